This is an optimization exercise on Yosys and OpenROAD, whose aim is a short achievable clock period and few clock cycles, not a production implementation. RTL that was checked went through simulation tests only; none was proved equivalent to the original. Runs are listed by start time; runs that overlapped did not see each other's results, and the first one shown may already differ from the original design. The series may have gaps, and a smaller design here may also do less where the tests do not look. The RTL of run 2 was laid out without a check of its function. Power and IR drop assume default switching activity.

File: design.v
`timescale 1ns / 1ps
`default_nettype none
module mips(
    input wire clk,
    input wire reset,
    output wire [31:0] i_addr,
    input wire [31:0] i_data,
    output wire [11:0] d_addr,
    output wire d_we,
    output wire [3:0] d_be,
    output wire [31:0] d_wdata,
    input wire [31:0] d_rdata,
    output wire rf_we,
    output wire [4:0] rf_waddr,
    output wire [31:0] rf_wdata,
    output wire [31:0] rf_wpc
    );
    localparam DIV_BPC = 16;
    localparam DIV_STEPS = 32 / DIV_BPC;
    reg [31:0] pcF;
    reg        vD;
    reg [31:0] irD, pcD;
    reg        vE;
    reg [3:0]  opE;
    reg [31:0] aE, bE, pcE;
    reg        fwdAE, fwdBE;           
    reg        weE, ldE;
    reg [4:0]  waE;
    reg [2:0]  ltE;                    
    reg [1:0]  alE;                    
    reg        multE, divE, sgnE, mthiE, mtloE;
    reg        vM;
    reg        weM, ldM;
    reg [4:0]  waM;
    reg [2:0]  ltM;
    reg [1:0]  alM;
    reg [31:0] resM_alu, rdM, pcM;
    reg        dwe_q;
    reg [11:0] daddr_q;
    reg [3:0]  dbe_q;
    reg [31:0] dwdata_q;
    reg        twe_q;
    reg [4:0]  twa_q;
    reg [31:0] twd_q, tpc_q;
    reg [31:0] HI, LO;
    reg [31:0] rf [1:31];
    reg [31:1] rfv;
    localparam LW = 3'd0, LH = 3'd1, LHU = 3'd2, LB = 3'd3, LBU = 3'd4;
    wire [15:0] halfM = alM[1] ? rdM[31:16] : rdM[15:0];
    wire [7:0]  byteM = alM[0] ? halfM[15:8] : halfM[7:0];
    reg  [31:0] ldvM;
    always @* begin
        case (ltM)
            LH:  ldvM = {{16{halfM[15]}}, halfM};
            LHU: ldvM = {16'h0, halfM};
            LB:  ldvM = {{24{byteM[7]}}, byteM};
            LBU: ldvM = {24'h0, byteM};
            default: ldvM = rdM;
        endcase
    end
    wire [31:0] resM = ldM ? ldvM : resM_alu;
    wire wrM = vM & weM;
    wire [31:0] A = fwdAE ? resM : aE;
    wire [31:0] B = fwdBE ? resM : bE;
    wire [32:0] sub33 = {1'b0, A} - {1'b0, B};
    wire        sltv = (A[31] ^ B[31]) ? A[31] : sub33[32];
    wire        sltuv = sub33[32];
    reg  [31:0] resE;
    always @* begin
        case (opE)
            4'd0:  resE = A + B;
            4'd1:  resE = sub33[31:0];
            4'd2:  resE = A & B;
            4'd3:   resE = A | B;
            4'd4:  resE = A ^ B;
            4'd5:  resE = ~(A | B);
            4'd6:  resE = {31'b0, sltv};
            4'd7: resE = {31'b0, sltuv};
            4'd8:  resE = B << A[4:0];
            4'd9:  resE = B >> A[4:0];
            4'd10:  resE = $signed(B) >>> A[4:0];
            4'd12: resE = HI;
            4'd13: resE = LO;
            default:  resE = B;
        endcase
    end
    wire wrE = vE & weE & ~ldE;        
    wire signed [32:0] mA = {sgnE & A[31], A};
    wire signed [32:0] mB = {sgnE & B[31], B};
    wire signed [65:0] prod = mA * mB;
    reg        dbusy;
    reg [4:0]  dcnt;
    reg [31:0] drem, dquo, ddvs;
    reg        dnegQ, dnegR;
    wire dlast = (dcnt == DIV_STEPS - 1);
    reg [31:0] nrem, nquo;
    reg [32:0] dpart, ddiff;
    integer k;
    always @* begin
        nrem = drem;
        nquo = dquo;
        for (k = 0; k < DIV_BPC; k = k + 1) begin
            dpart = {nrem, nquo[31]};
            ddiff = dpart - {1'b0, ddvs};
            nquo = {nquo[30:0], ~ddiff[32]};
            nrem = ddiff[32] ? dpart[31:0] : ddiff[31:0];
        end
    end
    wire [31:0] dq_fin = dnegQ ? -nquo : nquo;
    wire [31:0] dr_fin = dnegR ? -nrem : nrem;
    wire startDiv = vE & divE;
    wire negA = sgnE & A[31];
    wire negB = sgnE & B[31];
    always @(posedge clk) begin
        if (reset) begin
            dbusy <= 1'b0;
            HI <= 0;
            LO <= 0;
        end
        else begin
            if (startDiv) begin
                dbusy <= 1'b1;
                dcnt <= 0;
                drem <= 0;
                dquo <= negA ? -A : A;
                ddvs <= negB ? -B : B;
                dnegQ <= (negA ^ negB) & (B != 0);
                dnegR <= negA;
            end
            else if (vE & multE) begin
                dbusy <= 1'b0;
            end
            else if (dbusy) begin
                dcnt <= dcnt + 1'b1;
                drem <= nrem;
                dquo <= nquo;
                if (dlast) dbusy <= 1'b0;
            end
            if (vE & multE) begin
                HI <= prod[63:32];
                LO <= prod[31:0];
            end
            else if (vE & mthiE) HI <= A;
            else if (vE & mtloE) LO <= A;
            else if (dbusy & dlast & ~startDiv) begin
                HI <= dr_fin;
                LO <= dq_fin;
            end
        end
    end
    wire [5:0]  op = irD[31:26];
    wire [5:0]  fn = irD[5:0];
    wire [4:0]  rs = irD[25:21];
    wire [4:0]  rt = irD[20:16];
    wire [4:0]  rd = irD[15:11];
    wire [4:0]  sh = irD[10:6];
    wire [15:0] imm = irD[15:0];
    wire [31:0] sext = {{16{imm[15]}}, imm};
    wire rtype = (op == 6'h00);
    wire iSLL  = rtype & (fn == 6'h00);
    wire iSRL  = rtype & (fn == 6'h02);
    wire iSRA  = rtype & (fn == 6'h03);
    wire iSLLV = rtype & (fn == 6'h04);
    wire iSRLV = rtype & (fn == 6'h06);
    wire iSRAV = rtype & (fn == 6'h07);
    wire iJR   = rtype & (fn == 6'h08);
    wire iJALR = rtype & (fn == 6'h09);
    wire iMFHI = rtype & (fn == 6'h10);
    wire iMTHI = rtype & (fn == 6'h11);
    wire iMFLO = rtype & (fn == 6'h12);
    wire iMTLO = rtype & (fn == 6'h13);
    wire iMULT = rtype & (fn == 6'h18);
    wire iMULTU= rtype & (fn == 6'h19);
    wire iDIV  = rtype & (fn == 6'h1a);
    wire iDIVU = rtype & (fn == 6'h1b);
    wire iADD  = rtype & (fn == 6'h20 || fn == 6'h21);
    wire iSUB  = rtype & (fn == 6'h22 || fn == 6'h23);
    wire iAND  = rtype & (fn == 6'h24);
    wire iOR   = rtype & (fn == 6'h25);
    wire iXOR  = rtype & (fn == 6'h26);
    wire iNOR  = rtype & (fn == 6'h27);
    wire iSLT  = rtype & (fn == 6'h2a);
    wire iSLTU = rtype & (fn == 6'h2b);
    wire iREGIMM = (op == 6'h01);
    wire iJ    = (op == 6'h02);
    wire iJAL  = (op == 6'h03);
    wire iBEQ  = (op == 6'h04);
    wire iBNE  = (op == 6'h05);
    wire iBLEZ = (op == 6'h06);
    wire iBGTZ = (op == 6'h07);
    wire iADDI = (op == 6'h08 || op == 6'h09);
    wire iSLTI = (op == 6'h0a);
    wire iSLTIU= (op == 6'h0b);
    wire iANDI = (op == 6'h0c);
    wire iORI  = (op == 6'h0d);
    wire iXORI = (op == 6'h0e);
    wire iLUI  = (op == 6'h0f);
    wire iLB   = (op == 6'h20);
    wire iLH   = (op == 6'h21);
    wire iLW   = (op == 6'h23);
    wire iLBU  = (op == 6'h24);
    wire iLHU  = (op == 6'h25);
    wire iSB   = (op == 6'h28);
    wire iSH   = (op == 6'h29);
    wire iSW   = (op == 6'h2b);
    wire isLoad  = iLB | iLH | iLW | iLBU | iLHU;
    wire isStore = iSB | iSH | iSW;
    wire isBranch = iREGIMM | iBEQ | iBNE | iBLEZ | iBGTZ;
    wire isImmAlu = iADDI | iSLTI | iSLTIU | iANDI | iORI | iXORI | iLUI;
    wire isShImm = iSLL | iSRL | iSRA;
    wire isRAlu = iADD | iSUB | iAND | iOR | iXOR | iNOR | iSLT | iSLTU |
                  iSLLV | iSRLV | iSRAV | isShImm;
    wire isMdu = iMULT | iMULTU | iDIV | iDIVU | iMTHI | iMTLO;
    wire isHiLoRd = iMFHI | iMFLO;
    wire [4:0] wa = (isRAlu | isHiLoRd | iJALR) ? rd :
                    (isImmAlu | isLoad) ? rt :
                    iJAL ? 5'd31 : 5'd0;
    wire we = (wa != 5'd0);
    wire useRs = ~(iLUI | iJ | iJAL | isShImm | isHiLoRd);
    wire useRt = isRAlu | iBEQ | iBNE | isStore | iMULT | iMULTU | iDIV | iDIVU;
    wire needRsD = isBranch | iJR | iJALR | isLoad | isStore;
    wire needRtD = iBEQ | iBNE | isStore;
    wire [31:0] rf_rs = (rfv[rs] ? rf[rs] : 32'h0);
    wire [31:0] rf_rt = (rfv[rt] ? rf[rt] : 32'h0);
    wire eHitRs = vE & weE & (waE == rs);
    wire eHitRt = vE & weE & (waE == rt);
    wire mHitRs = wrM & (waM == rs);
    wire mHitRt = wrM & (waM == rt);
    wire [31:0] rsv = (rs == 5'd0) ? 32'h0 :
                      eHitRs ? resE :
                      mHitRs ? resM : rf_rs;
    wire [31:0] rtv = (rt == 5'd0) ? 32'h0 :
                      eHitRt ? resE :
                      mHitRt ? resM : rf_rt;
    wire ldHitRs = (rs != 5'd0) & eHitRs & ldE;
    wire ldHitRt = (rt != 5'd0) & eHitRt & ldE;
    wire mduPending = startDiv | (dbusy & ~dlast);
    wire stall = vD & ((ldHitRs & useRs & needRsD) |
                       (ldHitRt & useRt & needRtD) |
                       ((isHiLoRd | iMTHI | iMTLO) & mduPending));
    wire rsZero = (rsv == 32'h0);
    wire eq = (rsv == rtv);
    wire taken = iBEQ & eq |
                 iBNE & ~eq |
                 iBLEZ & (rsv[31] | rsZero) |
                 iBGTZ & ~(rsv[31] | rsZero) |
                 iREGIMM & (rt[0] ^ rsv[31]);
    wire [31:0] pcD4 = pcD + 32'd4;
    wire [31:0] npc = ~vD ? pcF + 32'd4 :
                      (isBranch & taken) ? pcD4 + {sext[29:0], 2'b00} :
                      (iJ | iJAL) ? {pcF[31:28], irD[25:0], 2'b00} :
                      (iJR | iJALR) ? rsv :
                      pcF + 32'd4;
    wire [31:0] agu = rsv + sext;
    reg [3:0] opD;
    always @* begin
        opD = 4'd11;
        if (iADD | iADDI) opD = 4'd0;
        else if (iSUB) opD = 4'd1;
        else if (iAND | iANDI) opD = 4'd2;
        else if (iOR | iORI) opD = 4'd3;
        else if (iXOR | iXORI) opD = 4'd4;
        else if (iNOR) opD = 4'd5;
        else if (iSLT | iSLTI) opD = 4'd6;
        else if (iSLTU | iSLTIU) opD = 4'd7;
        else if (iSLL | iSLLV) opD = 4'd8;
        else if (iSRL | iSRLV) opD = 4'd9;
        else if (iSRA | iSRAV) opD = 4'd10;
        else if (iMFHI) opD = 4'd12;
        else if (iMFLO) opD = 4'd13;
    end
    wire [31:0] aD = isShImm ? {27'b0, sh} : rsv;
    wire [31:0] zimm = {16'h0, imm};
    wire [31:0] bD = (iJAL | iJALR) ? pcD + 32'd8 :
                     iLUI ? {imm, 16'h0} :
                     (iANDI | iORI | iXORI) ? zimm :
                     (iADDI | iSLTI | iSLTIU) ? sext :
                     rtv;
    wire bIsReg = ~(iJAL | iJALR | isImmAlu);
    reg [3:0]  beD;
    reg [31:0] wdD;
    always @* begin
        if (iSW) begin
            beD = 4'b1111; wdD = rtv;
        end
        else if (iSH) begin
            beD = agu[1] ? 4'b1100 : 4'b0011; wdD = {2{rtv[15:0]}};
        end
        else begin
            beD = 4'b0001 << agu[1:0]; wdD = {4{rtv[7:0]}};
        end
    end
    wire [2:0] ltD = iLH ? LH : iLHU ? LHU : iLB ? LB : iLBU ? LBU : LW;
    wire go = vD & ~stall;             
    always @(posedge clk) begin
        if (reset) begin
            pcF <= 32'h00003000;
            vD <= 1'b0;
            vE <= 1'b0;
            vM <= 1'b0;
            dwe_q <= 1'b0;
            twe_q <= 1'b0;
            rfv <= 31'b0;
        end
        else begin
            if (~stall) begin
                pcF <= npc;
                irD <= i_data;
                pcD <= pcF;
                vD <= 1'b1;
            end
            vE <= go;
            dwe_q <= go & isStore;
            vM <= vE;
            twe_q <= wrM;
            if (wrM) rfv[waM] <= 1'b1;
        end
    end
    always @(posedge clk) begin
        opE <= opD;
        aE <= aD;
        bE <= bD;
        pcE <= pcD;
        fwdAE <= ldHitRs & ~isShImm;
        fwdBE <= ldHitRt & bIsReg;
        weE <= we & ~isStore & ~isBranch;
        waE <= wa;
        ldE <= isLoad;
        ltE <= ltD;
        alE <= agu[1:0];
        multE <= iMULT | iMULTU;
        divE <= iDIV | iDIVU;
        sgnE <= iMULT | iDIV;
        mthiE <= iMTHI;
        mtloE <= iMTLO;
        daddr_q <= agu[13:2];
        dbe_q <= beD;
        dwdata_q <= wdD;
        weM <= weE;
        ldM <= ldE;
        waM <= waE;
        ltM <= ltE;
        alM <= alE;
        resM_alu <= resE;
        rdM <= d_rdata;
        pcM <= pcE;
        twa_q <= waM;
        twd_q <= resM;
        tpc_q <= pcM;
        if (wrM) rf[waM] <= resM;
    end
    assign i_addr = pcF;
    assign d_addr = daddr_q;
    assign d_we = dwe_q;
    assign d_be = dbe_q;
    assign d_wdata = dwdata_q;
    assign rf_we = twe_q;
    assign rf_waddr = twa_q;
    assign rf_wdata = twd_q;
    assign rf_wpc = tpc_q;
endmodule
File: run.sh
#!/bin/bash
# synth_recipe.tcl (not shown) runs the flow's synth.tcl, then flattens the netlist and writes it again
# the make line also repeats each setting of config.mk as NAME=value (left out here)
make -C /OpenROAD-flow-scripts/flow DESIGN_CONFIG=/design/flow/config.mk WORK_HOME=/design/flow/orfs CLKGATE_MAP_FILE= SYNTH_SCRIPT=/design/flow/synth_recipe.tcl finish
File: config.mk
export PLATFORM = sky130hd
export DESIGN_NAME = mips
export DESIGN_NICKNAME = mips
export VERILOG_FILES = /design/flow/design.v
export SDC_FILE = /design/flow/constraint.sdc
export NUM_CORES = 4
export LEC_CHECK = 0
export CAP_MARGIN = 20
export CORE_MARGIN = 2
export CORE_UTILIZATION = 45
export PLACE_DENSITY = 0.6
export SETUP_SLACK_MARGIN = 5
export SLEW_MARGIN = 20
File: constraint.sdc
create_clock -name core_clock -period 180.0 [get_ports {clk}]
set_input_delay 36.0000 -clock core_clock [delete_from_list [all_inputs] [get_ports {clk}]]
set_output_delay 36.0000 -clock core_clock [all_outputs]
set_load 0.01 [all_outputs]
==> results by group, run 1 <==
Outcome
  • Status: no timing/DRC/antenna violations

Die
  • CORE AREA: 332900 sq um
  • Die span in y: 581.9 um
  • Die footprint: around 340000 sq um
  • # IOs: between 200 and 250
  • Site Rows: ~210
  • Chip Width: 581.9 um
  • Starting Density: roughly 45%

Yosys
  • Seq/Total Area, Yosys: a little under 30%
  • Syn avg cell area: approximately 10 sq um
  • Syn. warnings: 1
  • Synth area leader: edfxtp_1
  • Number of flops mapped to enable cells by yosys: 1159
  • Main synth FF type: edfxtp_1
  • Ys async rst share: 0%
  • Post-Synthesis Cells: 15190
  • Synth cell count leaders: 1693 x nand2_1, 1587 x inv_1, 1446 x nor2_1
  • Syn_nets: 17320
  • Cell variety after synth: 121
  • Post-Syn Area: 150300 sq um
  • Most numerous cell in the Yosys netlist: nand2_1
  • Flops & latches, synth: 1646
  • Synth top area share: between 20 and 25%
  • Largest cells by area after synthesis: edfxtp_1 23%, fa_1 15%, mux4_2 8.9%

Critical path
  • Most frequent CP cell: o21ai_0
  • Critical Path Start Type: flop
  • Slowest stage cell, crit path: edfxtp_1
  • CP Data Required Time: 180680 ps
  • Flop-to-flop setup slack: 92290 ps
  • CP arrival: 88400 ps
  • Critical path capture point type: flop
  • CP Max Fanout: 54
  • Max incr delay on CP: roughly 850 ps
  • Crit Path Category: reg2reg

Clocking
  • Clk sinks: 1646
  • CTS-repair resized insts: 0
  • Clk buf depth: 4
  • CTS Buf Count: 182
  • Root Buffer: clkbuf_16
  • Worst skew pair latency: around 910 ps
  • TritonCTS clock tree: built
  • Htree depth: 4
  • Clock transition at the registers of the reported paths: 60 ps
  • Cts-stage hold buffer count: 0
  • Postcts setup bufs: 0

Routing
  • Initial DRC Count: around 17000
  • Via density: between 6 and 7
  • WL met2: 251300 um
  • Met3 wire length: 89300 um
  • Detailed-routing wirelength on met1: 250000 um
  • Via count: 125500
  • Final wirelength: about 630000 um
  • DR pass1 iterations: 10
  • Top sig layer: met5
  • Wire per inst: approximately 32 um
  • Residual DRC: 0
  • Final antenna-violating net count: 0

STA
  • RSZ-0062 raised after global routing: no
  • Slew HR: 2.081%
  • Max Freq: 0.01140 GHz
  • Setup TNS Final: 0 ps
  • Clock skew: a little under 80 ps
  • Measured slew at the worst slew-check pin: roughly 1500 ps
  • Endpoints failing setup: 0
  • Minimum period implied by the final worst setup slack: between 80000 and 90000 ps
  • Slew Limit Fails: 0
  • Final Cycle Share: 48.73%
  • Endpoints failing hold: 0

GRT
  • Total track usage: 36.55%
  • GRT Residual Overflow: 0
  • First-pass GRT wire length: 884100 um
  • Initial antenna violation count: 78
  • Vias in the first global route: 119900
  • Largest net degree at the start of global routing: 66

Placed design
  • Port Buffers: about 220
  • Routability Congestion: 1.098
  • HPWL after detailed placement: 464100 um

Job
  • Max Cap Viol: 0

Finish
  • Layout cell share with drive strength beyond 1: a little under an eighth
  • Fillers: around 30000
  • Area Growth Syn to Fin: 10.16%
  • Final-stage net count: ~17000

Worst hold path
  • HP Class: reg2reg
==> critical path, delay by kind of cell (launching register included) <==
family          cells  cell delay (ps)
mux                 6             2000
compound gates    278            62190
buf+inv            16             4690
xor+xnor            7             2110
flops               1              850
simple gates       43             9310
fa+ha+maj          18             6150
==> final cells by class <==
class                   instances  area (sq um)  share of cell area (%)
well taps                    4387          5489                   3.316
clock buffers                 232          4913                   2.968
flip-flops and latches       1646         44600                   26.94
diodes                         50         125.1                 0.07558
clock inverters                89         972.2                  0.5873
inverters                    1617          6073                   3.669
multi-input cells           11140         97720                   59.03
repair buffers                679          5652                   3.414
==> cell families (layout without fill, tap and decap cells) <==
logic type | after synthesis | count (layout) | synth area share [%]
other | 0 | 50 | 0
flip-flops | 1646 | 1646 | 29.65
adder cells (fa/ha/maj) | 2060 | 2060 | 22.87
multiplexers | 1075 | 1075 | 12.26
buffers and inverters | 2408 | 2617 | 6.081
AND/OR/NAND/NOR | 4104 | 4104 | 11.67
XOR/XNOR | 675 | 675 | 3.954
AO/OA/AOI/OAI | 3226 | 3226 | 13.51
==> final timing paths <==
path / from / depth (start not counted) / endpoint
max: ddvs[0]$_DFFE_PP_ / 368 / LO[30]$_SDFFE_PP0P_
min: pcM[4]$_DFF_P_ / 0 / tpc_q[4]$_DFF_P_
max reg2reg: ddvs[0]$_DFFE_PP_ / 368 / LO[30]$_SDFFE_PP0P_
min reg2reg: pcM[4]$_DFF_P_ / 0 / tpc_q[4]$_DFF_P_
==> placed cells by master, fill, tap and decap left out, drive strengths merged, types with 195 or more instances in the layout <==
| master | count |
|---|---|
| mux2 | 203 |
| inv | 1609 |
| buf | 463 |
| nand3 | 195 |
| nor2 | 1447 |
| edfxtp | 1159 |
| mux2i | 280 |
| a21oi | 1006 |
| clkdlybuf4s50 | 215 |
| xnor2 | 458 |
| o21ai | 760 |
| xor2 | 217 |
| clkbuf | 233 |
| nand2 | 1698 |
| mux4 | 592 |
| fa | 1145 |
| ha | 915 |
| dfxtp | 487 |
==> routing by layer <==
layer / track usage, % / vias to the layer above
met1: 49.88 / 62400
met4: 18.36 / 41
met3: 13.67 / 1672
met5: 0.5528 / -
li1: - / 53540
met2: 50.43 / 7883
==> registers in the layout (all words and copies together) (netlist names), 12 cells and up, named ones only <==
signal / flops
pcM: 32
pcD: 32
daddr_q: 12
twd_q: 32
HI: 32
bE: 32
drem: 32
pcF: 32
LO: 32
resM_alu: 32
ddvs: 32
tpc_q: 32
rfv: 31
pcE: 32
irD: 32
dquo: 32
aE: 32
rf: 992
rdM: 32
dwdata_q: 32
==> metrics by stage <==
step / worst slack, ps / cells / area [sq um] / util [%] / hold WS [ps]
final: 92290 / 19840 / 165500 / 49.73 / 291.8
after global routing: 83090 / 19800 / 165400 / 49.70 / 286.4
after CTS: 93710 / 19790 / 165300 / 49.66 / 274.0
after detailed placement: 94450 / 19470 / 159400 / 47.89 / 312.1
after global placement: 95670 / 19470 / 159400 / 47.88 / 310.2
after floorplan: 102890 / 15190 / 150300 / - / 309.6
Testbench counts, summed over its fixed seeds: cycles 27,632.
Power of run 1 is not shown: default switching activity piles up to over one toggle a cycle in this logic, so the estimate is an artifact.
==> inputs of run 2 (changes only) <==
--- a/design.v
+++ b/design.v
@@ -81,4 +81,4 @@
             4'd10:  resE = $signed(B) >>> A[4:0];
-            4'd12: resE = HI;
-            4'd13: resE = LO;
+            4'd12: resE = HIv;
+            4'd13: resE = LOv;
             default:  resE = B;
@@ -93,2 +93,3 @@
     reg [31:0] drem, dquo, ddvs;
+    reg [33:0] ddvs3;
     reg        dnegQ, dnegR;
@@ -96,3 +97,4 @@
     reg [31:0] nrem, nquo;
-    reg [32:0] dpart, ddiff;
+    reg [33:0] dpart;
+    reg [34:0] s1, s2, s3;
     integer k;
@@ -101,7 +103,19 @@
         nquo = dquo;
-        for (k = 0; k < DIV_BPC; k = k + 1) begin
-            dpart = {nrem, nquo[31]};
-            ddiff = dpart - {1'b0, ddvs};
-            nquo = {nquo[30:0], ~ddiff[32]};
-            nrem = ddiff[32] ? dpart[31:0] : ddiff[31:0];
+        for (k = 0; k < DIV_BPC / 2; k = k + 1) begin
+            dpart = {nrem, nquo[31:30]};
+            s1 = {1'b0, dpart} - {3'b0, ddvs};
+            s2 = {1'b0, dpart} - {2'b0, ddvs, 1'b0};
+            s3 = {1'b0, dpart} - {1'b0, ddvs3};
+            if (!s3[34]) begin
+                nquo = {nquo[29:0], 2'd3}; nrem = s3[31:0];
+            end
+            else if (!s2[34]) begin
+                nquo = {nquo[29:0], 2'd2}; nrem = s2[31:0];
+            end
+            else if (!s1[34]) begin
+                nquo = {nquo[29:0], 2'd1}; nrem = s1[31:0];
+            end
+            else begin
+                nquo = {nquo[29:0], 2'd0}; nrem = dpart[31:0];
+            end
         end
@@ -113,37 +127,56 @@
     wire negB = sgnE & B[31];
+    wire [31:0] magA = negA ? -A : A;
+    wire [31:0] magB = negB ? -B : B;
     always @(posedge clk) begin
-        if (reset) begin
+        if (reset)
+            dbusy <= 1'b0;
+        else if (startDiv)
+            dbusy <= 1'b1;
+        else if (vE & multE)
             dbusy <= 1'b0;
-            HI <= 0;
-            LO <= 0;
+        else if (dbusy & dlast)
+            dbusy <= 1'b0;
+    end
+    always @(posedge clk) begin
+        if (startDiv) begin
+            dcnt <= 0;
+            drem <= 0;
+            dquo <= magA;
+            ddvs <= magB;
+            ddvs3 <= {2'b0, magB} + {1'b0, magB, 1'b0};
+            dnegQ <= (negA ^ negB) & (B != 0);
+            dnegR <= negA;
+        end
+        else if (dbusy) begin
+            dcnt <= dcnt + 1'b1;
+            drem <= nrem;
+            dquo <= nquo;
+        end
+    end
+    reg hiv, lov;
+    wire [31:0] HIv = hiv ? HI : 32'h0;
+    wire [31:0] LOv = lov ? LO : 32'h0;
+    wire wHIdiv = dbusy & dlast & ~startDiv & ~(vE & multE);
+    wire wHI = vE & (multE | mthiE) | wHIdiv;
+    wire wLO = vE & (multE | mtloE) | wHIdiv;
+    always @(posedge clk) begin
+        if (reset) begin
+            hiv <= 1'b0;
+            lov <= 1'b0;
         end
         else begin
-            if (startDiv) begin
-                dbusy <= 1'b1;
-                dcnt <= 0;
-                drem <= 0;
-                dquo <= negA ? -A : A;
-                ddvs <= negB ? -B : B;
-                dnegQ <= (negA ^ negB) & (B != 0);
-                dnegR <= negA;
-            end
-            else if (vE & multE) begin
-                dbusy <= 1'b0;
-            end
-            else if (dbusy) begin
-                dcnt <= dcnt + 1'b1;
-                drem <= nrem;
-                dquo <= nquo;
-                if (dlast) dbusy <= 1'b0;
-            end
-            if (vE & multE) begin
-                HI <= prod[63:32];
-                LO <= prod[31:0];
-            end
-            else if (vE & mthiE) HI <= A;
-            else if (vE & mtloE) LO <= A;
-            else if (dbusy & dlast & ~startDiv) begin
-                HI <= dr_fin;
-                LO <= dq_fin;
-            end
+            if (wHI) hiv <= 1'b1;
+            if (wLO) lov <= 1'b1;
+        end
+    end
+    always @(posedge clk) begin
+        if (vE & multE) begin
+            HI <= prod[63:32];
+            LO <= prod[31:0];
+        end
+        else if (vE & mthiE) HI <= A;
+        else if (vE & mtloE) LO <= A;
+        else if (wHIdiv) begin
+            HI <= dr_fin;
+            LO <= dq_fin;
         end
@@ -307,4 +340,2 @@
                 pcF <= npc;
-                irD <= i_data;
-                pcD <= pcF;
                 vD <= 1'b1;
@@ -319,2 +350,6 @@
     always @(posedge clk) begin
+        if (~stall) begin
+            irD <= i_data;
+            pcD <= pcF;
+        end
         opE <= opD;
==> flow/run.sh (new file) <==
#!/bin/bash
# Layout flow: the standard ORFS flow (standard.sh: standard synthesis,
# floorplan, placement, CTS, routing, finish) with the same constraint.sdc,
# but with ORFS's timing repair told to aim for a large setup slack margin,
# so that repair keeps sizing and buffering paths far below the 180 ns
# constraint. The make output goes to flow_make.log; each ORFS step writes
# its own log under orfs/logs/.
set -euo pipefail
MARGIN=${MARGIN:-141}
bash standard.sh SETUP_SLACK_MARGIN=$MARGIN finish > flow_make.log 2>&1
==> standard.sh (new file) <==
#!/bin/bash
# synth_recipe.tcl (not shown) runs the flow's synth.tcl, then flattens the netlist and writes it again
# the make line also repeats each setting of config.mk as NAME=value (left out here)
make -C /OpenROAD-flow-scripts/flow DESIGN_CONFIG=/design/flow/config.mk WORK_HOME=/design/flow/orfs CLKGATE_MAP_FILE= SYNTH_SCRIPT=/design/flow/synth_recipe.tcl "${@:-finish}"
removed: run.sh
==> results by group, run 2 <==
Clocking
  • TritonCTS clock tree: built (unchanged)
  • Clock transition at the registers of the reported paths: 60 ps (about the same)
  • Htree depth: 4 (unchanged)
  • Clk sinks: 1681 (was 1646)
  • Clk buf depth: 4 (unchanged)
  • Worst skew pair latency: 970 ps (was 910 ps)
  • Cts-stage hold buffer count: 0 (unchanged)
  • Root Buffer: clkbuf_16 (unchanged)
  • CTS Buf Count: 186 (was 182)

Yosys
  • Seq/Total Area, Yosys: 27.77% (was 29.65%)
  • Syn avg cell area: 9.755 sq um (was 9.890 sq um)
  • Syn. warnings: 1 (unchanged)
  • Flops & latches, synth: 1681 (was 1646)
  • Synth cell count leaders: 1673 x nand2_1, 1542 x inv_1, 1471 x nor2_1 (was 1693 x nand2_1, 1587 x inv_1, 1446 x nor2_1)
  • Number of flops mapped to enable cells by yosys: 1219 (was 1159)
  • Synth area leader: edfxtp_1 (unchanged)
  • Post-Syn Area: 165100 sq um (was 150300 sq um)
  • Post-Synthesis Cells: 16930 (was 15190)
  • Most numerous cell in the Yosys netlist: nand2_1 (unchanged)
  • Largest cells by area after synthesis: edfxtp_1 22%, fa_1 14%, ha_1 9.2% (was edfxtp_1 23%, fa_1 15%, mux4_2 8.9%)
  • Syn_nets: 19360 (was 17320)
  • Cell variety after synth: 113 (was 121)
  • Synth top area share: 22.17% (was 23.16%)
  • Main synth FF type: edfxtp_1 (unchanged)
  • Ys async rst share: 0% (unchanged)

STA
  • Final WS setup: 141810 ps (was 92290 ps)
  • Max Freq: 0.02618 GHz (was 0.01140 GHz)
  • Endpoints failing setup: 0 (unchanged)
  • Final Cycle Share: 21.22% (was 48.73%)
  • Minimum period implied by the final worst setup slack: 38190 ps (was 87710 ps)
  • RSZ-0062 raised after global routing: no (unchanged)
  • Clock skew: 139.4 ps (was 78.18 ps)
  • Endpoints failing hold: 0 (unchanged)
  • Slew HR: 10.03% (was 2.081%)
  • Slew Limit Fails: 0 (unchanged)
  • Measured slew at the worst slew-check pin: 1340 ps (was 1463 ps)
  • Setup TNS Final: 0 ps (unchanged)

Finish
  • Number of flip-flops in the largest register: 992 (unchanged)
  • Commonest non-fill, non-tap cell in the layout: nand2_1 (unchanged)
  • Layout cell share with drive strength beyond 1: 11.41% (was 11.74%)
  • Final-stage net count: 19510 (was 17390)
  • Most flops, register: rf (unchanged)
  • Area Growth Syn to Fin: 10.68% (was 10.16%)
  • Regs by FF count: rf: 992 flops, ddvs3: 34 flops
  • Commonest non-fill, non-tap cells in the layout: 1667 x nand2_1, 1538 x inv_1, 1433 x nor2_1, 1219 x edfxtp_1, 1212 x ha_1 (was 1689 x nand2_1, 1579 x inv_1, 1405 x nor2_1, 1159 x edfxtp_1, 1145 x fa_1)

GRT
  • GRT Residual Overflow: 0 (unchanged)
  • Largest net degree at the start of global routing: 92 (was 66)
  • First-pass GRT wire length: 1020000 um (was 884100 um)
  • Vias in the first global route: 137100 (was 119900)
  • Total track usage: 38.39% (was 36.55%)
  • Initial antenna violation count: 61 (was 78)

Critical path
  • Reg2reg end: LO[20]$_DFFE_PP_ (was LO[30]$_SDFFE_PP0P_)
  • CP cell instances: clkdlybuf4s50_1
  • Slowest stage cell, crit path: clkdlybuf4s50_1 (was edfxtp_1)
  • Crit Path Category: reg2out (was reg2reg)
  • Worst-case reg-to-reg path depth: 165 (was 368)
  • Worst R2R Start: ddvs3[0]$_DFFE_PP_ (was ddvs[0]$_DFFE_PP_)
  • Buf+Inv Stages, Crit Path: 1 (was 16)
  • Critical path capture point type: output port (was flop)
  • CP Max Fanout: 1 (was 54)
  • CP Data Required Time: 144000 ps (was 180680 ps)
  • Critical Path Start Type: flop (unchanged)
  • Max incr delay on CP: 680 ps (was 850 ps)
  • CP arrival: 2190 ps (was 88400 ps)
  • Worst path top cell family by delay: buffers and inverters (was compound AO/OA/AOI/OAI gates)
  • Flop-to-flop setup slack: 142790 ps (was 92290 ps)

Routing
  • Wire per inst: 32.93 um (was 31.72 um)
  • Residual DRC: 0 (unchanged)
  • Via count: 142900 (was 125500)
  • Final antenna-violating net count: 0 (unchanged)
  • Via density: 6.454 (was 6.328)
  • DR pass1 iterations: 7 (was 10)
  • Final wirelength: 728900 um (was 629400 um)
  • Initial DRC Count: 17910 (was 16810)

Worst hold path
  • Hold path depth: 0 (unchanged)
  • HP Class: reg2reg (unchanged)
  • Hold path start: pcE[3]$_DFF_P_ (was pcM[4]$_DFF_P_)
  • Hold path endpoint: pcM[3]$_DFF_P_ (was tpc_q[4]$_DFF_P_)

Placed design
  • Post-Place Worst Slack: 136330 ps (was 94450 ps)
  • Port Buffers: 216 (unchanged)
  • HPWL after detailed placement: 533700 um (was 464100 um)
  • Routability Congestion: 1.066 (was 1.098)

Die
  • Die footprint: 371800 sq um (was 338600 sq um)
  • # IOs: 217 (unchanged)
  • Die span in y: 609.8 um (was 581.9 um)
  • Site Rows: 222 (was 212)
  • CORE AREA: 365500 sq um (was 332900 sq um)
  • Starting Density: 45.17% (was 45.14%)
  • Chip Width: 609.8 um (was 581.9 um)

Job
  • Max Cap Viol: 0 (unchanged)

Outcome
  • Status: no timing/DRC/antenna violations (unchanged)
run 2: worst max path at each step:
stage / start / cells past startpoint / endpoint
after global routing: ddvs3[0]$_DFFE_PP_ / 166 / LO[24]$_DFFE_PP_
after floorplan: reset / 5 / pcF[11]$_SDFFE_PP0N_
final: dwdata_q[19]$_DFF_P_ / 1 / d_wdata[19]
after detailed placement: ddvs3[0]$_DFFE_PP_ / 157 / LO[28]$_DFFE_PP_
after global placement: ddvs[1]$_DFFE_PP_ / 156 / LO[30]$_DFFE_PP_
after CTS: ddvs3[0]$_DFFE_PP_ / 164 / LO[20]$_DFFE_PP_
run 2: through the flow:
step / hold slack (ps) / cells / cell area (sq um) / utilization, %
floorplan: 309.6 / 16930 / 165100 / -
CTS: 281.3 / 22020 / 181800 / 49.72
global placement: 310.7 / 21660 / 175000 / 47.88
detailed placement: 312.1 / 21660 / 175100 / 47.89
global route: 305.3 / 22110 / 182700 / 49.98
finish: 294.4 / 22140 / 182800 / 50.00
run 2: routing by layer:
layer  global-route usage [%]  vias up  part of all wire, %
met5                  0.06457        -                0.029
met4                    28.79       34                  9.0
met3                    9.461     2085                   11
met2                    57.55     8698                   43
met1                    47.94    70970                   37
li1                         -    61080                    -
run 2: cells by family (layout without fill, tap and decap cells):
family                     count (synthesis)  count (layout)  share of synthesized area, %
other                                      0              92                             0
adders and majority gates               2366            2366                         23.17
muxes                                    947             947                         10.35
DFF                                     1681            1681                         27.77
xor gates and xnor gates                 921             921                         4.885
AOI/OAI and AO/OA                       3983            3983                         15.78
buffers and inverters                   2425            2724                         5.559
and+or+nand+nor                         4605            4605                         12.49
run 2: what timing repair did:
| item | 4_1_cts | 5_1_grt |
|---|---|---|
| setup endpoints to repair | 98 | 98 |
| pin swaps | 6 | 24 |
| resized for setup | 77 | 133 |
| buffers inserted | 14 | 22 |
run 2: final cells by class:
type / instances / area [sq um]
Fill cell: 33620 / 182800
Multi-Input combinational cell: 12820 / 111700
Sequential cell: 1681 / 45890
Timing Repair Buffer: 797 / 6638
Tap cell: 4816 / 6026
Inverter: 1585 / 5961
Clock buffer: 243 / 5209
Clock inverter: 99 / 1060
Antenna cell: 92 / 230.2
Power of run 2 is left out for the same reason.
==> inputs of run 3 (changes only) <==
--- a/design.v
+++ b/design.v
@@ -1,2 +1,37 @@
 `timescale 1ns / 1ps
+module DivSteps #(parameter N = 1) (
+    input  [31:0] remIn,
+    input  [31:0] quoIn,
+    input  [31:0] dvs,
+    input  [33:0] dvs3,
+    output reg [31:0] remOut,
+    output reg [31:0] quoOut
+    );
+    reg [33:0] part;
+    reg [34:0] s1, s2, s3;
+    integer k;
+    always @* begin
+        remOut = remIn;
+        quoOut = quoIn;
+        for (k = 0; k < N; k = k + 1) begin
+            part = {remOut, quoOut[31:30]};
+            s1 = {1'b0, part} - {3'b0, dvs};
+            s2 = {1'b0, part} - {2'b0, dvs, 1'b0};
+            s3 = {1'b0, part} - {1'b0, dvs3};
+            if (!s3[34]) begin
+                quoOut = {quoOut[29:0], 2'd3}; remOut = s3[31:0];
+            end
+            else if (!s2[34]) begin
+                quoOut = {quoOut[29:0], 2'd2}; remOut = s2[31:0];
+            end
+            else if (!s1[34]) begin
+                quoOut = {quoOut[29:0], 2'd1}; remOut = s1[31:0];
+            end
+            else begin
+                quoOut = {quoOut[29:0], 2'd0}; remOut = part[31:0];
+            end
+        end
+    end
+endmodule
+`timescale 1ns / 1ps
 `default_nettype none
@@ -17,4 +52,2 @@
     );
-    localparam DIV_BPC = 16;
-    localparam DIV_STEPS = 32 / DIV_BPC;
     reg [31:0] pcF;
@@ -90,4 +123,4 @@
     wire signed [65:0] prod = mA * mB;
-    reg        dbusy;
-    reg [4:0]  dcnt;
+    localparam DIV_D = 4, DIV_E = 6, DIV_C1 = 16 - DIV_D - DIV_E;
+    reg        dbusy, dph;             
     reg [31:0] drem, dquo, ddvs;
@@ -95,62 +128,10 @@
     reg        dnegQ, dnegR;
-    wire dlast = (dcnt == DIV_STEPS - 1);
-    reg [31:0] nrem, nquo;
-    reg [33:0] dpart;
-    reg [34:0] s1, s2, s3;
-    integer k;
-    always @* begin
-        nrem = drem;
-        nquo = dquo;
-        for (k = 0; k < DIV_BPC / 2; k = k + 1) begin
-            dpart = {nrem, nquo[31:30]};
-            s1 = {1'b0, dpart} - {3'b0, ddvs};
-            s2 = {1'b0, dpart} - {2'b0, ddvs, 1'b0};
-            s3 = {1'b0, dpart} - {1'b0, ddvs3};
-            if (!s3[34]) begin
-                nquo = {nquo[29:0], 2'd3}; nrem = s3[31:0];
-            end
-            else if (!s2[34]) begin
-                nquo = {nquo[29:0], 2'd2}; nrem = s2[31:0];
-            end
-            else if (!s1[34]) begin
-                nquo = {nquo[29:0], 2'd1}; nrem = s1[31:0];
-            end
-            else begin
-                nquo = {nquo[29:0], 2'd0}; nrem = dpart[31:0];
-            end
-        end
-    end
-    wire [31:0] dq_fin = dnegQ ? -nquo : nquo;
-    wire [31:0] dr_fin = dnegR ? -nrem : nrem;
-    wire startDiv = vE & divE;
-    wire negA = sgnE & A[31];
-    wire negB = sgnE & B[31];
-    wire [31:0] magA = negA ? -A : A;
-    wire [31:0] magB = negB ? -B : B;
-    always @(posedge clk) begin
-        if (reset)
-            dbusy <= 1'b0;
-        else if (startDiv)
-            dbusy <= 1'b1;
-        else if (vE & multE)
-            dbusy <= 1'b0;
-        else if (dbusy & dlast)
-            dbusy <= 1'b0;
-    end
-    always @(posedge clk) begin
-        if (startDiv) begin
-            dcnt <= 0;
-            drem <= 0;
-            dquo <= magA;
-            ddvs <= magB;
-            ddvs3 <= {2'b0, magB} + {1'b0, magB, 1'b0};
-            dnegQ <= (negA ^ negB) & (B != 0);
-            dnegR <= negA;
-        end
-        else if (dbusy) begin
-            dcnt <= dcnt + 1'b1;
-            drem <= nrem;
-            dquo <= nquo;
-        end
-    end
+    wire [31:0] e_rem, e_quo, c1_rem, c1_quo;
+    DivSteps #(.N(DIV_E)) divSE (.remIn(drem), .quoIn(dquo), .dvs(ddvs), .dvs3(ddvs3),
+                                 .remOut(e_rem), .quoOut(e_quo));
+    DivSteps #(.N(DIV_C1)) divSC (.remIn(drem), .quoIn(dquo), .dvs(ddvs), .dvs3(ddvs3),
+                                  .remOut(c1_rem), .quoOut(c1_quo));
+    wire dlast = dph;
+    wire [31:0] dq_fin = dnegQ ? -c1_quo : c1_quo;
+    wire [31:0] dr_fin = dnegR ? -c1_rem : c1_rem;
     reg hiv, lov;
@@ -158,3 +139,3 @@
     wire [31:0] LOv = lov ? LO : 32'h0;
-    wire wHIdiv = dbusy & dlast & ~startDiv & ~(vE & multE);
+    wire wHIdiv = dbusy & dlast & ~(vE & multE);
     wire wHI = vE & (multE | mthiE) | wHIdiv;
@@ -253,4 +234,4 @@
     wire useRt = isRAlu | iBEQ | iBNE | isStore | iMULT | iMULTU | iDIV | iDIVU;
-    wire needRsD = isBranch | iJR | iJALR | isLoad | isStore;
-    wire needRtD = iBEQ | iBNE | isStore;
+    wire needRsD = isBranch | iJR | iJALR | isLoad | isStore | iDIV | iDIVU;
+    wire needRtD = iBEQ | iBNE | isStore | iDIV | iDIVU;
     wire [31:0] rf_rs = (rfv[rs] ? rf[rs] : 32'h0);
@@ -269,3 +250,3 @@
     wire ldHitRt = (rt != 5'd0) & eHitRt & ldE;
-    wire mduPending = startDiv | (dbusy & ~dlast);
+    wire mduPending = dbusy & ~dlast;
     wire stall = vD & ((ldHitRs & useRs & needRsD) |
@@ -273,2 +254,3 @@
                        ((isHiLoRd | iMTHI | iMTLO) & mduPending));
+    wire go = vD & ~stall;             
     wire rsZero = (rsv == 32'h0);
@@ -286,2 +268,38 @@
                       pcF + 32'd4;
+    wire isDiv = iDIV | iDIVU;
+    wire startDiv = go & isDiv;
+    wire dNegA = iDIV & rsv[31];
+    wire dNegB = iDIV & rtv[31];
+    wire [31:0] dMagA = dNegA ? -rsv : rsv;
+    wire [31:0] dMagB = dNegB ? -rtv : rtv;
+    wire [33:0] dMagB3 = {2'b0, dMagB} + {1'b0, dMagB, 1'b0};
+    wire [31:0] d_rem, d_quo;
+    DivSteps #(.N(DIV_D)) divSD (.remIn(32'h0), .quoIn(dMagA), .dvs(dMagB), .dvs3(dMagB3),
+                                 .remOut(d_rem), .quoOut(d_quo));
+    always @(posedge clk) begin
+        if (reset)
+            dbusy <= 1'b0;
+        else if (startDiv)
+            dbusy <= 1'b1;
+        else if (vE & multE)
+            dbusy <= 1'b0;
+        else if (dbusy & dlast)
+            dbusy <= 1'b0;
+    end
+    always @(posedge clk) begin
+        if (startDiv) begin
+            dph <= 1'b0;
+            drem <= d_rem;
+            dquo <= d_quo;
+            ddvs <= dMagB;
+            ddvs3 <= dMagB3;
+            dnegQ <= (dNegA ^ dNegB) & (rtv != 0);
+            dnegR <= dNegA;
+        end
+        else if (dbusy & ~dph) begin
+            dph <= 1'b1;
+            drem <= e_rem;
+            dquo <= e_quo;
+        end
+    end
     wire [31:0] agu = rsv + sext;
@@ -326,3 +344,2 @@
     wire [2:0] ltD = iLH ? LH : iLHU ? LHU : iLB ? LB : iLBU ? LBU : LW;
-    wire go = vD & ~stall;             
     always @(posedge clk) begin
--- a/flow/run.sh
+++ b/flow/run.sh
@@ -8,3 +8,3 @@
 set -euo pipefail
-MARGIN=${MARGIN:-141}
+MARGIN=${MARGIN:-143}
 bash standard.sh SETUP_SLACK_MARGIN=$MARGIN finish > flow_make.log 2>&1
--- a/config.mk
+++ b/config.mk
@@ -9,4 +9,4 @@
 export CORE_MARGIN = 2
-export CORE_UTILIZATION = 45
-export PLACE_DENSITY = 0.6
+export CORE_UTILIZATION = 35
+export PLACE_DENSITY = 0.5
 export SETUP_SLACK_MARGIN = 5
==> results by group, run 3 <==
Routing
  • Final antenna-violating net count: 0 (unchanged)
  • DR pass1 iterations: 8 (was 7)
  • Initial DRC Count: 18110 (was 17910)
  • Via density: 6.071 (was 6.454)
  • Final wirelength: 835200 um (was 728900 um)
  • Via count: 154900 (was 142900)
  • Wire per inst: 32.73 um (was 32.93 um)
  • Residual DRC: 0 (unchanged)

Yosys
  • Post-Syn Area: 176500 sq um (was 165100 sq um)
  • Synth area leader: edfxtp_1 (unchanged)
  • Post-synthesis xor/xnor area fraction: 5.139% (was 4.885%)
  • Synth Area in Simple Gates: 13.02% (was 12.49%)
  • Syn avg cell area: 9.549 sq um (was 9.755 sq um)
  • Main combinational cell family by area after synthesis: adder cells (unchanged)
  • Synth top area share: 21.29% (was 22.17%)
  • Number of flops mapped to enable cells by yosys: 1251 (was 1219)
  • Synth Area in Compound Gates: 17.36% (was 15.78%)
  • Syn_nets: 21050 (was 19360)
  • Largest cells by area after synthesis: edfxtp_1 21%, fa_1 13%, ha_1 9.5% (was edfxtp_1 22%, fa_1 14%, ha_1 9.2%)
  • Ys async rst share: 0% (unchanged)
  • Post-Synthesis Cells: 18480 (was 16930)
  • Seq/Total Area, Yosys: 26.11% (was 27.77%)
  • Main synth FF type: edfxtp_1 (unchanged)
  • Cell variety after synth: 140 (was 113)
  • Post-Synth Adder-Cell Area: 22.66% (was 23.17%)
  • Syn. warnings: 3 (was 1)
  • Mux contribution to synthesized area: 10.18% (was 10.35%)
  • Flops & latches, synth: 1676 (was 1681)
  • Synth cell count leaders: 1806 x nand2_1, 1602 x inv_1, 1480 x nor2_1 (was 1673 x nand2_1, 1542 x inv_1, 1471 x nor2_1)
  • Most numerous cell in the Yosys netlist: nand2_1 (unchanged)

Critical path
  • Critical path capture point type: output port (unchanged)
  • Slowest stage cell, crit path: dfxtp_4 (was clkdlybuf4s50_1)
  • Worst path top cell family by delay: flip-flops (was buffers and inverters)
  • CP Max Fanout: 2 (was 1)
  • CP arrival: 1410 ps (was 2190 ps)
  • CP Data Required Time: 144000 ps (about the same)
  • Buf+Inv Stages, Crit Path: 1 (unchanged)
  • Crit Path Category: reg2out (unchanged)
  • CP cell instances: buf_6 (was clkdlybuf4s50_1)
  • Critical Path Start Type: flop (unchanged)
  • Max incr delay on CP: 350 ps (was 680 ps)

Power
  • Int Pwr: approximately 0.0014 W
  • Clock share of power: 14.8%
  • P_leak: 77.65 nW
  • P per Cell Area: 13.97 nW/um^2
  • Power Total: 0.002738 W
  • Max VDD drop: 0.07254 mV
  • Sw Ratio: 49.80%
  • Net Sw Power: about 0.0014 W
  • Logic pwr share: 69.0%
  • Sequential Power Share: 16.1%

Die
  • Chip Width: 714.1 um (was 609.8 um)
  • Die footprint: 509900 sq um (was 371800 sq um)
  • Starting Density: 35.18% (was 45.17%)
  • # IOs: 217 (unchanged)
  • Die span in y: 714.1 um (was 609.8 um)
  • Site Rows: 260 (was 222)
  • CORE AREA: 501600 sq um (was 365500 sq um)

Finish
  • Regs by FF count: rf: 992 flops, ddvs3: 33 flops (was rf: 992 flops, ddvs3: 34 flops)
  • Final-stage net count: 21220 (was 19510)
  • Finished Layout Cells: 25510 (was 22140)
  • Most flops, register: rf (unchanged)
  • Final core occ: 39.08% (was 50.00%)
  • Commonest non-fill, non-tap cells in the layout: 1803 x nand2_1, 1595 x inv_1, 1439 x nor2_1, 1342 x ha_1, 1251 x edfxtp_1 (was 1667 x nand2_1, 1538 x inv_1, 1433 x nor2_1, 1219 x edfxtp_1, 1212 x ha_1)
  • Layout cell share with drive strength beyond 1: 12.09% (was 11.41%)
  • Number of flip-flops in the largest register: 992 (unchanged)
  • Area Growth Syn to Fin: 11.08% (was 10.68%)
  • Commonest non-fill, non-tap cell in the layout: nand2_1 (unchanged)

STA
  • Clock skew: 118.2 ps (was 139.4 ps)
  • RSZ-0062 raised after global routing: yes (was no)
  • Measured slew at the worst slew-check pin: 1320 ps (was 1340 ps)
  • Slew HR: 11.56% (was 10.03%)
  • Endpoints failing hold: 0 (unchanged)
  • Slew Limit Fails: 0 (unchanged)
  • Endpoints failing setup: 0 (unchanged)
  • Final Cycle Share: 20.78% (was 21.22%)
  • Setup TNS Final: 0 ps (unchanged)
  • Max Freq: 0.02673 GHz (was 0.02618 GHz)
  • Minimum period implied by the final worst setup slack: 37410 ps (was 38190 ps)
  • Worst hold-check slack: 309.8 ps (was 294.4 ps)

Clocking
  • Clock transition at the registers of the reported paths: 70 ps (was 60 ps)
  • Worst skew pair latency: 930 ps (was 970 ps)
  • Htree depth: 4 (unchanged)
  • Clk buf depth: 4 (unchanged)
  • Clk sinks: 1676 (was 1681)
  • Root Buffer: clkbuf_16 (unchanged)
  • CTS Buf Count: 184 (was 186)
  • TritonCTS clock tree: built (unchanged)
  • Cts-stage hold buffer count: 0 (unchanged)

GRT
  • Vias in the first global route: 149400 (was 137100)
  • Total track usage: 31.80% (was 38.39%)
  • First-pass GRT wire length: 1160000 um (was 1020000 um)
  • Initial antenna violation count: 68 (was 61)
  • Largest net degree at the start of global routing: 105 (was 92)
  • GRT Residual Overflow: 0 (unchanged)

Placed design
  • Port Buffers: 216 (unchanged)
  • Routability Congestion: 1.062 (was 1.066)
  • Placed cell count: 25110 (was 21660)
  • HPWL after detailed placement: 627500 um (was 533700 um)

Job
  • Max Cap Viol: 0 (unchanged)

Outcome
  • Status: no timing/DRC/antenna violations (unchanged)

Worst hold path
  • HP Class: reg2reg (unchanged)
run 3: changes by cell type after synthesis, sizes merged, moves of 39 or more:
cell	before	now
a21oi	1084	1278
o21ai	833	1014
nand2	1675	1807
ha	1212	1342
mux2i	290	366
inv	1557	1625
xnor2	626	685
and3	112	167
xor2	295	346
nor3	256	303
a211oi	165	206
nand3	267	307
o211ai	121	161
nand2b	162	201
run 3: repair_timing:
item	4_1_cts	5_1_grt
setup endpoints to repair	151	151
buffers inserted	34	2
endpoints found under the hold margin	0	0
resized for setup	760	77
run 3: cells by family after synthesis:
kind of cell / after synthesis
and+or+nand+nor: 5048
muxes: 1041
adders and majority gates: 2501
DFF: 1676
AOI/OAI and AO/OA: 4668
buffers and inverters: 2514
xor gates and xnor gates: 1032
run 3: final cells by class:
type,count,area [sq um]
Antenna cell,30,75.07
Clock buffer,228,5105
Clock inverter,104,1205
Fill cell,50110,305600
Inverter,1643,6177
Multi-Input combinational cell,14290,121900
Sequential cell,1676,46300
Tap cell,6681,8359
Timing Repair Buffer,861,6917
run 3: worst paths after layout:
path | start | end | slack (ps) | cells after the start
worst min register to register | pcE[1]$_DFF_P_ | pcM[1]$_DFF_P_ | 310 | 0
worst max-delay path | pcF[13]$_SDFFE_PP1N_ | i_addr[13] | 142590 | 1
worst max register to register | ltM[2]$_DFF_P_ | drem[21]$_DFFE_PP_ | 145820 | 110
worst min-delay path | pcE[1]$_DFF_P_ | pcM[1]$_DFF_P_ | 310 | 0
run 3: per-layer routing:
| layer | up-vias | global-route usage (%) | wire length [um] |
|---|---|---|---|
| li1 | 67210 | - | - |
| met1 | 78150 | 40.52 | 329500 |
| met2 | 7709 | 50.61 | 375600 |
| met3 | 1787 | 5.342 | 67650 |
| met4 | 20 | 19.26 | 62340 |
| met5 | - | 0.02828 | 134 |
run 3: per-stage QoR:
stage / worst slack (ps) / area (sq um)
detailed placement: 142670 / 189300
global placement: 142680 / 189300
floorplan: 143090 / 176500
finish: 142590 / 196000
global route: 142560 / 195900
CTS: 142560 / 195600
run 3: power groups by stage:
| stage | sequential [W] | combinational [W] | clock, W |
|---|---|---|---|
| 3_3_place_gp | 0.000450 | 0.00184 | 0 |
| 2_1_floorplan | 0.000446 | 0.00130 | 0 |
| 6_report | 0.000442 | 0.00189 | 0.000406 |
| 5_1_grt | 0.000442 | 0.00205 | 0.000424 |
| 3_5_place_dp | 0.000450 | 0.00184 | 0 |
| 4_1_cts | 0.000441 | 0.00185 | 0.000410 |
Testbench counts for the RTL of run 3, summed over its fixed seeds: cycles 27,552.
==> inputs of run 4 (changes only) <==
--- a/design.v
+++ b/design.v
@@ -119,3 +119,2 @@
     end
-    wire wrE = vE & weE & ~ldE;        
     wire signed [32:0] mA = {sgnE & A[31], A};
@@ -141,2 +140,4 @@
     wire wHI = vE & (multE | mthiE) | wHIdiv;
+    wire lateE = vE & dbusy & dlast & ((opE == 4'd12) | (opE == 4'd13));
+    wire [31:0] resEwb = ~lateE ? resE : (opE == 4'd12) ? dr_fin : dq_fin;
     wire wLO = vE & (multE | mtloE) | wHIdiv;
@@ -157,7 +158,7 @@
         end
-        else if (vE & mthiE) HI <= A;
-        else if (vE & mtloE) LO <= A;
-        else if (wHIdiv) begin
-            HI <= dr_fin;
-            LO <= dq_fin;
+        else begin
+            if (vE & mthiE) HI <= A;
+            else if (wHIdiv) HI <= dr_fin;
+            if (vE & mtloE) LO <= A;
+            else if (wHIdiv) LO <= dq_fin;
         end
@@ -248,8 +249,6 @@
                       mHitRt ? resM : rf_rt;
-    wire ldHitRs = (rs != 5'd0) & eHitRs & ldE;
-    wire ldHitRt = (rt != 5'd0) & eHitRt & ldE;
-    wire mduPending = dbusy & ~dlast;
+    wire ldHitRs = (rs != 5'd0) & eHitRs & (ldE | lateE);
+    wire ldHitRt = (rt != 5'd0) & eHitRt & (ldE | lateE);
     wire stall = vD & ((ldHitRs & useRs & needRsD) |
-                       (ldHitRt & useRt & needRtD) |
-                       ((isHiLoRd | iMTHI | iMTLO) & mduPending));
+                       (ldHitRt & useRt & needRtD));
     wire go = vD & ~stall;             
@@ -395,3 +394,3 @@
         alM <= alE;
-        resM_alu <= resE;
+        resM_alu <= resEwb;
         rdM <= d_rdata;
==> results by group, run 4 <==
Power
  • Sw Ratio: 49.82% (was 49.80%)
  • Clock share of power: 16.6% (was 14.8%)
  • Sequential Power Share: 19.0% (was 16.1%)
  • Net Sw Power: 0.001167 W (was 0.001364 W)
  • P_leak: 78.24 nW (was 77.65 nW)
  • Int Pwr: 0.001175 W (was 0.001375 W)
  • Max VDD drop: 0.05509 mV (was 0.07254 mV)
  • P per Cell Area: 11.81 nW/um^2 (was 13.97 nW/um^2)
  • Logic pwr share: 64.4% (was 69.0%)

Yosys
  • Main combinational cell family by area after synthesis: adder cells (unchanged)
  • Syn_nets: 21440 (was 21050)
  • Synth Area in Compound Gates: 17.99% (was 17.36%)
  • Synth area leader: edfxtp_1 (unchanged)
  • Synth Area in Simple Gates: 13.29% (was 13.02%)
  • Number of flops mapped to enable cells by yosys: 1251 (unchanged)
  • Flops & latches, synth: 1676 (unchanged)
  • Largest cells by area after synthesis: edfxtp_1 21%, fa_1 13%, ha_1 9.4% (was edfxtp_1 21%, fa_1 13%, ha_1 9.5%)
  • Synth top area share: 21.07% (was 21.29%)
  • Post-Synth Adder-Cell Area: 22.43% (was 22.66%)
  • Post-synthesis xor/xnor area fraction: 4.995% (was 5.139%)
  • Synth cell count leaders: 1755 x nand2_1, 1677 x inv_1, 1592 x nor2_1 (was 1806 x nand2_1, 1602 x inv_1, 1480 x nor2_1)
  • Mux contribution to synthesized area: 9.752% (was 10.18%)
  • Cell variety after synth: 129 (was 140)
  • Most numerous cell in the Yosys netlist: nand2_1 (unchanged)
  • Syn avg cell area: 9.445 sq um (was 9.549 sq um)
  • Ys async rst share: 0% (unchanged)
  • Main synth FF type: edfxtp_1 (unchanged)
  • Post-Syn Area: 178300 sq um (was 176500 sq um)
  • Post-Synthesis Cells: 18880 (was 18480)
  • Syn. warnings: 3 (unchanged)
  • Seq/Total Area, Yosys: 25.84% (was 26.11%)

GRT
  • Vias in the first global route: 154700 (was 149400)
  • GRT Residual Overflow: 0 (unchanged)
  • Initial antenna violation count: 84 (was 68)
  • Largest net degree at the start of global routing: 88 (was 105)
  • First-pass GRT wire length: 1257000 um (was 1160000 um)
  • Total track usage: 34.50% (was 31.80%)

Finish
  • Number of flip-flops in the largest register: 992 (unchanged)
  • Final-stage net count: 21680 (was 21220)
  • Area Growth Syn to Fin: 11.21% (was 11.08%)
  • Commonest non-fill, non-tap cells in the layout: 1753 x nand2_1, 1660 x inv_1, 1549 x nor2_1, 1342 x ha_1, 1251 x edfxtp_1 (was 1803 x nand2_1, 1595 x inv_1, 1439 x nor2_1, 1342 x ha_1, 1251 x edfxtp_1)
  • Layout cell share with drive strength beyond 1: 12.36% (was 12.09%)
  • Regs by FF count: rf: 992 flops, ddvs3: 33 flops (unchanged)
  • Commonest non-fill, non-tap cell in the layout: nand2_1 (unchanged)
  • Footprint of the multi-input gates: 123500 sq um (was 121900 sq um)
  • Reg area: 46310 sq um (was 46300 sq um)
  • Most flops, register: rf (unchanged)
  • Fillers: 50950 (was 50110)

Routing
  • Final wirelength: 919200 um (was 835200 um)
  • Via count: 161100 (was 154900)
  • Via density: 6.193 (was 6.071)
  • Wire per inst: 35.32 um (was 32.73 um)
  • Residual DRC: 0 (unchanged)
  • Final antenna-violating net count: 0 (unchanged)
  • Initial DRC Count: 20550 (was 18110)
  • DR pass1 iterations: 8 (unchanged)

Die
  • # IOs: 217 (unchanged)
  • Chip Width: 717.7 um (was 714.1 um)
  • CORE AREA: 508100 sq um (was 501600 sq um)
  • Die span in y: 717.7 um (was 714.1 um)
  • Starting Density: 35.09% (was 35.18%)
  • Die footprint: 515100 sq um (was 509900 sq um)
  • Site Rows: 262 (was 260)

Placed design
  • Port Buffers: 216 (unchanged)
  • Routability Congestion: 1.079 (was 1.062)
  • HPWL after detailed placement: 698500 um (was 627500 um)

Critical path
  • Buf+Inv Stages, Crit Path: 2 (was 1)
  • Critical Path Start Type: flop (unchanged)
  • CP arrival: 1480 ps (was 1410 ps)
  • Critical path capture point type: output port (unchanged)
  • Slowest stage cell, crit path: dfxtp_4 (unchanged)
  • CP Data Required Time: 144000 ps (about the same)
  • Crit Path Category: reg2out (unchanged)
  • CP cell instances: buf_8 -> buf_6 (was buf_6)
  • Max incr delay on CP: 350 ps (about the same)
  • CP Max Fanout: 3 (was 2)
  • Worst path top cell family by delay: flip-flops (unchanged)

Clocking
  • Clk buf depth: 4 (unchanged)
  • TritonCTS clock tree: built (unchanged)
  • Worst skew pair latency: 960 ps (was 930 ps)
  • Clk sinks: 1676 (unchanged)
  • Cts-stage hold buffer count: 0 (unchanged)
  • Htree depth: 4 (unchanged)
  • CTS Buf Count: 182 (was 184)
  • Clock transition at the registers of the reported paths: 60 ps (was 70 ps)
  • Root Buffer: clkbuf_16 (unchanged)

STA
  • Setup TNS Final: 0 ps (unchanged)
  • Endpoints failing setup: 0 (unchanged)
  • Minimum period implied by the final worst setup slack: 37480 ps (was 37410 ps)
  • Slew HR: 9.264% (was 11.56%)
  • Final Cycle Share: 20.82% (was 20.78%)
  • Worst hold-check slack: 272.2 ps (was 309.8 ps)
  • RSZ-0062 raised after global routing: yes (unchanged)
  • Endpoints failing hold: 0 (unchanged)
  • Clock skew: 125.6 ps (was 118.2 ps)
  • Max Freq: 0.02668 GHz (was 0.02673 GHz)
  • Slew Limit Fails: 0 (unchanged)
  • Measured slew at the worst slew-check pin: 1361 ps (was 1320 ps)

Worst hold path
  • HP Class: reg2reg (unchanged)

Outcome
  • Status: no timing/DRC/antenna violations (unchanged)

Job
  • Max Cap Viol: 0 (unchanged)
## run 4: area by class of cell
| class | count | area share [%] |
|---|---|---|
| well taps | 6732 | 4.248 |
| multi-input cells | 14580 | 62.26 |
| diodes | 37 | 0.04670 |
| clock inverters | 92 | 0.4159 |
| clock buffers | 234 | 2.584 |
| repair buffers | 942 | 3.812 |
| flip-flops and latches | 1676 | 23.35 |
| inverters | 1730 | 3.278 |
## run 4: layer usage
metal	global-route usage, %	share of wire [%]
met3	7.374	9.4
met2	52.00	43
met1	45.16	40
met4	21.43	7.5
met5	0	0.034
## run 4: cells by family after synthesis
logic type               Yosys count
XOR/XNOR                        1012
AND/OR/NAND/NOR                 5204
adder cells (fa/ha/maj)         2501
multiplexers                     986
flip-flops                      1676
AO/OA/AOI/OAI                   4875
buffers and inverters           2622
## run 4: path summary, 6_finish.rpt
kind / depth (start not counted) / slack (ps) / end / start
setup / recovery: 2 / 142520 / i_addr[9] / pcF[9]$_SDFFE_PP0N_
hold / removal: 0 / 270 / tpc_q[17]$_DFF_P_ / pcM[17]$_DFF_P_
setup reg to reg: 108 / 144690 / drem[27]$_DFFE_PP_ / ltM[0]$_DFF_P_
hold reg to reg: 0 / 270 / tpc_q[17]$_DFF_P_ / pcM[17]$_DFF_P_
## run 4: stage by stage
| step | setup WS (ps) | total power [W] | cells | instance area, sq um | util [%] |
|---|---|---|---|---|---|
| 6_report | 142520 | 0.002343 | 26020 | 198300 | 39.02 |
| 5_1_grt | 142500 | 0.002456 | 25990 | 198200 | 39.01 |
| 4_1_cts | 142490 | 0.002294 | 25980 | 197800 | 38.93 |
| 3_5_place_dp | 142500 | 0.001905 | 25620 | 191800 | 37.76 |
| 3_3_place_gp | 142450 | 0.001910 | 25620 | 191800 | 37.75 |
| 2_1_floorplan | 143280 | 0.001411 | 18880 | 178300 | - |
## run 4: power by group through the flow
stage | logic, W | registers, W | clock network (W)
4_1_cts | 0.00146 | 0.000444 | 0.000392
5_1_grt | 0.00161 | 0.000445 | 0.000405
2_1_floorplan | 0.000963 | 0.000448 | 0
3_5_place_dp | 0.00145 | 0.000453 | 0
3_3_place_gp | 0.00146 | 0.000453 | 0
6_report | 0.00151 | 0.000445 | 0.000388
## run 4: timing repair
item / 4_1_cts / 5_1_grt
gates resized for setup: 762 / 80
endpoints found under the setup margin: 151 / 151
buffers inserted: 33 / 1
pin swaps: 0 / 0
Testbench counts for the RTL of run 4, summed over its fixed seeds: cycles 27,490.
==> inputs of run 5 (changes only) <==
--- a/design.v
+++ b/design.v
@@ -251,4 +251,5 @@
     wire ldHitRt = (rt != 5'd0) & eHitRt & (ldE | lateE);
+    wire stFwd = isStore & ldE;
     wire stall = vD & ((ldHitRs & useRs & needRsD) |
-                       (ldHitRt & useRt & needRtD));
+                       (ldHitRt & useRt & needRtD & ~stFwd));
     wire go = vD & ~stall;             
@@ -331,11 +332,24 @@
     reg [31:0] wdD;
+    wire [15:0] halfE = alE[1] ? d_rdata[31:16] : d_rdata[15:0];
+    wire [7:0]  byteE = alE[0] ? halfE[15:8] : halfE[7:0];
+    reg  [31:0] ldvE;
+    always @* begin
+        case (ltE)
+            LH:  ldvE = {{16{halfE[15]}}, halfE};
+            LHU: ldvE = {16'h0, halfE};
+            LB:  ldvE = {{24{byteE[7]}}, byteE};
+            LBU: ldvE = {24'h0, byteE};
+            default: ldvE = d_rdata;
+        endcase
+    end
+    wire [31:0] rtS = (ldHitRt & stFwd) ? ldvE : rtv;
     always @* begin
         if (iSW) begin
-            beD = 4'b1111; wdD = rtv;
+            beD = 4'b1111; wdD = rtS;
         end
         else if (iSH) begin
-            beD = agu[1] ? 4'b1100 : 4'b0011; wdD = {2{rtv[15:0]}};
+            beD = agu[1] ? 4'b1100 : 4'b0011; wdD = {2{rtS[15:0]}};
         end
         else begin
-            beD = 4'b0001 << agu[1:0]; wdD = {4{rtv[7:0]}};
+            beD = 4'b0001 << agu[1:0]; wdD = {4{rtS[7:0]}};
         end
--- a/config.mk
+++ b/config.mk
@@ -10,2 +10,4 @@
 export CORE_UTILIZATION = 35
+export CTS_CLUSTER_DIAMETER = 100
+export CTS_CLUSTER_SIZE = 20
 export PLACE_DENSITY = 0.5
==> results by group, run 5 <==
Yosys
  • Flops & latches, synth: 1676 (unchanged)
  • Post-Synthesis Cells: 18820 (was 18880)
  • Largest cells by area after synthesis: edfxtp_1 21%, fa_1 13%, ha_1 9.5% (was edfxtp_1 21%, fa_1 13%, ha_1 9.4%)
  • Main synth FF type: edfxtp_1 (unchanged)
  • Synth area leader: edfxtp_1 (unchanged)
  • Synth top area share: 21.17% (was 21.07%)
  • Syn. warnings: 3 (unchanged)
  • Post-Syn Area: 177500 sq um (was 178300 sq um)
  • Synth cell count leaders: 1839 x nand2_1, 1677 x inv_1, 1508 x nor2_1 (was 1755 x nand2_1, 1677 x inv_1, 1592 x nor2_1)
  • Seq/Total Area, Yosys: 25.96% (was 25.84%)
  • Number of flops mapped to enable cells by yosys: 1251 (unchanged)
  • Syn avg cell area: 9.427 sq um (was 9.445 sq um)
  • Most numerous cell in the Yosys netlist: nand2_1 (unchanged)
  • Ys async rst share: 0% (unchanged)
  • Cell variety after synth: 128 (was 129)
  • Syn_nets: 21390 (was 21440)

Finish
  • Number of flip-flops in the largest register: 992 (unchanged)
  • Regs by FF count: rf: 992 flops, ddvs3: 33 flops (unchanged)
  • Cell area after layout: 194800 sq um (was 198300 sq um)
  • Reg area: 46340 sq um (was 46310 sq um)
  • Finished Layout Cells: 25770 (was 26020)
  • Fillers: 50780 (was 50950)
  • Final-stage net count: 21510 (was 21680)
  • Commonest non-fill, non-tap cell in the layout: nand2_1 (unchanged)
  • Commonest non-fill, non-tap cells in the layout: 1836 x nand2_1, 1660 x inv_1, 1462 x nor2_1, 1342 x ha_1, 1288 x a21oi_1 (was 1753 x nand2_1, 1660 x inv_1, 1549 x nor2_1, 1342 x ha_1, 1251 x edfxtp_1)
  • Most flops, register: rf (unchanged)
  • Footprint of the multi-input gates: 122700 sq um (was 123500 sq um)
  • Layout cell share with drive strength beyond 1: 11.51% (was 12.36%)
  • Area Growth Syn to Fin: 9.761% (was 11.21%)

Die
  • CORE AREA: 505200 sq um (was 508100 sq um)
  • Site Rows: 261 (was 262)
  • Starting Density: 35.13% (was 35.09%)
  • Die footprint: 512700 sq um (was 515100 sq um)
  • # IOs: 217 (unchanged)
  • Chip Width: 716.0 um (was 717.7 um)
  • Die span in y: 716.0 um (was 717.7 um)

Placed design
  • Routability Congestion: 1.074 (was 1.079)
  • Port Buffers: 216 (unchanged)
  • HPWL after detailed placement: 643000 um (was 698500 um)
  • Placed cell count: 25500 (was 25620)
  • Placed cell area: 190700 sq um (was 191800 sq um)

STA
  • Endpoints failing hold: 0 (unchanged)
  • Slew HR: 9.936% (was 9.264%)
  • Measured slew at the worst slew-check pin: 1351 ps (was 1361 ps)
  • Minimum period implied by the final worst setup slack: 37510 ps (was 37480 ps)
  • Clock skew: 52.48 ps (was 125.6 ps)
  • Slew Limit Fails: 0 (unchanged)
  • Final Cycle Share: 20.84% (was 20.82%)
  • Setup TNS Final: 0 ps (unchanged)
  • Max Freq: 0.02666 GHz (was 0.02668 GHz)
  • Endpoints failing setup: 0 (unchanged)
  • RSZ-0062 raised after global routing: yes (unchanged)

Routing
  • Residual DRC: 0 (unchanged)
  • Initial DRC Count: 18550 (was 20550)
  • Final wirelength: 845700 um (was 919200 um)
  • DR pass1 iterations: 9 (was 8)
  • Via count: 157500 (was 161100)
  • Wire per inst: 32.82 um (was 35.32 um)
  • Via density: 6.110 (was 6.193)
  • Final antenna-violating net count: 0 (unchanged)

Power
  • P per Cell Area: 10.00 nW/um^2 (was 11.81 nW/um^2)
  • Clock share of power: 13.5% (was 16.6%)
  • Net Sw Power: 0.0009422 W (was 0.001167 W)
  • Logic pwr share: 63.7% (was 64.4%)
  • P_leak: 76.49 nW (was 78.24 nW)
  • Int Pwr: 0.001006 W (was 0.001175 W)
  • Sequential Power Share: 22.8% (was 19.0%)
  • Max VDD drop: 0.03843 mV (was 0.05509 mV)
  • Sw Ratio: 48.36% (was 49.82%)

GRT
  • First-pass GRT wire length: 1177000 um (was 1257000 um)
  • Initial antenna violation count: 61 (was 84)
  • Vias in the first global route: 150300 (was 154700)
  • GRT Residual Overflow: 0 (unchanged)
  • Largest net degree at the start of global routing: 96 (was 88)
  • Total track usage: 32.19% (was 34.50%)

Clocking
  • Clock transition at the registers of the reported paths: 90 ps (was 60 ps)
  • Root Buffer: clkbuf_16 (unchanged)
  • Htree depth: 3 (was 4)
  • CTS Buf Count: 103 (was 182)
  • Clk buf depth: 3 (was 4)
  • Worst skew pair latency: 860 ps (was 960 ps)
  • Clk sinks: 1676 (unchanged)
  • TritonCTS clock tree: built (unchanged)

Critical path
  • Slowest stage cell, crit path: dfxtp_4 (unchanged)
  • Worst path top cell family by delay: flip-flops (unchanged)
  • CP arrival: 1510 ps (was 1480 ps)
  • Max incr delay on CP: 500 ps (was 350 ps)
  • CP Max Fanout: 1 (was 3)
  • Critical Path Start Type: flop (unchanged)
  • Critical path capture point type: output port (unchanged)
  • Crit Path Category: reg2out (unchanged)
  • Buf+Inv Stages, Crit Path: 1 (was 2)
  • CP Data Required Time: 144000 ps (about the same)
  • CP cell instances: buf_6 (was buf_8 -> buf_6)

Worst hold path
  • HP Class: reg2reg (unchanged)

Job
  • Max Cap Viol: 0 (unchanged)

Outcome
  • Status: no timing/DRC/antenna violations (unchanged)
==> run 5: cell types whose count changed after synthesis, moves of 30 or more <==
cell,before,now
nor2b_1,210,170
o22ai_1,130,98
buf_2,120,90
nand2_1,1755,1839
o2111ai_1,68,34
mux2i_1,315,278
nor3_1,363,316
a211oi_1,246,214
o21ai_1,30,71
clkbuf_1,601,640
nor2_1,1592,1508
a21oi_1,1280,1331
==> run 5: final timing paths <==
| path | to | cells past startpoint | startpoint | slack [ps] |
|---|---|---|---|---|
| setup / recovery | d_wdata[6] | 1 | dwdata_q[6]$_DFF_P_ | 142490 |
| hold / removal | tpc_q[17]$_DFF_P_ | 0 | pcM[17]$_DFF_P_ | 320 |
| hold reg to reg | tpc_q[17]$_DFF_P_ | 0 | pcM[17]$_DFF_P_ | 320 |
| setup reg to reg | LO[24]$_DFFE_PP_ | 110 | ddvs[0]$_DFFE_PP_ | 144970 |
==> run 5: repair_timing <==
item	4_1_cts	5_1_grt
cloned	1	0
hold buffers	0	0
setup buffers	41	4
endpoints found under the hold margin	0	0
resized for setup	849	94
setup endpoints to repair	175	171
pin swaps	1	9
==> run 5: logic make-up (layout without fill, tap and decap cells) <==
family	count (synthesis)	after routing	synth area share, %
AND/OR/NAND/NOR	5187	5187	13.35
AO/OA/AOI/OAI	4891	4891	17.98
buffers and inverters	2627	2836	5.692
adder cells (fa/ha/maj)	2501	2501	22.54
flip-flops	1676	1676	25.96
XOR/XNOR	1012	1012	4.995
multiplexers	929	929	9.479
other	0	33	0
==> run 5: through the flow <==
| step | power [W] | worst slack [ps] | hold slack (ps) | utilization (%) |
|---|---|---|---|---|
| 2_1_floorplan | 0.001290 | 142420 | 309.6 | - |
| 3_3_place_gp | 0.001652 | 141490 | 311.3 | 37.73 |
| 3_5_place_dp | 0.001654 | 141540 | 312.1 | 37.75 |
| 4_1_cts | 0.001919 | 142460 | 330.7 | 38.44 |
| 5_1_grt | 0.002063 | 142460 | 338.4 | 38.54 |
| 6_report | 0.001949 | 142490 | 325.0 | 38.55 |
==> run 5: cell type report <==
cell class | instances | area share (%)
multi-input cells | 14520 | 63.00
clock inverters | 27 | 0.2101
flip-flops and latches | 1676 | 23.79
inverters | 1722 | 3.323
repair buffers | 923 | 3.861
clock buffers | 164 | 1.468
well taps | 6706 | 4.308
diodes | 33 | 0.04240
==> run 5: per-layer routing <==
layer	routed length (um)	track usage, %
met1	346700	43.06
met2	364400	48.90
met3	73970	5.834
met4	60390	18.51
met5	283	0
==> run 5: power groups by stage <==
stage | logic, W | clock network, W | registers (W)
6_report | 0.00124 | 0.000264 | 0.000444
5_1_grt | 0.00134 | 0.000279 | 0.000444
3_3_place_gp | 0.00120 | 0 | 0.000452
2_1_floorplan | 0.000843 | 0 | 0.000447
4_1_cts | 0.00121 | 0.000268 | 0.000443
3_5_place_dp | 0.00120 | 0 | 0.000452
Testbench counts for the RTL of run 5, summed over its fixed seeds: cycles 27,463.
==> inputs of run 6 (changes only) <==
--- a/design.v
+++ b/design.v
@@ -63,3 +63,3 @@
     reg [1:0]  alE;                    
-    reg        multE, divE, sgnE, mthiE, mtloE;
+    reg        multE, divE, divLE, sgnE, mthiE, mtloE;
     reg        vM;
@@ -235,4 +235,4 @@
     wire useRt = isRAlu | iBEQ | iBNE | isStore | iMULT | iMULTU | iDIV | iDIVU;
-    wire needRsD = isBranch | iJR | iJALR | isLoad | isStore | iDIV | iDIVU;
-    wire needRtD = iBEQ | iBNE | isStore | iDIV | iDIVU;
+    wire needRsD = isBranch | iJR | iJALR | isLoad | isStore;
+    wire needRtD = iBEQ | iBNE | isStore;
     wire [31:0] rf_rs = (rfv[rs] ? rf[rs] : 32'h0);
@@ -252,4 +252,7 @@
     wire stFwd = isStore & ldE;
+    wire divLate = ldHitRs | ldHitRt;
+    wire lateDivE = vE & divE & divLE;
     wire stall = vD & ((ldHitRs & useRs & needRsD) |
-                       (ldHitRt & useRt & needRtD & ~stFwd));
+                       (ldHitRt & useRt & needRtD & ~stFwd) |
+                       ((isHiLoRd | iMTHI | iMTLO) & lateDivE));
     wire go = vD & ~stall;             
@@ -269,3 +272,11 @@
     wire isDiv = iDIV | iDIVU;
-    wire startDiv = go & isDiv;
+    wire startDiv = go & isDiv & ~divLate;
+    wire eNegA = sgnE & A[31];
+    wire eNegB = sgnE & B[31];
+    wire [31:0] eMagA = eNegA ? -A : A;
+    wire [31:0] eMagB = eNegB ? -B : B;
+    wire [33:0] eMagB3 = {2'b0, eMagB} + {1'b0, eMagB, 1'b0};
+    wire [31:0] l_rem, l_quo;
+    DivSteps #(.N(DIV_D)) divSL (.remIn(32'h0), .quoIn(eMagA), .dvs(eMagB), .dvs3(eMagB3),
+                                 .remOut(l_rem), .quoOut(l_quo));
     wire dNegA = iDIV & rsv[31];
@@ -281,3 +292,3 @@
             dbusy <= 1'b0;
-        else if (startDiv)
+        else if (startDiv | lateDivE)
             dbusy <= 1'b1;
@@ -298,2 +309,11 @@
         end
+        else if (lateDivE) begin
+            dph <= 1'b0;
+            drem <= l_rem;
+            dquo <= l_quo;
+            ddvs <= eMagB;
+            ddvs3 <= eMagB3;
+            dnegQ <= (eNegA ^ eNegB) & (B != 0);
+            dnegR <= eNegA;
+        end
         else if (dbusy & ~dph) begin
@@ -397,2 +417,3 @@
         divE <= iDIV | iDIVU;
+        divLE <= divLate;
         sgnE <= iMULT | iDIV;
--- a/config.mk
+++ b/config.mk
@@ -10,4 +10,2 @@
 export CORE_UTILIZATION = 35
-export CTS_CLUSTER_DIAMETER = 100
-export CTS_CLUSTER_SIZE = 20
 export PLACE_DENSITY = 0.5
==> results by group, run 6 <==
Outcome
  • Status: no timing/DRC/antenna violations (unchanged)

Yosys
  • Main synth FF type: edfxtp_1 (unchanged)
  • Number of flops mapped to enable cells by yosys: 1251 (unchanged)
  • Largest cells by area after synthesis: edfxtp_1 19%, fa_1 12%, ha_1 11% (was edfxtp_1 21%, fa_1 13%, ha_1 9.5%)
  • Syn_nets: 25070 (was 21390)
  • Synth area leader: edfxtp_1 (unchanged)
  • Most numerous cell in the Yosys netlist: nand2_1 (unchanged)
  • Ys async rst share: 0% (unchanged)
  • Seq/Total Area, Yosys: 23.08% (was 25.96%)
  • Syn. warnings: 3 (unchanged)
  • Synth cell count leaders: 2123 x nand2_1, 1892 x nor2_1, 1725 x inv_1 (was 1839 x nand2_1, 1677 x inv_1, 1508 x nor2_1)
  • Cell variety after synth: 130 (was 128)
  • Synth top area share: 18.80% (was 21.17%)
  • Flops & latches, synth: 1678 (was 1676)
  • Syn avg cell area: 9.027 sq um (was 9.427 sq um)
  • Post-Syn Area: 199800 sq um (was 177500 sq um)
  • Post-Synthesis Cells: 22130 (was 18820)

Finish
  • Commonest non-fill, non-tap cells in the layout: 2114 x nand2_1, 1839 x nor2_1, 1722 x inv_1, 1702 x ha_1, 1546 x a21oi_1 (was 1836 x nand2_1, 1660 x inv_1, 1462 x nor2_1, 1342 x ha_1, 1288 x a21oi_1)
  • Cell area after layout: 221900 sq um (was 194800 sq um)
  • Final-stage net count: 25250 (was 21510)
  • Regs by FF count: rf: 992 flops, ddvs3: 33 flops (unchanged)
  • Most flops, register: rf (unchanged)
  • Commonest non-fill, non-tap cell in the layout: nand2_1 (unchanged)
  • Fillers: 57580 (was 50780)
  • Finished Layout Cells: 30090 (was 25770)
  • Final core occ: 39.01% (was 38.55%)
  • Layout cell share with drive strength beyond 1: 11.71% (was 11.51%)
  • Number of flip-flops in the largest register: 992 (unchanged)
  • Area Growth Syn to Fin: 11.03% (was 9.761%)

Die
  • Die span in y: 759.6 um (was 716.0 um)
  • Die footprint: 576900 sq um (was 512700 sq um)
  • Chip Width: 759.6 um (was 716.0 um)
  • Site Rows: 277 (was 261)
  • Starting Density: 35.13% (about the same)
  • # IOs: 217 (unchanged)
  • CORE AREA: 568700 sq um (was 505200 sq um)

GRT
  • Met1 usage: 45.71% (was 43.06%)
  • Routing usage on met2: 50.32% (was 48.90%)
  • GRT Residual Overflow: 0 (unchanged)
  • Largest net degree at the start of global routing: 85 (was 96)
  • First-pass GRT wire length: 1412000 um (was 1177000 um)
  • Busiest grt layer: met2 (unchanged)
  • Vias in the first global route: 177100 (was 150300)
  • Total track usage: 34.31% (was 32.19%)
  • Initial antenna violation count: 140 (was 61)
  • M3 GR Usage: 8.555% (was 5.834%)

Critical path
  • Buf+Inv Stages, Crit Path: 1 (unchanged)
  • Flop-to-flop setup slack: 144820 ps (was 144970 ps)
  • Worst path top cell family by delay: flip-flops (unchanged)
  • Worst R2R Start: ddvs[25]$_DFFE_PP_ (was ddvs[0]$_DFFE_PP_)
  • CP arrival: 1460 ps (was 1510 ps)
  • Critical Path Start Type: flop (unchanged)
  • CP Data Required Time: 144000 ps (about the same)
  • CP Max Fanout: 2 (was 1)
  • Worst Setup SP: pcF[10]$_SDFFE_PP0N_ (was dwdata_q[6]$_DFF_P_)
  • Critical path capture point type: output port (unchanged)
  • CP cell instances: buf_6 (unchanged)
  • Slowest stage cell, crit path: dfxtp_4 (unchanged)
  • Crit Path Category: reg2out (unchanged)
  • Max incr delay on CP: 410 ps (was 500 ps)

Clocking
  • Clock transition at the registers of the reported paths: 70 ps (was 90 ps)
  • Worst skew pair latency: 960 ps (was 860 ps)
  • TritonCTS clock tree: built (unchanged)
  • Cts-stage hold buffer count: 0 (unchanged)
  • Clk buf depth: 4 (was 3)
  • Clk sinks: 1678 (was 1676)
  • Htree depth: 4 (was 3)
  • Root Buffer: clkbuf_16 (unchanged)
  • CTS Buf Count: 188 (was 103)

STA
  • Setup TNS Final: 0 ps (unchanged)
  • Measured slew at the worst slew-check pin: 1426 ps (was 1351 ps)
  • Final Cycle Share: 20.81% (was 20.84%)
  • RSZ-0062 raised after global routing: yes (unchanged)
  • Endpoints failing hold: 0 (unchanged)
  • Max Freq: 0.02670 GHz (was 0.02666 GHz)
  • Endpoints failing setup: 0 (unchanged)
  • Clock skew: 112.4 ps (was 52.48 ps)
  • Slew HR: 4.233% (was 9.936%)
  • Minimum period implied by the final worst setup slack: 37460 ps (was 37510 ps)
  • Slew Limit Fails: 0 (unchanged)

Placed design
  • Routability Congestion: 1.077 (was 1.074)
  • HPWL after detailed placement: 782000 um (was 643000 um)
  • Placed cell area: 214800 sq um (was 190700 sq um)
  • Placed cell count: 29610 (was 25500)
  • Port Buffers: 216 (unchanged)

Routing
  • Final wirelength: 1031000 um (was 845700 um)
  • Wire per inst: 34.27 um (was 32.82 um)
  • DR pass1 iterations: 9 (unchanged)
  • Residual DRC: 0 (unchanged)
  • Via count: 189000 (was 157500)
  • Via density: 6.280 (was 6.110)
  • Final antenna-violating net count: 0 (unchanged)
  • Initial DRC Count: 24590 (was 18550)

Job
  • Max Cap Viol: 0 (unchanged)

Worst hold path
  • HP Class: reg2reg (unchanged)
  • Hold path start: pcE[20]$_DFF_P_ (was pcM[17]$_DFF_P_)
==> run 6: cell count changes after synthesis, moves of 101 or more <==
cell,delta
xnor2_1,+199
a21oi_1,+253
nand2_1,+284
nor3_1,+134
clkbuf_1,+101
a211oi_1,+107
ha_1,+360
o21ai_0,+321
nor2_1,+384
==> run 6: logic make-up after synthesis <==
kind of cell	after synthesis	synth area share (%)
buffers and inverters	2832	5.459
AOI/OAI and AO/OA	5980	19.52
muxes	1074	9.175
adders and majority gates	2874	22.40
and+or+nand+nor	6388	14.63
xor gates and xnor gates	1308	5.737
DFF	1678	23.08
==> run 6: timing repair <==
action / 4_1_cts / 5_1_grt
setup endpoints to repair: 167 / 165
buffers inserted: 35 / 7
gates resized for setup: 796 / 76
endpoints found under the hold margin: 0 / 0
pin swaps: 1 / 2
==> run 6: worst paths after layout <==
check                                             to  cells past startpoint
worst max register to register  resM_alu[28]$_DFF_P_                    111
worst max-delay path                      i_addr[10]                      1
worst min register to register       pcM[20]$_DFF_P_                      0
worst min-delay path                 pcM[20]$_DFF_P_                      0
==> run 6: layer usage <==
layer  vias to the layer above  part of all wire, %
met5                         -                0.036
li1                      80890                    -
met3                      2389                   10
met4                        52                  7.2
met1                     94950                   41
met2                     10680                   42
==> run 6: final cells by class <==
class | instances | area (sq um) | area share, %
Antenna cell | 85 | 212.7 | 0.09588
Timing Repair Buffer | 1060 | 8539 | 3.849
Multi-Input combinational cell | 17620 | 144400 | 65.11
Clock inverter | 111 | 1186 | 0.5347
Inverter | 1761 | 6613 | 2.981
Sequential cell | 1678 | 46350 | 20.89
Tap cell | 7533 | 9425 | 4.248
Clock buffer | 238 | 5086 | 2.293
==> run 6: stage by stage <==
stage	hold slack [ps]	worst slack [ps]
2_1_floorplan	309.6	142690
3_3_place_gp	310.8	141620
3_5_place_dp	312.1	141620
4_1_cts	324.8	142480
5_1_grt	331.6	142530
6_report	322.6	142540
Testbench counts for the RTL of run 6, summed over its fixed seeds: cycles 27,444.
Power of run 6 is left out: the tool's default activity adds up to more than one toggle a clock period on the data nets, which glitch-free logic cannot reach.
==> inputs of run 7 (changes only) <==
--- a/design.v
+++ b/design.v
@@ -52,8 +52,8 @@
     );
-    reg [31:0] pcF;
+    reg [31:0] pcF, pcF4;
     reg        vD;
-    reg [31:0] irD, pcD;
+    reg [31:0] irD, pcD4;             
     reg        vE;
     reg [3:0]  opE;
-    reg [31:0] aE, bE, pcE;
+    reg [31:0] aE, bE, pcE;           
     reg        fwdAE, fwdBE;           
@@ -265,8 +265,7 @@
                  iREGIMM & (rt[0] ^ rsv[31]);
-    wire [31:0] pcD4 = pcD + 32'd4;
-    wire [31:0] npc = ~vD ? pcF + 32'd4 :
+    wire [31:0] npc = ~vD ? pcF4 :
                       (isBranch & taken) ? pcD4 + {sext[29:0], 2'b00} :
-                      (iJ | iJAL) ? {pcF[31:28], irD[25:0], 2'b00} :
+                      (iJ | iJAL) ? {pcD4[31:28], irD[25:0], 2'b00} :
                       (iJR | iJALR) ? rsv :
-                      pcF + 32'd4;
+                      pcF4;
     wire isDiv = iDIV | iDIVU;
@@ -344,3 +343,3 @@
     wire [31:0] zimm = {16'h0, imm};
-    wire [31:0] bD = (iJAL | iJALR) ? pcD + 32'd8 :
+    wire [31:0] bD = (iJAL | iJALR) ? pcD4 + 32'd4 :
                      iLUI ? {imm, 16'h0} :
@@ -380,2 +379,3 @@
             pcF <= 32'h00003000;
+            pcF4 <= 32'h00003004;
             vD <= 1'b0;
@@ -390,2 +390,3 @@
                 pcF <= npc;
+                pcF4 <= npc + 32'd4;
                 vD <= 1'b1;
@@ -402,3 +403,3 @@
             irD <= i_data;
-            pcD <= pcF;
+            pcD4 <= pcF4;
         end
@@ -407,3 +408,3 @@
         bE <= bD;
-        pcE <= pcD;
+        pcE <= pcD4;
         fwdAE <= ldHitRs & ~isShImm;
@@ -434,3 +435,3 @@
         twd_q <= resM;
-        tpc_q <= pcM;
+        tpc_q <= pcM - 32'd4;
         if (wrM) rf[waM] <= resM;
--- a/config.mk
+++ b/config.mk
@@ -10,2 +10,4 @@
 export CORE_UTILIZATION = 35
+export CTS_CLUSTER_DIAMETER = 100
+export CTS_CLUSTER_SIZE = 20
 export PLACE_DENSITY = 0.5
==> results by group, run 7 <==
Critical path
  • Slowest stage cell, crit path: dfxtp_2 (was dfxtp_4)
  • CP Data Required Time: 144000 ps (about the same)
  • CP Max Fanout: 1 (was 2)
  • Critical path capture point type: output port (unchanged)
  • CP cell instances: buf_12 (was buf_6)
  • Buf+Inv Stages, Crit Path: 1 (unchanged)
  • Worst-case reg-to-reg path depth: 112 (was 111)
  • Worst path top cell family by delay: flip-flops (unchanged)
  • Crit Path Category: reg2out (unchanged)
  • Critical Path Start Type: flop (unchanged)
  • CP arrival: 1430 ps (was 1460 ps)
  • Worst path depth: 1 (unchanged)
  • Max incr delay on CP: 360 ps (was 410 ps)

STA
  • Slew Limit Fails: 0 (unchanged)
  • Clock skew: 147.4 ps (was 112.4 ps)
  • Final Cycle Share: 20.80% (was 20.81%)
  • Endpoints failing setup: 0 (unchanged)
  • Setup TNS Final: 0 ps (unchanged)
  • Endpoints failing hold: 0 (unchanged)
  • Max Freq: 0.02671 GHz (was 0.02670 GHz)
  • RSZ-0062 raised after global routing: yes (unchanged)
  • Measured slew at the worst slew-check pin: 1402 ps (was 1426 ps)
  • Slew HR: 6.558% (was 4.233%)
  • Minimum period implied by the final worst setup slack: 37440 ps (was 37460 ps)

Yosys
  • Flops & latches, synth: 1708 (was 1678)
  • Largest cells by area after synthesis: edfxtp_1 19%, fa_1 12%, ha_1 10% (was edfxtp_1 19%, fa_1 12%, ha_1 11%)
  • Main synth FF type: edfxtp_1 (unchanged)
  • Ys async rst share: 0% (unchanged)
  • Synth cell count leaders: 2172 x nand2_1, 1864 x nor2_1, 1712 x inv_1 (was 2123 x nand2_1, 1892 x nor2_1, 1725 x inv_1)
  • Post-Synthesis Cells: 22080 (was 22130)
  • Synth top area share: 18.70% (was 18.80%)
  • Seq/Total Area, Yosys: 23.25% (was 23.08%)
  • Number of flops mapped to enable cells by yosys: 1251 (unchanged)
  • Synth area leader: edfxtp_1 (unchanged)
  • Syn avg cell area: 9.098 sq um (was 9.027 sq um)
  • Cell variety after synth: 143 (was 130)
  • Syn. warnings: 3 (unchanged)
  • Post-Syn Area: 200900 sq um (was 199800 sq um)
  • Syn_nets: 25000 (was 25070)
  • Most numerous cell in the Yosys netlist: nand2_1 (unchanged)

Clocking
  • CTS Buf Count: 116 (was 188)
  • Clock transition at the registers of the reported paths: 90 ps (was 70 ps)
  • Clk buf depth: 4 (unchanged)
  • Clk sinks: 1708 (was 1678)
  • Worst skew pair latency: 1010 ps (was 960 ps)
  • TritonCTS clock tree: built (unchanged)
  • Htree depth: 3 (was 4)
  • Root Buffer: clkbuf_16 (unchanged)

Die
  • Starting Density: 35.09% (was 35.13%)
  • Site Rows: 278 (was 277)
  • Die span in y: 761.6 um (was 759.6 um)
  • # IOs: 217 (unchanged)
  • CORE AREA: 572500 sq um (was 568700 sq um)
  • Die footprint: 580100 sq um (was 576900 sq um)
  • Chip Width: 761.6 um (was 759.6 um)

Finish
  • Area Growth Syn to Fin: 9.847% (was 11.03%)
  • Fillers: 58040 (was 57580)
  • Footprint of the multi-input gates: 145200 sq um (was 144400 sq um)
  • Most flops, register: rf (unchanged)
  • Regs by FF count: rf: 992 flops, ddvs3: 33 flops (unchanged)
  • Reg area: 46910 sq um (was 46350 sq um)
  • Number of flip-flops in the largest register: 992 (unchanged)
  • Finished Layout Cells: 29970 (was 30090)
  • Commonest non-fill, non-tap cell in the layout: nand2_1 (unchanged)
  • Commonest non-fill, non-tap cells in the layout: 2164 x nand2_1, 1815 x nor2_1, 1711 x inv_1, 1676 x ha_1, 1580 x a21oi_1 (was 2114 x nand2_1, 1839 x nor2_1, 1722 x inv_1, 1702 x ha_1, 1546 x a21oi_1)
  • Layout cell share with drive strength beyond 1: 11.48% (was 11.71%)
  • Final-stage net count: 25170 (was 25250)

Placed design
  • Port Buffers: 216 (unchanged)
  • Routability Congestion: 1.104 (was 1.077)
  • Placed cell count: 29690 (was 29610)
  • HPWL after detailed placement: 840900 um (was 782000 um)

Outcome
  • Status: no timing/DRC/antenna violations (unchanged)

Routing
  • Wire per inst: 36.59 um (was 34.27 um)
  • Final antenna-violating net count: 0 (unchanged)
  • Residual DRC: 0 (unchanged)
  • Initial DRC Count: 26090 (was 24590)
  • Via count: 189800 (was 189000)
  • Via density: 6.332 (was 6.280)
  • Final wirelength: 1097000 um (was 1031000 um)
  • DR pass1 iterations: 10 (was 9)

Job
  • Max Cap Viol: 0 (unchanged)

GRT
  • Largest net degree at the start of global routing: 89 (was 85)
  • Total track usage: 36.53% (was 34.31%)
  • GRT Residual Overflow: 0 (unchanged)
  • Vias in the first global route: 180400 (was 177100)
  • Initial antenna violation count: 164 (was 140)
  • First-pass GRT wire length: 1487000 um (was 1412000 um)

Worst hold path
  • Hold path depth: 0 (unchanged)
  • HP Class: reg2reg (unchanged)
run 7: through the flow:
stage	hold WS (ps)	setup slack [ps]	util, %	instance area (sq um)
floorplan	309.6	142590	-	200900
global placement	314.5	141630	37.81	216500
global route	341.8	142540	38.51	220500
detailed placement	314.3	141710	37.82	216500
finish	334.7	142570	38.54	220700
CTS	335.7	142530	38.42	220000
run 7: path summary, 6_finish.rpt:
check,startpoint,endpoint,slack (ps)
hold reg to reg,pcE[11]$_DFF_P_,pcM[11]$_DFF_P_,330
setup / recovery,twe_q$_SDFF_PP0_,rf_we,142570
setup reg to reg,ldM$_DFF_P_,drem[25]$_DFFE_PP_,144650
hold / removal,pcE[11]$_DFF_P_,pcM[11]$_DFF_P_,330
run 7: what timing repair did:
item	in CTS	in global routing
hold buffers	0	0
resized for setup	770	114
setup buffers	5	2
endpoints found under the setup margin	170	180
pin swaps	3	4
run 7: logic make-up (layout without fill, tap and decap cells):
group           Yosys count  count (layout)  share of synthesized area (%)
simple gates           6404            6404                          14.68
xor+xnor               1356            1356                          5.912
buf+inv                2783            3023                          5.402
mux                    1156            1156                          9.543
compound gates         5828            5828                          19.11
other cells               0              87                              0
fa+ha+maj              2847            2847                          22.11
flops                  1708            1708                          23.25
run 7: per-layer routing:
| layer | routed length, um | vias to the layer above | global-route usage (%) | share of wire (%) |
|---|---|---|---|---|
| met3 | 119900 | 2776 | 10.41 | 11 |
| met1 | 430900 | 95140 | 46.71 | 39 |
| met2 | 455500 | 11320 | 53.84 | 42 |
| li1 | - | 80500 | - | - |
| met5 | 543 | - | 0.6062 | 0.050 |
| met4 | 89730 | 38 | 23.72 | 8.2 |
run 7: layout make-up:
| class | count | area share [%] |
|---|---|---|
| antenna | 87 | 0.09865 |
| clock buffer | 149 | 1.410 |
| clock inverter | 36 | 0.2268 |
| inverter | 1764 | 3.005 |
| multi-input combinational | 17590 | 65.80 |
| sequential | 1708 | 21.25 |
| tap | 7560 | 4.286 |
| timing repair buffer | 1074 | 3.914 |
Testbench counts for the RTL of run 7, summed over its fixed seeds: cycles 27,444.
Power of run 7 is not shown: the default activity estimate is doubtful for this run.

static timing again, ports no longer ideal:
How much do the figures lean on ideal ports? The routed layouts below were timed once more, with nothing changed but the port constraints.
Step 1 sets driving cells, clkbuf_16 on the clock port and buf_2 on the other inputs (assumed; they add their load-dependent delay and slew).
Step 2 also shifts input and output timing later by t, the mid clock arrival at the registers, as if the neighbouring blocks saw the same clock.
a / b / c = ideal ports / drivers / drivers and shift; a / b = the first two.
| run | t (ns) | setup WS [ns] | worst hold slack (ns) | slew at the worst register clock pin (ns) | cell pins on the clock port's net |
|---|---|---|---|---|---|
| run 1 | 0.992 | 92.287 / 92.287 / 92.287 | 0.292 / 0.292 / 0.292 | 0.07 / 0.07 | 1 |
| run 2 | 1.006 | 141.807 / 141.702 / 142.271 | 0.294 / 0.294 / 0.294 | 0.08 / 0.08 | 1 |
| run 3 | 0.974 | 142.594 / 142.498 / 142.638 | 0.310 / 0.310 / 0.310 | 0.09 / 0.09 | 1 |
| run 4 | 0.994 | 142.524 / 142.424 / 142.366 | 0.272 / 0.272 / 0.272 | 0.11 / 0.11 | 1 |
| run 5 | 0.919 | 142.491 / 142.405 / 142.110 | 0.325 / 0.325 / 0.325 | 0.11 / 0.11 | 1 |
| run 6 | 1.015 | 142.543 / 142.430 / 142.124 | 0.323 / 0.323 / 0.323 | 0.08 / 0.08 | 1 |
| run 7 | 1.034 | 142.565 / 142.463 / 142.157 | 0.335 / 0.335 / 0.335 | 0.10 / 0.10 | 1 |
After both steps setup and hold are still met in every run listed. The setup slack of run 6, which loses most, moves by -0.113 ns with the drivers and by -0.419 ns with both steps.
